Background: an optimization exercise with open tools, aiming at small area and a short achievable clock period. Do not read the settings as production practice.
In this exercise RTL edits were held to simulation tests only and were not proved equivalent to the original.
The runs stand in the order in which they began. Some may have run side by side, so a run need not build on the results above it, and the first need not be the original design.
Not every run is shown, and edits may drop behaviour that the tests do not exercise.
Power is estimated from default activity; no workload was simulated.

<file path="run.sh">
#!/bin/bash
# synth_recipe.tcl (not shown) runs the flow's synth.tcl, then flattens the netlist and writes it again
# the make line also repeats each setting of config.mk as NAME=value (left out here)
make -C /OpenROAD-flow-scripts/flow DESIGN_CONFIG=/design/flow/config.mk WORK_HOME=/design/flow/orfs CLKGATE_MAP_FILE= SYNTH_SCRIPT=/design/flow/synth_recipe.tcl finish
</file>
<file path="design.v">
module immgen
(
    input logic [31:0]instruction,
    output logic [31:0]itype_imm,
    output logic [31:0]utype_imm,
    output logic [31:0]stype_imm,
    output logic [31:0]sbtype_imm,
    output logic [31:0]ujtype_imm
);
always_comb
begin
	utype_imm = {instruction[31:12] ,12'b0 };
		begin
			if(instruction[31]==1)
				itype_imm = {20'hFFFFF, instruction[31:20]};
			else 
				itype_imm = {20'd0, instruction[31:20]};
		end
		begin
			if(instruction[31]==1)
				stype_imm = {20'hFFFFF,instruction[31:25],instruction[11:7]};
			else 
				stype_imm = {20'd0,instruction[31:25],instruction[11:7]};
		end
		begin
			if(instruction[31]==1)
				sbtype_imm = {19'h7FFFF,instruction[31],instruction[7],instruction[30:25],instruction[11:8],1'b0};
			else 
				sbtype_imm = {19'd0,instruction[31],instruction[7],instruction[30:25],instruction[11:8],1'b0};
		end
		begin
			if(instruction[31]==1)
				ujtype_imm = {11'h7FF ,instruction[31],instruction[19:12],instruction[20],instruction[30:21],1'b0};
			else 
				ujtype_imm = {11'd0,instruction[31],instruction[19:12],instruction[20],instruction[30:21],1'b0};
		end
end
endmodule
module ALU_Control
(
    input logic [2:0]funct3,
    input logic [6:0] funct7,
    input logic [2:0] alu_op,
    output logic [5:0]ALU_Control
);
always_comb begin   
     ALU_Control = (alu_op == 3'b011)? 
               6'b111_111 :       
               (alu_op == 3'b010)? 
               {3'b010,funct3} :  
               ({alu_op, funct7} == {3'b000, 7'b0})? 
               {3'b000,funct3} : 
               ({alu_op, funct7} == {3'b000, 7'b0100000})? 
               {3'b001,funct3} :
               ({alu_op, funct3, funct7} == {3'b001, 3'b101, 7'b0})? 
               {3'b000,funct3} : 
               ({alu_op, funct3, funct7} == {3'b001, 3'b101, 7'b0100000})? 
               {3'b001,funct3} : 
               ({alu_op, funct3} == {3'b001, 3'b101})? 
               {3'b000,funct3} : 
               (alu_op == 3'b001)?                  
               {3'b000,funct3} : 
               6'b000_000;       
 end
endmodule:ALU_Control
module alu (
input logic [5:0] ALU_Control,
input logic [31:0] operand_A,operand_B,
output logic [31:0] ALU_result);
logic [4:0] shamt;
logic [31:0] sra_result;
assign shamt = operand_B[4:0];
assign sra_result = $signed(operand_A) >>> shamt;
always_comb begin 
   ALU_result= 
            (ALU_Control == 6'b000_000)? operand_A + operand_B:                 
            (ALU_Control == 6'b001_000)? operand_A - operand_B:                 
            (ALU_Control == 6'b000_100)? operand_A ^ operand_B:                 
            (ALU_Control == 6'b000_110)? operand_A | operand_B:                 
            (ALU_Control == 6'b000_111)? operand_A & operand_B:                 
            (ALU_Control == 6'b000_010)? {31'b0,$signed(operand_A) < $signed(operand_B)}:                 
            (ALU_Control == 6'b000_011)? {31'b0,operand_A < operand_B}:                 
            (ALU_Control == 6'b000_001)? operand_A << shamt:                    
            (ALU_Control == 6'b000_101)? operand_A >> shamt:                    
            (ALU_Control == 6'b001_101)? sra_result:                    
            (ALU_Control == 6'b111_111)? operand_A:                             
            (ALU_Control == 6'b010_000)? {31'b0,operand_A == operand_B}:              
            (ALU_Control == 6'b010_001)? {31'b0,operand_A != operand_B}:              
            (ALU_Control == 6'b010_100)? {31'b0,$signed(operand_A) < $signed(operand_B)}:               
            (ALU_Control == 6'b010_101)? {31'b0,$signed(operand_A) >= $signed(operand_B)}:              
            (ALU_Control == 6'b010_110)? {31'b0,operand_A < operand_B}:               
            (ALU_Control == 6'b010_111)? {31'b0,operand_A >= operand_B}: 32'b0;           
end
endmodule 
module controldecode 
(output bit regwrite , memwrite ,memread , memtoreg , operandbsel , branch_o ,
output bit [1:0] operandasel , nextpcsel , extendsel ,
output logic [2:0] aluop , 
input logic [6:0] opcodes );
always_comb begin 
case(opcodes) 
7'h33 : begin
memread=1'b0;
memwrite=1'b0;
memtoreg=1'b0;
regwrite=1'b1;
branch_o=1'b0;
operandasel=2'b0;
operandbsel=1'b0;
extendsel=2'b0;
nextpcsel=2'b0;
aluop=3'b0;
end
7'h3 : begin
memread=1'b1;
memwrite=1'b0;
memtoreg=1'b1;
regwrite=1'b1;
branch_o=1'b0;
operandasel=2'b0;
operandbsel=1'b1;
extendsel=2'b0;
nextpcsel=2'b0;
aluop=3'b100;
end
7'h23 : begin
memread=1'b0;
memwrite=1'b1;
memtoreg=1'b0;
regwrite=1'b0;
branch_o=1'b0;
operandasel=2'b0;
operandbsel=1'b1;
extendsel=2'b10;
nextpcsel=2'b0;
aluop=3'b101;
end
7'h63 : begin
memread=1'b0;
memwrite=1'b0;
memtoreg=1'b0;
regwrite=1'b0;
branch_o=1'b1;
operandasel=2'b0;
operandbsel=1'b0;
extendsel=2'b0;
nextpcsel=2'b01;
aluop=3'b010;
end
7'h13 : begin
memread=1'b0;
memwrite=1'b0;
memtoreg=1'b0;
regwrite=1'b1;
branch_o=1'b0;
operandasel=2'b0;
operandbsel=1'b1;
extendsel=2'b0;
nextpcsel=2'b0;
aluop=3'b001;
end
7'h67 : begin
memread=1'b0;
memwrite=1'b0;
memtoreg=1'b0;
regwrite=1'b1;
branch_o=1'b0;
operandasel=2'b01;
operandbsel=1'b0;
extendsel=2'b0;
nextpcsel=2'b11;
aluop=3'b011;
end
7'h6f : begin
memread=1'b0;
memwrite=1'b0;
memtoreg=1'b0;
regwrite=1'b1;
branch_o=1'b0;
operandasel=2'b01;
operandbsel=1'b0;
extendsel=2'b0;
nextpcsel=2'b10;
aluop=3'b011;
end
7'h37 : begin
memread=1'b0;
memwrite=1'b0;
memtoreg=1'b0;
regwrite=1'b1;
branch_o=1'b0;
operandasel=2'b10;
operandbsel=1'b1;
extendsel=2'b01;
nextpcsel=2'b00;
aluop=3'b110;
end
default : begin
memread=1'b0;
memwrite=1'b0;
memtoreg=1'b0;
regwrite=1'b0;
branch_o=1'b0;
operandasel=2'b0;
operandbsel=1'b0;
extendsel=2'b0;
nextpcsel=2'b0;
aluop=3'b0;
end
endcase
end
endmodule 
module splitter 
(
input logic [31:0] d_instr , pc_splitter , aluresult ,
output logic [6:0] opcode ,
output logic [4:0] rs1,rs2,rd,
output logic [2:0] funct3,
output logic [6:0] funct7,
output logic [19:0] instrmem_addr,
output logic [9:0] datamem_addr );
always_comb begin
opcode = d_instr[6:0];
rd = d_instr[11:7];
rs1 = d_instr[19:15];
rs2 = d_instr[24:20];
funct3 = d_instr[14:12];
funct7 = d_instr[31:25];
instrmem_addr = pc_splitter[21:2];
datamem_addr = aluresult[9:0];
end
endmodule
module operandSel 
(
input logic [1:0] operand_ASel ,extend_Sel ,
input logic [31:0] pc,
input logic operand_BSel ,
input logic [31:0] rs1,rs2,
input logic [31:0] stype_imm ,sbtype_imm , ujtype_imm, utype_imm ,itype_imm,
output logic [31:0] operand_A ,operand_B );
always_comb begin 
if (operand_BSel == 1'b1) begin
if (extend_Sel == 2'b0 ) 
operand_B=itype_imm;
else if (extend_Sel == 2'b01 )
operand_B=utype_imm;
else
operand_B=stype_imm;
end
else
operand_B=rs2;
if(operand_ASel == 2'b01)
operand_A=(pc+32'h4);
else if(operand_ASel == 2'b10)
operand_A=32'h0;
else
operand_A=rs1;
end
endmodule 
module ifu(
input logic clk,reset,
input [6:0] opcode,
output logic [31:0]  pc_ifu,
input [31:0] itype_imm_ifu,sbtype_imm_ifu,ujtype_imm_ifu,aluresult,rs1_ifu );
logic [31:0] pc; 
integer i;
always@(posedge clk) begin
if (reset)
pc <= 32'h0;
else if(aluresult == 32'b1 && opcode == 7'h63) 
pc <= sbtype_imm_ifu + pc;
else if (opcode == 7'h6f) 
pc <= pc + ujtype_imm_ifu;
else if (opcode == 7'h67) 
pc <= rs1_ifu + itype_imm_ifu;
else 
pc <= pc+32'h4;
end
assign pc_ifu=pc;
endmodule
module regfile( 
input logic  clk_regfile , reset_regfile , regwrite_regfile ,
input logic [4:0] rd , rs1_i  , rs2_i , 
input logic [31:0] writedata,
output logic [31:0] rs1_o , rs2_o);
logic [31:0] registers [0:31] ; 
integer i;
always @ (posedge clk_regfile ) begin
if (reset_regfile==1'b1) begin
for ( i=0 ; i<32 ; i=i+1)
registers[i] <= 32'b0; 
end
else begin
if(regwrite_regfile==1'b1) begin
if(rd==5'b0)
registers[rd] <= 32'b0;
else
registers[rd] <= writedata ; 
end
end
end
assign rs1_o = registers[rs1_i];
assign rs2_o = registers[rs2_i];
endmodule
module datamemory (
input logic memread ,
input logic [31:0] aluresult ,
input logic [31:0] dmem_rdata ,
output logic [31:0] writedata_to_reg );
always_comb begin
if (memread == 1'b1) 
writedata_to_reg = dmem_rdata ; 
else
writedata_to_reg = aluresult ;
end
endmodule 
module murtajiz_core (
input  logic        clk,
input  logic        reset,
output logic [19:0] imem_addr,
input  logic [31:0] imem_rdata,
output logic [9:0]  dmem_addr,
output logic [31:0] dmem_wdata,
output logic        dmem_we,
output logic        dmem_re,
input  logic [31:0] dmem_rdata );
logic regwrite , memwrite ,memread , memtoreg , operandbsel , branch_o ; 
logic [1:0] operandasel , nextpcsel , extendsel  ;
logic [2:0] alu_op , funct3 ;
logic [6:0] funct7 ;
logic [31:0] stype_imm , sbtype_imm , itype_imm , utype_imm , ujtype_imm ,rs1_o ,rs2_o ;
logic [31:0] operand_A,operand_B , ALU_result , pc_top , d_instr , writedata ;
logic [5:0] ALU_Control;
logic [4:0] rd ,rs1_in , rs2_in ;
logic [19:0] instrmem_addr;
logic [9:0] datamem_addr; 
logic [6:0] opcode ;
assign d_instr = (reset == 1'b0) ? imem_rdata : 32'h0;
assign imem_addr = instrmem_addr;
assign dmem_addr = datamem_addr;
assign dmem_wdata = rs2_o;
assign dmem_we = memwrite;
assign dmem_re = memread;
controldecode controldecodetop (
 .regwrite(regwrite)
,.memwrite(memwrite)
,.memread(memread)
,.memtoreg(memtoreg)
,.operandbsel(operandbsel)
,.branch_o(branch_o)
,.operandasel(operandasel)
,.nextpcsel(nextpcsel)
,.extendsel(extendsel)
,.aluop(alu_op)
,.opcodes(opcode)
);
immgen immgentop (
.stype_imm(stype_imm)
,.sbtype_imm(sbtype_imm)
,.utype_imm(utype_imm)
,.ujtype_imm(ujtype_imm)
,.itype_imm(itype_imm)
,.instruction(d_instr)
);
ALU_Control alucontroltop (
.funct3(funct3)
,.funct7(funct7)
,.alu_op(alu_op)
,.ALU_Control(ALU_Control)
);
alu alutop(
 .operand_A(operand_A)
,.operand_B(operand_B)
,.ALU_result(ALU_result)
,.ALU_Control(ALU_Control)
);
splitter splittertop (
 .opcode(opcode)
,.rs1(rs1_in)
,.rs2(rs2_in)
,.rd(rd)
,.funct3(funct3)
,.funct7(funct7)
,.instrmem_addr(instrmem_addr)
,.datamem_addr(datamem_addr)
,.pc_splitter(pc_top)
,.aluresult(ALU_result)
,.d_instr(d_instr)
);
operandSel operandseltop (
 .operand_ASel(operandasel)
,.operand_BSel(operandbsel)
,.pc(pc_top)
,.extend_Sel(extendsel)
,.rs1(rs1_o)
,.rs2(rs2_o)
,.stype_imm(stype_imm)
,.sbtype_imm(sbtype_imm)
,.utype_imm(utype_imm)
,.ujtype_imm(ujtype_imm)
,.itype_imm(itype_imm)
,.operand_A(operand_A)
,.operand_B(operand_B)
);
ifu ifutop (
 .clk(clk)
,.reset(reset)
,.opcode(opcode)
,.pc_ifu(pc_top)
,.rs1_ifu(rs1_o)
,.aluresult(ALU_result)
,.sbtype_imm_ifu(sbtype_imm)
,.itype_imm_ifu(itype_imm)
,.ujtype_imm_ifu(ujtype_imm)
);
regfile regfiletop(
 .clk_regfile(clk)
,.regwrite_regfile(regwrite)
,.reset_regfile(reset)
,.rs1_o(rs1_o)
,.rs2_o(rs2_o)
,.rd(rd)
,.rs1_i(rs1_in)
,.rs2_i(rs2_in)
,.writedata(writedata)
);
datamemory datamemorytop(
 .memread(memread)
,.aluresult(ALU_result)
,.dmem_rdata(dmem_rdata)
,.writedata_to_reg(writedata)
); 
endmodule 
</file>
<file path="constraint.sdc">
create_clock -name core_clock -period 11.0 [get_ports {clk}]
set_input_delay 2.2000 -clock core_clock [delete_from_list [all_inputs] [get_ports {clk}]]
set_output_delay 2.2000 -clock core_clock [all_outputs]
set_load 0.01 [all_outputs]
</file>
<file path="config.mk">
export PLATFORM = sky130hd
export DESIGN_NAME = murtajiz_core
export DESIGN_NICKNAME = murtajiz_core
export VERILOG_FILES = /design/flow/design.v
export SDC_FILE = /design/flow/constraint.sdc
export NUM_CORES = 4
export LEC_CHECK = 0
export CAP_MARGIN = 20
export CORE_MARGIN = 2
export CORE_UTILIZATION = 40
export SLEW_MARGIN = 20
</file>
==> summary.log, run 1 <==
INFO  logic_synthesis ys.warnings.count=9
INFO  worst_setup_path critPathMaxStageDelay=0.76ns
INFO  global_route   global_route.overflow_total=0
INFO  placed_design  port-buffer-count=129
INFO  pwr            power_frac_clock=0.318
INFO  pwr            swShare=0.356
INFO  worst_setup_path critical_path.n_buffers_inverters=6
INFO  worst_setup_path r2r-start=ifutop.pc[2]
INFO  job            maxCapViolations=0
INFO  logic_synthesis synthMostInstantiatedCell=sky130_fd_sc_hd__nor2_1
INFO  floorplanning  fp.dieArea=0.184mm2
INFO  floorplanning  std_cell_rows=155
INFO  cells_and_area drive_gt1_frac=0.159
INFO  hold_path      min_delay_worst_endpoint=ifutop.pc[0]
INFO  floorplanning  die_x=428um
INFO  logic_synthesis synth_seq_cells=1056
INFO  clock_network  cts_tree=done
INFO  logic_synthesis synth.top_cells.by_count=sky130_fd_sc_hd__nor2_1, sky130_fd_sc_hd__edfxtp_1, sky130_fd_sc_hd__nand2_1
INFO  sta            max_slew_margin=0.164
INFO  worst_setup_path timing.critical_path.to_type=output pin
INFO  pwr            total_leakage_power=30.1nW
INFO  sta            fin_hold_ws=0.476ns
INFO  floorplanning  floorplan.core_area=0.179mm2
INFO  worst_setup_path worstReg2RegEnd=regfiletop.registers[4][30]
INFO  routing        route.vias.total=67100
INFO  logic_synthesis yosysSeqAreaShare=0.436
INFO  global_route   first_global_vias=63800
INFO  routing        viasPerCell=6.86
INFO  clock_network  clockRootBuffer=sky130_fd_sc_hd__clkbuf_16
INFO  placed_design  place.gp.congestion=1.06
INFO  logic_synthesis synth_edf_count=1024
INFO  worst_setup_path criticalPathCategory=in -> out
INFO  logic_synthesis synth_area_per_cell=9.94um2
INFO  worst_setup_path cp_cell_sequence=clkdlybuf4s50_1 > nand4bb_1 > buf_4 > a2111oi_2 > buf_4 > nand2_1 > o21ai_0 > buf_4 > a21oi_1 > ha_1 > a21o_1 > a21oi_1 > o21bai_1 > o21bai_1 > a21oi_1 > a211o_1 > o311ai_0 > a31o_2 > nor2_1 > a21oi_1 > buf_4 > clkdlybuf4s50_1
INFO  sta            worst_slew_pin_slew=1.24ns
INFO  sta            max_freq=92.0MHz
INFO  global_route   grt_pass1_wl=502000um
INFO  sta            final_max_slew_viol_count=0
INFO  global_route   global_route.usage.total=0.384
INFO  logic_synthesis synth_top_area_frac=0.427
INFO  clock_network  cts_buffers=117
INFO  worst_setup_path number_of_cells_on_the_worst_reg_to_reg_path=23
INFO  worst_setup_path start_kind=primary input
INFO  status         run_status=finished clean
INFO  worst_setup_path cp_max_stage_cell=sky130_fd_sc_hd__a2111oi_2
INFO  pwr            power.share.combinational=0.303
INFO  sta            hold_viol_final=0
INFO  sta            rsz0062_at_grt=false
INFO  logic_synthesis async_flop_share=0
INFO  clock_network  clkLatencyLatePin=0.82ns
INFO  floorplanning  floorplan.die.height=428um
INFO  placed_design  dp.final_hpwl=255000um
INFO  pwr            power_density=149mW/mm2
INFO  worst_setup_path required_time_at_the_endpoint_of_the_critical_path=8.80ns
INFO  routing        routed_wirelength=364000um
INFO  clock_network  clk_pin_slew_worst_paths=0.06ns
INFO  routing        post_drt_wl_per_cell=37.2um
INFO  floorplanning  top_level_ports=130
INFO  worst_setup_path timing.critical_path.fanout_max=10
INFO  pwr            power_report.internal_total=7.87mW
INFO  cells_and_area area.growth.synth_to_final=13.5%
INFO  logic_synthesis synth_ff_type=sky130_fd_sc_hd__edfxtp_1
INFO  logic_synthesis syn-cell-area=0.0721mm2
INFO  sta            post-route-min-period=10.87ns
INFO  pwr            net-switching-power=4.35mW
INFO  worst_setup_path cp-startpoint=imem_rdata[2]
INFO  clock_network  clock_path_buffers=3
INFO  sta            finalCritPeriodShare=0.988
INFO  placed_design  placed_cells_incl_taps=9570
INFO  routing        final_antenna_net_count=0
INFO  pwr            worst_ir_drop_vdd=0.142mV
INFO  pwr            power.share.sequential=0.379
INFO  hold_path      worstHoldPathType=reg -> reg
INFO  logic_synthesis synthesis.instances=7250
INFO  routing        drc=0
INFO  clock_network  cts.htree.levels=3
INFO  worst_setup_path worst_path_dominant_cell_family=compound AO/OA/AOI/OAI gates
INFO  logic_synthesis synth.area.top_cells=sky130_fd_sc_hd__edfxtp_1, sky130_fd_sc_hd__nor2_1, sky130_fd_sc_hd__mux2i_1
INFO  hold_path      hold_path_startpoint=ifutop.pc[0]
INFO  worst_setup_path crit_arrival=8.67ns
INFO  clock_network  cts_hold_buf=0
INFO  sta            timing.final.setup_violations=0
INFO  worst_setup_path reg2reg_setup_slack=3.33ns
INFO  cells_and_area footprint_of_the_multi_input_gates=0.0374mm2
INFO  global_route   grt_max_degree=99
INFO  routing        initialDrtViolationCount=10300
INFO  logic_synthesis post_synth_num_cell_types=119
INFO  hold_path      whs_path_depth=2
INFO  sta            setup_tns=0ns
INFO  floorplanning  floorplan.initialDensity=0.403
INFO  cells_and_area filler_free_cell_count_of_the_finished_design=9790
INFO  cells_and_area seqCellArea=0.0314mm2
INFO  cells_and_area layout.nets=7581
INFO  clock_network  cts.sinks=1056
INFO  logic_synthesis post-synth-top-area-cell=sky130_fd_sc_hd__edfxtp_1
INFO  cells_and_area fillers=16900
INFO  sta            clock_skew=0.102ns
INFO  routing        drt_pre_antenna_iters=8
INFO  global_route   grt_antenna_before_repair=16
flip-flops by register name, indices dropped and copies added, names as in the netlist:
name,count
ifutop.pc,32
regfiletop.registers,1024
what timing repair did:
item | CTS | global route
pin swaps | 1 | 0
setup buffers | 1 | 0
setup endpoints to repair | 1 | 2
resized for setup | 1 | 2
worst min-delay path, stage by stage (launching register included):
cell and delay [ns]:
sky130_fd_sc_hd__dfxtp_1 0.31, sky130_fd_sc_hd__nand2_1 0.05, sky130_fd_sc_hd__a21oi_1 0.06
cell usage in the layout, fill, tap and decap left out, types with 29 or more instances in the layout:
| master | Yosys | final |
|---|---|---|
| sky130_fd_sc_hd__a31oi_1 | 44 | 42 |
| sky130_fd_sc_hd__nor2_2 | 71 | 80 |
| sky130_fd_sc_hd__mux2i_1 | 457 | 455 |
| sky130_fd_sc_hd__nor4_1 | 68 | 67 |
| sky130_fd_sc_hd__clkdlybuf4s50_1 | 0 | 122 |
| sky130_fd_sc_hd__o21ai_0 | 275 | 270 |
| sky130_fd_sc_hd__nand2b_1 | 59 | 55 |
| sky130_fd_sc_hd__mux4_2 | 192 | 192 |
| sky130_fd_sc_hd__nor2_1 | 1222 | 1212 |
| sky130_fd_sc_hd__ha_1 | 172 | 172 |
| sky130_fd_sc_hd__a21oi_1 | 427 | 421 |
| sky130_fd_sc_hd__o21bai_1 | 29 | 29 |
| sky130_fd_sc_hd__nand2_1 | 512 | 449 |
| sky130_fd_sc_hd__buf_12 | 0 | 49 |
| sky130_fd_sc_hd__a211oi_1 | 230 | 230 |
| sky130_fd_sc_hd__inv_1 | 149 | 148 |
| sky130_fd_sc_hd__buf_4 | 77 | 447 |
| sky130_fd_sc_hd__o21a_1 | 30 | 30 |
| sky130_fd_sc_hd__xnor2_1 | 60 | 60 |
| sky130_fd_sc_hd__nand4_1 | 47 | 47 |
| sky130_fd_sc_hd__conb_1 | 1 | 32 |
| sky130_fd_sc_hd__or3_1 | 31 | 31 |
| sky130_fd_sc_hd__o211ai_1 | 51 | 51 |
| sky130_fd_sc_hd__o22ai_1 | 142 | 141 |
| sky130_fd_sc_hd__xor2_1 | 42 | 42 |
| sky130_fd_sc_hd__and3b_1 | 102 | 102 |
| sky130_fd_sc_hd__nor3_1 | 167 | 166 |
| sky130_fd_sc_hd__a221o_1 | 89 | 89 |
| sky130_fd_sc_hd__dfxtp_1 | 32 | 32 |
| sky130_fd_sc_hd__clkbuf_16 | 0 | 119 |
| sky130_fd_sc_hd__nand2_2 | 3 | 61 |
| sky130_fd_sc_hd__a221oi_1 | 121 | 121 |
| sky130_fd_sc_hd__edfxtp_1 | 1024 | 1024 |
| sky130_fd_sc_hd__nor2b_1 | 67 | 66 |
| sky130_fd_sc_hd__nand3_1 | 85 | 84 |
| sky130_fd_sc_hd__a21o_1 | 51 | 51 |
| sky130_fd_sc_hd__clkinv_1 | 4 | 30 |
kinds of logic after synthesis:
family                   after synthesis  share of synthesized area
AND/OR/NAND/NOR                     2576                      0.166
AO/OA/AOI/OAI                       1811                      0.174
flip-flops                          1056                      0.436
buffers and inverters                856                     0.0544
multiplexers                         671                      0.127
adder cells (fa/ha/maj)              177                     0.0312
XOR/XNOR                             102                     0.0124
other                                  1                  0.0000520
worst max-delay path by stage:
stage | endpoint | slack (ns) | depth (start not counted)
5_1_grt | dmem_addr[0] | 0.07 | 21
6_report | dmem_addr[0] | 0.13 | 22
2_1_floorplan | dmem_addr[0] | 0.84 | 24
4_1_cts | dmem_addr[0] | 0.04 | 26
3_5_place_dp | dmem_addr[0] | -0.04 | 23
3_3_place_gp | dmem_addr[0] | -0.13 | 23
layout make-up:
class	count	area share
Inverter	167	0.00803
Sequential cell	1056	0.384
Timing Repair Buffer	627	0.0694
Clock inverter	76	0.00797
Tap cell	2355	0.0360
Antenna cell	4	0.000122
Multi-Input combinational cell	5369	0.458
Clock buffer	136	0.0372
layer usage:
metal,vias up,GRT usage,routed length (um)
met5,-,0,78
li1,27500,-,-
met1,33200,0.466,129000
met3,1315,0.0921,41600
met4,14,0.300,34600
met2,5082,0.588,159000
power by group through the flow:
| stage | Combinational [mW] | Sequential (mW) | Clock, mW |
|---|---|---|---|
| after floorplan | 2.00 | 4.68 | 0 |
| after global placement | 3.54 | 4.70 | 0 |
| after detailed placement | 3.53 | 4.71 | 0 |
| after CTS | 3.54 | 4.63 | 3.89 |
| after global routing | 3.80 | 4.64 | 4.04 |
| final | 3.70 | 4.63 | 3.89 |
metrics by stage:
step           power [mW]   util  setup WS (ns)  cell area, um2
2_1_floorplan        6.68      -          0.838           72200
3_3_place_gp         8.24  0.436         -0.125           78000
3_5_place_dp         8.24  0.436        -0.0404           78000
4_1_cts              12.1  0.457         0.0411           81700
5_1_grt              12.5  0.457         0.0699           81800
6_report             12.2  0.457          0.127           81800
==> inputs of run 2 (changes only) <==
==> design.v (replaced) <==
module murtajiz_core (
input  logic        clk,
input  logic        reset,
output logic [19:0] imem_addr,
input  logic [31:0] imem_rdata,
output logic [9:0]  dmem_addr,
output logic [31:0] dmem_wdata,
output logic        dmem_we,
output logic        dmem_re,
input  logic [31:0] dmem_rdata );
logic [31:0] pc;
logic [31:1][31:0] rf;             
wire [31:0] ins  = imem_rdata;
wire [6:0]  opc  = ins[6:0];
wire [4:0]  rd   = ins[11:7];
wire [4:0]  rs1a = ins[19:15];
wire [4:0]  rs2a = ins[24:20];
wire [2:0]  f3   = ins[14:12];
wire [6:0]  f7   = ins[31:25];
wire op_r    = (opc == 7'h33);
wire op_i    = (opc == 7'h13);
wire op_lui  = (opc == 7'h37);
wire op_ld   = (opc == 7'h03);
wire op_st   = (opc == 7'h23);
wire op_br   = (opc == 7'h63);
wire op_jal  = (opc == 7'h6f);
wire op_jalr = (opc == 7'h67);
wire f7_0  = (f7 == 7'h00);
wire f7_20 = (f7 == 7'h20);
wire r_add = op_r & ~f7_0 & ~f7_20;
wire arith = op_r | op_i;
wire [2:0] ef3 = r_add ? 3'b000 : f3;
wire alt   = f7_20 & ~r_add;                        
wire r_zero = op_r & f7_20 & (f3 != 3'b000) & (f3 != 3'b101);
wire do_sub = (op_r & f7_20 & (f3 == 3'b000)) | op_br |
              (arith & (ef3[2:1] == 2'b01));        
wire do_sra = alt & (f3 == 3'b101);
wire [31:0] iimm = {{20{ins[31]}}, ins[31:20]};
wire [31:0] bimm = {{19{ins[31]}}, ins[31], ins[7], ins[30:25], ins[11:8], 1'b0};
wire [31:0] jimm = {{11{ins[31]}}, ins[31], ins[19:12], ins[20], ins[30:21], 1'b0};
wire [31:0] uimm = {ins[31:12], 12'b0};
logic [31:0] rs1v, rs2v;
always_comb begin
  rs1v = 32'b0;
  rs2v = 32'b0;
  for (int i = 1; i < 32; i++) begin
    rs1v = rs1v | (rf[i] & {32{rs1a == 5'(i)}});
    rs2v = rs2v | (rf[i] & {32{rs2a == 5'(i)}});
  end
end
wire [9:0] ls_off = {ins[29:25], ins[5] ? ins[11:7] : ins[24:20]};
assign dmem_addr  = rs1v[9:0] + ls_off;
assign dmem_wdata = rs2v;
assign dmem_we    = ~reset & op_st;
assign dmem_re    = ~reset & op_ld;
wire use_rs2 = op_r | op_br;
wire [31:0] opb  = use_rs2 ? rs2v : iimm;
wire [31:0] opbx = opb ^ {32{do_sub}};
wire [32:0] sum  = {1'b0, rs1v} + {1'b0, opbx} + {32'b0, do_sub};
wire ltu = ~sum[32];
wire lt  = (rs1v[31] ^ opb[31]) ? rs1v[31] : sum[31];
wire eq  = (rs1v == opb);
wire [4:0]  shamt = opb[4:0];
wire shl = (ef3 == 3'b001);
logic [31:0] shin, shout, shres;
always_comb begin
  for (int k = 0; k < 32; k++) shin[k] = shl ? rs1v[31-k] : rs1v[k];
end
wire fill = do_sra & rs1v[31];
wire [63:0] shx = {{32{fill}}, shin} >> shamt;
assign shout = shx[31:0];
always_comb begin
  for (int k = 0; k < 32; k++) shres[k] = shl ? shout[31-k] : shout[k];
end
wire a_ok   = arith & ~r_zero & ~reset;
wire s_add  = a_ok & (ef3 == 3'b000);
wire s_sh   = a_ok & ((ef3 == 3'b001) | (ef3 == 3'b101));
wire s_slt  = a_ok & (ef3 == 3'b010);
wire s_sltu = a_ok & (ef3 == 3'b011);
wire s_xor  = a_ok & (ef3 == 3'b100);
wire s_or   = a_ok & (ef3 == 3'b110);
wire s_and  = a_ok & (ef3 == 3'b111);
wire s_lui  = op_lui & ~reset;
wire s_ld   = op_ld & ~reset;
wire s_link = (op_jal | op_jalr) & ~reset;
wire [31:0] pc4 = {pc[31:2] + 30'd1, pc[1:0]};
wire [31:0] wd =
    ({32{s_add}}  & sum[31:0]) |
    ({32{s_sh}}   & shres) |
    ({32{s_slt}}  & {31'b0, lt}) |
    ({32{s_sltu}} & {31'b0, ltu}) |
    ({32{s_xor}}  & (rs1v ^ opb)) |
    ({32{s_or}}   & (rs1v | opb)) |
    ({32{s_and}}  & (rs1v & opb)) |
    ({32{s_lui}}  & uimm) |
    ({32{s_ld}}   & dmem_rdata) |
    ({32{s_link}} & pc4);
wire regwrite = (arith | op_lui | op_ld | op_jal | op_jalr);
always_ff @(posedge clk) begin
  for (int i = 1; i < 32; i++)
    if (reset | (regwrite & (rd == 5'(i))))
      rf[i] <= wd;
end
wire taken = op_br & (f3[2] ? ((f3[1] ? ltu : lt) ^ f3[0])
                            : (~f3[1] & (eq ^ f3[0])));
wire [31:0] pc_tgt = pc + (op_jal ? jimm : bimm);
always_ff @(posedge clk) begin
  if (reset)                 pc <= 32'h0;
  else if (op_jalr)          pc <= sum[31:0];
  else if (op_jal | taken)   pc <= pc_tgt;
  else                       pc <= pc4;
end
assign imem_addr = pc[21:2];
endmodule
==> summary.log, run 2 <==
INFO  placed_design  place_area=0.0592mm2 [-24%]
INFO  logic_synthesis ys.warnings.count=1 [-8]
INFO  logic_synthesis yosysSeqAreaShare=0.556 [+0.120]
INFO  global_route   global_route.overflow_total=0 [unchanged]
INFO  worst_setup_path cp_cell_sequence=clkdlybuf4s50_1 > buf_4 > nor2b_4 > buf_4 > and2_1 > buf_4 > a22oi_1 > nand4_1 > or4_1 > ha_1 > a21oi_1 > o21bai_1 > a21oi_1 > o21bai_1 > a21oi_1 > xnor2_1 > clkdlybuf4s50_1
INFO  placed_design  dp.final_hpwl=170000um [-33%]
INFO  worst_setup_path reg2reg_setup_slack=3.91ns [+0.58 ns]
INFO  worst_setup_path crit_arrival=8.19ns [-0.48 ns]
INFO  cells_and_area drive_gt1_frac=0.116 [-0.0437]
INFO  clock_network  cts.htree.levels=3 [unchanged]
INFO  logic_synthesis synth_area_per_cell=11.2um2 [+13%]
INFO  logic_synthesis post_synth_num_cell_types=88 [-26%]
INFO  cells_and_area fillers=12300 [-27%]
INFO  logic_synthesis synth.area.top_cells=sky130_fd_sc_hd__edfxtp_1, sky130_fd_sc_hd__a22oi_1, sky130_fd_sc_hd__nand3_1
INFO  placed_design  place.gp.congestion=1.02 [-4.0%]
INFO  sta            rsz0062_at_grt=false
INFO  cells_and_area finish.utilization=0.464 [+0.00651]
INFO  floorplanning  top_level_ports=130 [unchanged]
INFO  sta            max_slew_margin=0.148 [-0.0167]
INFO  floorplanning  floorplan.core_area=0.136mm2 [-24%]
INFO  clock_network  clock_path_buffers=3 [unchanged]
INFO  logic_synthesis synth_ff_type=sky130_fd_sc_hd__edfxtp_1
INFO  cells_and_area seqCellArea=0.0304mm2 [-3.1%]
INFO  clock_network  clkLatencyLatePin=0.77ns [-0.05 ns]
INFO  pwr            worst_ir_drop_vdd=0.149mV [+4.8%]
INFO  clock_network  clk_pin_slew_worst_paths=0.06ns [about the same]
INFO  logic_synthesis synthMostInstantiatedCell=sky130_fd_sc_hd__edfxtp_1
INFO  logic_synthesis synthesis.instances=4884 [-33%]
INFO  cells_and_area layout.cells.most_common_list=sky130_fd_sc_hd__edfxtp_1, sky130_fd_sc_hd__nand3_1, sky130_fd_sc_hd__a22oi_1
INFO  sta            worst_slew_pin_slew=1.28ns [+0.0387 ns]
INFO  worst_setup_path critPathMaxStageDelay=0.69ns [-0.07 ns]
INFO  routing        post_drt_wl_per_cell=41.2um [+11%]
INFO  pwr            power_density=161mW/mm2 [+7.8%]
INFO  global_route   grt_max_degree=161 [+63%]
INFO  hold_path      whs_path_depth=2 [unchanged]
INFO  logic_synthesis synth_top_area_frac=0.544 [+0.117]
INFO  hold_path      worstHoldPathType=reg -> reg
INFO  cells_and_area max_ffs_per_register=992 [-3.1%]
INFO  routing        drc=0 [unchanged]
INFO  logic_synthesis synth.top_cells.by_count=sky130_fd_sc_hd__edfxtp_1, sky130_fd_sc_hd__nand3_1, sky130_fd_sc_hd__a22oi_1
INFO  clock_network  cts_buffers=107 [-8.5%]
INFO  cells_and_area register_with_the_highest_flop_count=rf
INFO  hold_path      min_delay_worst_endpoint=pc[0]
INFO  logic_synthesis syn-cell-area=0.0548mm2 [-24%]
INFO  cells_and_area area.growth.synth_to_final=14.9%
INFO  clock_network  postCtsSetupBuffers=0 [-1]
INFO  logic_synthesis synth_seq_cells=1024 [-3.0%]
INFO  cells_and_area final_common_cell=sky130_fd_sc_hd__edfxtp_1
INFO  routing        routed_wirelength=280000um [-23%]
INFO  floorplanning  floorplan.initialDensity=0.404 [+0.000752]
INFO  cells_and_area reg_top3=rf (992), pc (32)
INFO  global_route   grt_pass1_wl=380000um [-24%]
INFO  routing        final_antenna_net_count=0 [unchanged]
INFO  global_route   global_route.usage.total=0.387 [+0.00247]
INFO  placed_design  port-buffer-count=129 [unchanged]
INFO  job            maxCapViolations=0 [unchanged]
INFO  floorplanning  fp.dieArea=0.140mm2 [-24%]
INFO  clock_network  cts_tree=done
INFO  routing        initialDrtViolationCount=10900 [+6.1%]
INFO  floorplanning  std_cell_rows=135 [-13%]
INFO  sta            hold_viol_final=0 [unchanged]
INFO  clock_network  post_cts_resize_count=0 [-1]
INFO  worst_setup_path timing.critical_path.fanout_max=47 [+37]
INFO  sta            finalCritPeriodShare=0.945 [-0.0436]
INFO  routing        drt_pre_antenna_iters=13 [+5]
INFO  status         run_status=finished clean
INFO  worst_setup_path required_time_at_the_endpoint_of_the_critical_path=8.80ns [about the same]
INFO  clock_network  cts.sinks=1024 [-3.0%]
INFO  logic_synthesis post-synth-top-area-cell=sky130_fd_sc_hd__edfxtp_1
INFO  cells_and_area layout.nets=5138 [-32%]
INFO  sta            final_max_slew_viol_count=0 [unchanged]
INFO  logic_synthesis async_flop_share=0 [unchanged]
INFO  global_route   first_global_vias=46800 [-27%]
INFO  floorplanning  die_x=374um [-13%]
INFO  sta            timing.final.setup_violations=0 [unchanged]
INFO  worst_setup_path timing.critical_path.to_type=output pin
INFO  worst_setup_path number_of_cells_on_the_worst_reg_to_reg_path=24 [+4.3%]
INFO  worst_setup_path r2r-start=rf[160]
INFO  cells_and_area footprint_of_the_multi_input_gates=0.0229mm2 [-39%]
INFO  cells_and_area postLayoutCellArea=0.0629mm2 [-23%]
INFO  global_route   grt_antenna_before_repair=15 [-1]
INFO  clock_network  cts_hold_buf=0 [unchanged]
INFO  worst_setup_path worstReg2RegEnd=pc[11]
INFO  pwr            total_leakage_power=23.1nW [-23%]
INFO  clock_network  clockRootBuffer=sky130_fd_sc_hd__clkbuf_16
INFO  logic_synthesis synth_edf_count=992 [-3.1%]
INFO  routing        route.vias.total=50700 [-24%]
INFO  sta            max_freq=96.2MHz [+4.6%]
INFO  worst_setup_path criticalPathCategory=in -> out
INFO  routing        viasPerCell=7.44 [+8.5%]
INFO  sta            setup_tns=0ns [unchanged]
INFO  worst_setup_path cp_max_stage_cell=sky130_fd_sc_hd__clkdlybuf4s50_1
INFO  floorplanning  floorplan.die.height=374um [-13%]
INFO  sta            post-route-min-period=10.39ns [-0.480 ns]
INFO  worst_setup_path start_kind=primary input
INFO  sta            clock_skew=0.0411ns [-0.0613 ns]
INFO  hold_path      hold_path_startpoint=pc[0]
## run 2: layout make-up
cell class              count  share of cell area
inverters                 100             0.00604
multi-input cells        3335               0.364
repair buffers            366              0.0521
diodes                     10            0.000398
flip-flops and latches   1024               0.483
clock buffers             122              0.0434
well taps                1781              0.0354
clock inverters            78              0.0148
## run 2: critical path: cells and delay by family
kind | cells | cell delay (ns)
xor gates and xnor gates | 1 | 0.16
and+or+nand+nor | 4 | 1.44
AOI/OAI and AO/OA | 6 | 1.26
buffers and inverters | 5 | 2.71
adders and majority gates | 1 | 0.38
## run 2: where the power goes
| part | switching, mW | internal, mW | leakage [nW] | total, mW |
|---|---|---|---|---|
| registers | 0.123 | 4.43 | 10.5 | 4.56 |
| clock network | 1.67 | 2.18 | 1.78 | 3.85 |
| logic | 1.23 | 0.500 | 10.8 | 1.73 |
| total | 3.02 | 7.11 | 23.1 | 10.1 |
## run 2: worst max-delay path by stage
stage                         startpoint      endpoint  slack (ns)
after CTS                 imem_rdata[15]  dmem_addr[9]        0.91
after global routing      imem_rdata[17]  dmem_addr[9]        0.58
after floorplan           imem_rdata[20]         pc[3]        2.77
after detailed placement  imem_rdata[15]  dmem_addr[9]        0.93
final                     imem_rdata[15]  dmem_addr[9]        0.61
after global placement    imem_rdata[15]  dmem_addr[9]        0.95
## run 2: layer usage
metal | global-route usage | vias to the layer above | share of wire
li1 | - | 19500 | -
met1 | 0.484 | 24400 | 0.34
met2 | 0.551 | 5283 | 0.40
met3 | 0.145 | 1446 | 0.16
met4 | 0.266 | 28 | 0.089
met5 | 0.00617 | - | 0.00089
## run 2: cell families after synthesis
logic type	share of synthesized area
buffers and inverters	0.0387
muxes	0.0321
xor gates and xnor gates	0.0208
and+or+nand+nor	0.160
AOI/OAI and AO/OA	0.161
adders and majority gates	0.0319
DFF	0.556
## run 2: per-stage QoR
| step | instances | hold WS [ns] | power (mW) | setup WS [ns] |
|---|---|---|---|---|
| finish | 6816 | 0.480 | 10.1 | 0.607 |
| floorplan | 4884 | 0.436 | 5.43 | 2.77 |
| CTS | 6805 | 0.471 | 10.0 | 0.908 |
| detailed placement | 6605 | 0.462 | 6.27 | 0.926 |
| global route | 6807 | 0.487 | 10.3 | 0.580 |
| global placement | 6604 | 0.458 | 6.28 | 0.946 |
==> inputs of run 3 (changes only) <==
--- a/design.v
+++ b/design.v
@@ -40,23 +40,32 @@
 wire [31:0] jimm = {{11{ins[31]}}, ins[31], ins[19:12], ins[20], ins[30:21], 1'b0};
 wire [31:0] uimm = {ins[31:12], 12'b0};
 logic [31:0] rs1v, rs2v;
+logic [31:1] sel1, sel2;
 always_comb begin
-  rs1v = 32'b0;
-  rs2v = 32'b0;
   for (int i = 1; i < 32; i++) begin
-    rs1v = rs1v | (rf[i] & {32{rs1a == 5'(i)}});
-    rs2v = rs2v | (rf[i] & {32{rs2a == 5'(i)}});
+    sel1[i] = (rs1a == 5'(i));
+    sel2[i] = (rs2a == 5'(i));
   end
 end
+for (genvar b = 0; b < 32; b++) begin : g_rd
+  logic [31:1] col;
+  for (genvar i = 1; i < 32; i++) begin : g_col
+    assign col[i] = rf[i][b];
+  end
+  rdbit u_rd1 (.d(col), .sel(sel1), .v(rs1v[b]));
+  rdbit u_rd2 (.d(col), .sel(sel2), .v(rs2v[b]));
+end
 wire [9:0] ls_off = {ins[29:25], ins[5] ? ins[11:7] : ins[24:20]};
-assign dmem_addr  = rs1v[9:0] + ls_off;
+logic co_unused;
+padd #(.N(10), .L(4)) u_aadd (.a(rs1v[9:0]), .b(ls_off), .cin(1'b0), .s(dmem_addr), .cout(co_unused));
 assign dmem_wdata = rs2v;
 assign dmem_we    = ~reset & op_st;
 assign dmem_re    = ~reset & op_ld;
 wire use_rs2 = op_r | op_br;
 wire [31:0] opb  = use_rs2 ? rs2v : iimm;
 wire [31:0] opbx = opb ^ {32{do_sub}};
-wire [32:0] sum  = {1'b0, rs1v} + {1'b0, opbx} + {32'b0, do_sub};
+logic [32:0] sum;
+padd #(.N(32), .L(5)) u_add (.a(rs1v), .b(opbx), .cin(do_sub), .s(sum[31:0]), .cout(sum[32]));
 wire ltu = ~sum[32];
 wire lt  = (rs1v[31] ^ opb[31]) ? rs1v[31] : sum[31];
 wire eq  = (rs1v == opb);
@@ -112,3 +121,35 @@
 end
 assign imem_addr = pc[21:2];
 endmodule
+module padd #(parameter int N = 32, parameter int L = 5) (
+input  logic [N-1:0] a, b,
+input  logic         cin,
+output logic [N-1:0] s,
+output logic         cout );
+wire [N-1:0] p0 = a ^ b;
+for (genvar l = 0; l <= L; l++) begin : lv
+  wire [N-1:0] g, p;
+  if (l == 0) begin : g_in
+    assign g = {a[N-1:1] & b[N-1:1], (a[0] & b[0]) | (p0[0] & cin)};
+    assign p = p0;
+  end else begin : g_pre
+    for (genvar i = 0; i < N; i++) begin : g_bit
+      if (i >= (1 << (l-1))) begin : g_op
+        assign g[i] = lv[l-1].g[i] | (lv[l-1].p[i] & lv[l-1].g[i - (1 << (l-1))]);
+        assign p[i] = lv[l-1].p[i] & lv[l-1].p[i - (1 << (l-1))];
+      end else begin : g_pass
+        assign g[i] = lv[l-1].g[i];
+        assign p[i] = lv[l-1].p[i];
+      end
+    end
+  end
+end
+assign s    = p0 ^ {lv[L].g[N-2:0], cin};
+assign cout = lv[L].g[N-1];
+endmodule
+module rdbit (
+input  logic [31:1] d,
+input  logic [31:1] sel,
+output logic        v );
+assign v = |(d & sel);
+endmodule
--- a/config.mk
+++ b/config.mk
@@ -8,4 +8,6 @@
 export CAP_MARGIN = 20
 export CORE_MARGIN = 2
 export CORE_UTILIZATION = 40
+export SETUP_SLACK_MARGIN = 3.5
 export SLEW_MARGIN = 20
+export SYNTH_HIERARCHICAL = 1
==> summary.log, run 3 <==
INFO  clock_network  cts.htree.levels=3 [unchanged]
INFO  worst_setup_path critPathMaxStageDelay=1.48ns [+0.79 ns]
INFO  floorplanning  floorplan.die.height=366um [-2.2%]
INFO  sta            clock_skew=0.0709ns [+0.0299 ns]
INFO  cells_and_area layout.cells.most_common_list=sky130_fd_sc_hd__edfxtp_1, sky130_fd_sc_hd__a22oi_1, sky130_fd_sc_hd__buf_4
INFO  worst_setup_path cp_cell_sequence=buf_16 > buf_4 > or3b_4 > buf_4 > nor2_2 > a22o_1 > a221oi_2 > nand3_1 > or4_1 > a21oi_1 > mux4_2 > o21ai_1 > nor2_1 > o21ai_1 > a221o_1 > buf_4
INFO  worst_setup_path timing.critical_path.to_type=flop
INFO  routing        route.vias.total=47300 [-6.7%]
INFO  clock_network  cts_tree=done
INFO  sta            max_slew_margin=-0.355 [-0.503]
INFO  routing        drt_pre_antenna_iters=9 [-4]
INFO  sta            worst_slew_pin_slew=2.03ns [+0.747 ns]
INFO  worst_setup_path start_kind=primary input
INFO  routing        viasPerCell=7.15 [-3.9%]
INFO  sta            final_max_slew_viol_count=39 [+39]
INFO  clock_network  cts_hold_buf=0 [unchanged]
INFO  worst_setup_path criticalPathCategory=in -> reg
INFO  status         run_status=complete, but fails checks
INFO  sta            finalCritPeriodShare=0.741 [-0.204]
INFO  cells_and_area fillers=11000 [-10%]
INFO  sta            hold_viol_final=0 [unchanged]
INFO  cells_and_area finish.utilization=0.514 [+0.0502]
INFO  clock_network  clk_pin_slew_worst_paths=0.06ns [about the same]
INFO  routing        routed_wirelength=254000um [-9.5%]
INFO  routing        initialDrtViolationCount=8152 [-25%]
INFO  clock_network  cts_buffers=108 [+0.93%]
INFO  worst_setup_path crit_arrival=8.64ns [+0.45 ns]
INFO  floorplanning  floorplan.initialDensity=0.404 [about the same]
INFO  sta            timing.final.setup_violations=0 [unchanged]
INFO  pwr            total_leakage_power=23.9nW [+3.2%]
INFO  clock_network  cts.sinks=1024 [unchanged]
INFO  floorplanning  die_x=366um [-2.2%]
INFO  worst_setup_path crit_path_frequent_cell=sky130_fd_sc_hd__buf_4
INFO  sta            setup_tns=0ns [unchanged]
INFO  cells_and_area filler_free_cell_count_of_the_finished_design=6615 [-2.9%]
INFO  pwr            power_density=147mW/mm2 [-8.6%]
INFO  pwr            p_total=9.82mW [-3.2%]
INFO  cells_and_area drive_gt1_frac=0.249 [+0.133]
INFO  floorplanning  floorplan.core_area=0.130mm2 [-4.4%]
INFO  logic_synthesis synthesis.instances=4175 [-15%]
INFO  cells_and_area reg_top3=rf (992), pc (32)
INFO  placed_design  dp.final_hpwl=159000um [-6.4%]
INFO  global_route   grt_max_degree=48 [-70%]
INFO  routing        post_drt_wl_per_cell=38.4um [-6.8%]
INFO  floorplanning  std_cell_rows=132 [-2.2%]
INFO  sta            max_freq=123MHz [+27%]
INFO  global_route   global_route.usage.total=0.359 [-0.0281]
INFO  floorplanning  fp.dieArea=0.134mm2 [-4.4%]
INFO  hold_path      worstHoldPathType=reg -> reg
INFO  logic_synthesis syn-cell-area=0.0523mm2 [-4.5%]
INFO  worst_setup_path cp_max_stage_cell=sky130_fd_sc_hd__o21ai_1
INFO  pwr            worst_ir_drop_vdd=0.140mV [-6.0%]
INFO  floorplanning  top_level_ports=130 [unchanged]
INFO  cells_and_area register_with_the_highest_flop_count=rf
INFO  cells_and_area final_common_cell=sky130_fd_sc_hd__edfxtp_1
INFO  status           check-failures=max-capacitance violations, max-slew violations
INFO  worst_setup_path timing.critical_path.fanout_max=31 [-34%]
INFO  routing        drc=0 [unchanged]
INFO  logic_synthesis ys.warnings.count=7 [+6]
INFO  worst_setup_path critical_path.n_buffers_inverters=4 [-1]
INFO  global_route   grt_antenna_before_repair=26 [+11]
INFO  cells_and_area max_ffs_per_register=992 [unchanged]
INFO  worst_setup_path worst_path_dominant_cell_family=compound AO/OA/AOI/OAI gates
INFO  global_route   first_global_vias=43000 [-8.0%]
INFO  clock_network  clkLatencyLatePin=0.77ns [about the same]
INFO  clock_network  clockRootBuffer=sky130_fd_sc_hd__clkbuf_16
INFO  global_route   global_route.overflow_total=0 [unchanged]
INFO  logic_synthesis synth_area_per_cell=12.5um2 [+12%]
INFO  placed_design  place.gp.congestion=1.03 [+1.1%]
INFO  sta            rsz0062_at_grt=true
INFO  job            maxCapViolations=5 [+5]
INFO  sta            post-route-min-period=8.15ns [-2.24 ns]
INFO  global_route   grt_pass1_wl=337000um [-11%]
INFO  cells_and_area layout.nets=4978 [-3.1%]
INFO  placed_design  port-buffer-count=129 [unchanged]
INFO  cells_and_area area.growth.synth_to_final=27.4%
INFO  clock_network  clock_path_buffers=3 [unchanged]
INFO  routing        final_antenna_net_count=0 [unchanged]
INFO  worst_setup_path required_time_at_the_endpoint_of_the_critical_path=11.49ns [+2.69 ns]
INFO  placed_design  placed_cells_incl_taps=6084 [-7.9%]
-- run 3: cell count changes in the layout (fill, tap and decap cells not counted), moves of 68 or more --
cell                       before  now
sky130_fd_sc_hd__a22oi_1      462  767
sky130_fd_sc_hd__a32oi_1      110    0
sky130_fd_sc_hd__nand3_1      636  169
sky130_fd_sc_hd__and3_1        91   22
sky130_fd_sc_hd__nand2_1      264  178
sky130_fd_sc_hd__buf_4        219  342
sky130_fd_sc_hd__mux2i_1      133   41
sky130_fd_sc_hd__a221oi_2       0   68
-- run 3: path summary, 6_finish.rpt --
path                       start      end  slack (ns)  depth (start not counted)
setup reg to reg         rf[128]  rf[674]        4.91                         17
setup / recovery  imem_rdata[16]   rf[11]        2.85                         16
hold reg to reg            pc[0]    pc[0]        0.47                          2
hold / removal             pc[0]    pc[0]        0.47                          2
-- run 3: stage by stage --
| stage | hold WS, ns | worst slack [ns] | area (um2) |
|---|---|---|---|
| floorplan | 0.436 | 3.04 | 53200 |
| global placement | 0.445 | 1.09 | 57800 |
| detailed placement | 0.455 | 1.08 | 57800 |
| CTS | 0.463 | 3.14 | 64400 |
| global route | 0.499 | 3.06 | 66700 |
| finish | 0.466 | 2.85 | 66700 |
-- run 3: layout make-up --
type | count | area (um2) | share of cell area
Sequential cell | 1024 | 30400 | 0.456
Tap cell | 1742 | 2180 | 0.0327
Timing Repair Buffer | 598 | 5990 | 0.0898
Multi-Input combinational cell | 2942 | 24300 | 0.364
Clock inverter | 70 | 583 | 0.00875
Inverter | 98 | 383 | 0.00574
Antenna cell | 14 | 35.0 | 0.000525
Clock buffer | 127 | 2770 | 0.0416
-- run 3: metal layers --
metal  part of all wire  GRT usage
met2               0.41      0.513
met3               0.15      0.128
met4              0.095      0.264
met5            0.00084          0
met1               0.34      0.446
-- run 3: power by group --
part / internal [mW] / switching (mW) / leakage [nW] / total [mW]
logic: 0.618 / 1.15 / 11.7 / 1.77
registers: 4.42 / 0.0863 / 10.5 / 4.51
clock network: 1.93 / 1.61 / 1.64 / 3.54
-- run 3: what timing repair did --
item | 4_1_cts | 5_1_grt
resized for setup | 372 | 224
endpoints found under the setup margin | 1065 | 657
pin swaps | 127 | 156
setup buffers | 180 | 93
cloned | 25 | 18
-- run 3: tightest hold or removal path, stage by stage, from the launching register on --
cell and delay, ns:
sky130_fd_sc_hd__dfxtp_1 0.31, sky130_fd_sc_hd__nand2_1 0.05, sky130_fd_sc_hd__a21oi_1 0.06
==> inputs of run 4 (changes only) <==
--- a/design.v
+++ b/design.v
@@ -32,28 +32,28 @@
 wire [2:0] ef3 = r_add ? 3'b000 : f3;
 wire alt   = f7_20 & ~r_add;                        
 wire r_zero = op_r & f7_20 & (f3 != 3'b000) & (f3 != 3'b101);
-wire do_sub = (op_r & f7_20 & (f3 == 3'b000)) | op_br |
-              (arith & (ef3[2:1] == 2'b01));        
+wire do_sub = op_r & f7_20 & (f3 == 3'b000);       
 wire do_sra = alt & (f3 == 3'b101);
 wire [31:0] iimm = {{20{ins[31]}}, ins[31:20]};
 wire [31:0] bimm = {{19{ins[31]}}, ins[31], ins[7], ins[30:25], ins[11:8], 1'b0};
 wire [31:0] jimm = {{11{ins[31]}}, ins[31], ins[19:12], ins[20], ins[30:21], 1'b0};
 wire [31:0] uimm = {ins[31:12], 12'b0};
 logic [31:0] rs1v, rs2v;
-logic [31:1] sel1, sel2;
-always_comb begin
-  for (int i = 1; i < 32; i++) begin
-    sel1[i] = (rs1a == 5'(i));
-    sel2[i] = (rs2a == 5'(i));
-  end
-end
-for (genvar b = 0; b < 32; b++) begin : g_rd
+logic [31:1] sel1lo, sel1hi, sel2;
+regdec u_dec1lo (.a(rs1a), .sel(sel1lo));
+regdec u_dec1hi (.a(rs1a), .sel(sel1hi));
+regdec u_dec2   (.a(rs2a), .sel(sel2));
+for (genvar k = 0; k < 32; k++) begin : g_rd
   logic [31:1] col;
   for (genvar i = 1; i < 32; i++) begin : g_col
-    assign col[i] = rf[i][b];
+    assign col[i] = rf[i][k];
   end
-  rdbit u_rd1 (.d(col), .sel(sel1), .v(rs1v[b]));
-  rdbit u_rd2 (.d(col), .sel(sel2), .v(rs2v[b]));
+  if (k < 10) begin : g_lo
+    rdbit u_rd1 (.d(col), .sel(sel1lo), .v(rs1v[k]));
+  end else begin : g_hi
+    rdbit u_rd1 (.d(col), .sel(sel1hi), .v(rs1v[k]));
+  end
+  rdbit u_rd2 (.d(col), .sel(sel2), .v(rs2v[k]));
 end
 wire [9:0] ls_off = {ins[29:25], ins[5] ? ins[11:7] : ins[24:20]};
 logic co_unused;
@@ -62,13 +62,13 @@
 assign dmem_we    = ~reset & op_st;
 assign dmem_re    = ~reset & op_ld;
 wire use_rs2 = op_r | op_br;
-wire [31:0] opb  = use_rs2 ? rs2v : iimm;
-wire [31:0] opbx = opb ^ {32{do_sub}};
+logic [31:0] opb, opbx;
+bsel u_bsa (.rs2(rs2v), .imm(iimm), .use_rs2(use_rs2), .inv(do_sub), .b(opbx));
+bsel u_bsl (.rs2(rs2v), .imm(iimm), .use_rs2(use_rs2), .inv(1'b0),   .b(opb));
 logic [32:0] sum;
 padd #(.N(32), .L(5)) u_add (.a(rs1v), .b(opbx), .cin(do_sub), .s(sum[31:0]), .cout(sum[32]));
-wire ltu = ~sum[32];
-wire lt  = (rs1v[31] ^ opb[31]) ? rs1v[31] : sum[31];
-wire eq  = (rs1v == opb);
+logic ltu, lt, eq;
+cmp32 u_cmp (.a(rs1v), .b(opb), .ltu(ltu), .lt(lt), .eq(eq));
 wire [4:0]  shamt = opb[4:0];
 wire shl = (ef3 == 3'b001);
 logic [31:0] shin, shout, shres;
@@ -93,9 +93,7 @@
 wire s_ld   = op_ld & ~reset;
 wire s_link = (op_jal | op_jalr) & ~reset;
 wire [31:0] pc4 = {pc[31:2] + 30'd1, pc[1:0]};
-wire [31:0] wd =
-    ({32{s_add}}  & sum[31:0]) |
-    ({32{s_sh}}   & shres) |
+wire [31:0] wd_early =
     ({32{s_slt}}  & {31'b0, lt}) |
     ({32{s_sltu}} & {31'b0, ltu}) |
     ({32{s_xor}}  & (rs1v ^ opb)) |
@@ -104,6 +102,8 @@
     ({32{s_lui}}  & uimm) |
     ({32{s_ld}}   & dmem_rdata) |
     ({32{s_link}} & pc4);
+logic [31:0] wd;
+wbsel u_wb (.e(wd_early), .sum(sum[31:0]), .sh(shres), .s_add(s_add), .s_sh(s_sh), .wd(wd));
 wire regwrite = (arith | op_lui | op_ld | op_jal | op_jalr);
 always_ff @(posedge clk) begin
   for (int i = 1; i < 32; i++)
@@ -113,11 +113,11 @@
 wire taken = op_br & (f3[2] ? ((f3[1] ? ltu : lt) ^ f3[0])
                             : (~f3[1] & (eq ^ f3[0])));
 wire [31:0] pc_tgt = pc + (op_jal ? jimm : bimm);
+wire [31:0] pc_nt = op_jalr ? sum[31:0] : (op_jal ? pc_tgt : pc4);
 always_ff @(posedge clk) begin
-  if (reset)                 pc <= 32'h0;
-  else if (op_jalr)          pc <= sum[31:0];
-  else if (op_jal | taken)   pc <= pc_tgt;
-  else                       pc <= pc4;
+  if (reset)      pc <= 32'h0;
+  else if (taken) pc <= pc_tgt;
+  else            pc <= pc_nt;
 end
 assign imem_addr = pc[21:2];
 endmodule
@@ -126,11 +126,25 @@
 input  logic         cin,
 output logic [N-1:0] s,
 output logic         cout );
-wire [N-1:0] p0 = a ^ b;
+logic [N-1:0] g0, p0;
+pgen #(.N(N)) u_pg (.a(a), .b(b), .g(g0), .p(p0));
+pfx #(.N(N), .L(L)) u_pfx (.g0(g0), .p0(p0), .cin(cin), .s(s), .cout(cout));
+endmodule
+module pgen #(parameter int N = 32) (
+input  logic [N-1:0] a, b,
+output logic [N-1:0] g, p );
+assign g = a & b;
+assign p = a ^ b;
+endmodule
+module pfx #(parameter int N = 32, parameter int L = 5) (
+input  logic [N-1:0] g0, p0,
+input  logic         cin,
+output logic [N-1:0] s,
+output logic         cout );
 for (genvar l = 0; l <= L; l++) begin : lv
   wire [N-1:0] g, p;
   if (l == 0) begin : g_in
-    assign g = {a[N-1:1] & b[N-1:1], (a[0] & b[0]) | (p0[0] & cin)};
+    assign g = {g0[N-1:1], g0[0] | (p0[0] & cin)};
     assign p = p0;
   end else begin : g_pre
     for (genvar i = 0; i < N; i++) begin : g_bit
@@ -151,5 +165,77 @@
 input  logic [31:1] d,
 input  logic [31:1] sel,
 output logic        v );
+logic [3:0] q;
+logic [1:0] qn;
+rdq8 u_q0 (.d({d[7:1], 1'b0}),  .sel({sel[7:1], 1'b0}),  .v(q[0]));
+rdq8 u_q1 (.d(d[15:8]),  .sel(sel[15:8]),  .v(q[1]));
+rdq8 u_q2 (.d(d[23:16]), .sel(sel[23:16]), .v(q[2]));
+rdq8 u_q3 (.d(d[31:24]), .sel(sel[31:24]), .v(q[3]));
+nor2m  u_n0 (.a(q[0]), .b(q[1]), .y(qn[0]));
+nor2m  u_n1 (.a(q[2]), .b(q[3]), .y(qn[1]));
+nand2m u_n2 (.a(qn[0]), .b(qn[1]), .y(v));
+endmodule
+module rdq8 (
+input  logic [7:0] d,
+input  logic [7:0] sel,
+output logic       v );
 assign v = |(d & sel);
 endmodule
+module nor2m (input logic a, b, output logic y);
+assign y = ~(a | b);
+endmodule
+module nand2m (input logic a, b, output logic y);
+assign y = ~(a & b);
+endmodule
+module regdec (
+input  logic [4:0]  a,
+output logic [31:1] sel );
+always_comb
+  for (int i = 1; i < 32; i++) sel[i] = (a == 5'(i));
+endmodule
+module cmp32 (
+input  logic [31:0] a, b,
+output logic        ltu, lt, eq );
+wire [30:0] l0 = ~a[30:0] & b[30:0];
+wire [30:0] e0 = ~(a[30:0] ^ b[30:0]);
+wire [15:0] l1, e1;
+wire [7:0]  l2, e2;
+wire [3:0]  l3, e3;
+wire [1:0]  l4, e4;
+assign l1[15] = l0[30];
+assign e1[15] = e0[30];
+for (genvar i = 0; i < 15; i++) begin : g1
+  assign l1[i] = l0[2*i+1] | (e0[2*i+1] & l0[2*i]);
+  assign e1[i] = e0[2*i+1] & e0[2*i];
+end
+for (genvar i = 0; i < 8; i++) begin : g2
+  assign l2[i] = l1[2*i+1] | (e1[2*i+1] & l1[2*i]);
+  assign e2[i] = e1[2*i+1] & e1[2*i];
+end
+for (genvar i = 0; i < 4; i++) begin : g3
+  assign l3[i] = l2[2*i+1] | (e2[2*i+1] & l2[2*i]);
+  assign e3[i] = e2[2*i+1] & e2[2*i];
+end
+for (genvar i = 0; i < 2; i++) begin : g4
+  assign l4[i] = l3[2*i+1] | (e3[2*i+1] & l3[2*i]);
+  assign e4[i] = e3[2*i+1] & e3[2*i];
+end
+wire lt30 = l4[1] | (e4[1] & l4[0]);
+wire eq30 = e4[1] & e4[0];
+wire e31  = ~(a[31] ^ b[31]);
+assign ltu = (~a[31] & b[31]) | (e31 & lt30);
+assign lt  = (a[31] & ~b[31]) | (e31 & lt30);
+assign eq  = e31 & eq30;
+endmodule
+module wbsel (
+input  logic [31:0] e, sum, sh,
+input  logic        s_add, s_sh,
+output logic [31:0] wd );
+assign wd = e | ({32{s_add}} & sum) | ({32{s_sh}} & sh);
+endmodule
+module bsel (
+input  logic [31:0] rs2, imm,
+input  logic        use_rs2, inv,
+output logic [31:0] b );
+assign b = (use_rs2 ? rs2 : imm) ^ {32{inv}};
+endmodule
--- a/config.mk
+++ b/config.mk
@@ -8,6 +8,6 @@
 export CAP_MARGIN = 20
 export CORE_MARGIN = 2
 export CORE_UTILIZATION = 40
-export SETUP_SLACK_MARGIN = 3.5
+export SETUP_SLACK_MARGIN = 4.2
 export SLEW_MARGIN = 20
 export SYNTH_HIERARCHICAL = 1
==> summary.log, run 4 <==
INFO  sta            setup_tns=0ns [unchanged]
INFO  clock_network  clock_path_buffers=3 [unchanged]
INFO  cells_and_area reg_top3=rf (992), pc (32)
INFO  cells_and_area layout.cells.most_common_list=sky130_fd_sc_hd__a22oi_1, sky130_fd_sc_hd__edfxtp_1, sky130_fd_sc_hd__buf_4
INFO  worst_setup_path cp-startpoint=imem_rdata[15]
INFO  cells_and_area layout.nets=5389 [+8.3%]
INFO  routing        post_drt_wl_per_cell=35.7um [-6.9%]
INFO  sta            worst_slew_pin_slew=1.42ns [-0.604 ns]
INFO  cells_and_area seqCellArea=0.0304mm2 [unchanged]
INFO  cells_and_area postLayoutCellArea=0.0696mm2 [+4.3%]
INFO  placed_design  port-buffer-count=129 [unchanged]
INFO  worst_setup_path worstReg2RegEnd=rf[156]
INFO  job            maxCapViolations=0 [-5]
INFO  worst_setup_path criticalPathCategory=in -> out
INFO  sta            clock_skew=0.0648ns [-0.00612 ns]
INFO  pwr            power_density=149mW/mm2 [+1.3%]
INFO  sta            max_slew_margin=0.0483 [+0.403]
INFO  placed_design  place_area=0.0598mm2 [+3.5%]
INFO  sta            worst_slack=3.85ns [+1.00 ns]
INFO  floorplanning  floorplan.die.height=373um [+1.9%]
INFO  sta            fin_hold_ws=0.481ns [+0.0147 ns]
INFO  routing        route.vias.total=48800 [+3.1%]
INFO  logic_synthesis synthesis.instances=4417 [+5.8%]
INFO  routing        viasPerCell=6.95 [-2.9%]
INFO  routing        initialDrtViolationCount=8528 [+4.6%]
INFO  worst_setup_path timing.critical_path.to_type=output pin
INFO  cells_and_area drive_gt1_frac=0.248 [-0.00137]
INFO  clock_network  cts_hold_buf=0 [unchanged]
INFO  worst_setup_path crit_arrival=4.95ns [-3.69 ns]
INFO  worst_setup_path critPathMaxStageDelay=0.47ns [-1.01 ns]
INFO  cells_and_area footprint_of_the_multi_input_gates=0.0262mm2 [+7.9%]
INFO  floorplanning  std_cell_rows=135 [+2.3%]
INFO  floorplanning  fp.dieArea=0.139mm2 [+3.9%]
INFO  cells_and_area area.growth.synth_to_final=27.9%
INFO  clock_network  cts.sinks=1024 [unchanged]
INFO  clock_network  cts_tree=done
INFO  routing        routed_wirelength=251000um [-1.2%]
INFO  clock_network  clkLatencyLatePin=0.75ns [-0.02 ns]
INFO  global_route   grt_pass1_wl=341000um [+1.2%]
INFO  sta            finalCritPeriodShare=0.650 [-0.0909]
INFO  worst_setup_path start_kind=primary input
INFO  sta            timing.final.setup_violations=0 [unchanged]
INFO  sta            final_max_slew_viol_count=0 [-100%]
INFO  worst_setup_path total_stage_count_of_the_critical_path=16 [unchanged]
INFO  floorplanning  die_x=373um [+1.9%]
INFO  logic_synthesis syn-cell-area=0.0544mm2 [+4.0%]
INFO  floorplanning  floorplan.initialDensity=0.402 [-0.00157]
INFO  routing        drc=0 [unchanged]
INFO  worst_setup_path r2r-start=rf[64]
INFO  global_route   grt_max_degree=58 [+21%]
INFO  routing        drt_pre_antenna_iters=12 [+3]
INFO  floorplanning  top_level_ports=130 [unchanged]
INFO  sta            rsz0062_at_grt=true
INFO  global_route   grt_antenna_before_repair=12 [-54%]
INFO  cells_and_area max_ffs_per_register=992 [unchanged]
INFO  status         run_status=finished clean
INFO  logic_synthesis synth_area_per_cell=12.3um2 [-1.7%]
INFO  global_route   first_global_vias=44700 [+3.9%]
INFO  clock_network  cts.htree.levels=3 [unchanged]
INFO  pwr            worst_ir_drop_vdd=0.143mV [+2.2%]
INFO  worst_setup_path crit_path_end=dmem_addr[6]
INFO  sta            max_freq=140MHz [+14%]
INFO  placed_design  place.gp.congestion=1.02 [-1.2%]
INFO  clock_network  clockRootBuffer=sky130_fd_sc_hd__clkbuf_16
INFO  worst_setup_path number_of_cells_on_the_worst_reg_to_reg_path=20 [+3]
INFO  routing        final_antenna_net_count=0 [unchanged]
INFO  placed_design  dp.final_hpwl=153000um [-3.9%]
INFO  worst_setup_path reg2reg_setup_slack=6.07ns [+1.16 ns]
INFO  placed_design  dpl_ws=1.14ns [+0.0633 ns]
INFO  cells_and_area final_common_cell=sky130_fd_sc_hd__a22oi_1
INFO  worst_setup_path timing.critical_path.fanout_max=8 [-74%]
INFO  cells_and_area fillers=11400 [+3.4%]
INFO  sta            post-route-min-period=7.15ns [-1.00 ns]
INFO  worst_setup_path cp_max_stage_cell=sky130_fd_sc_hd__or3b_4
INFO  worst_setup_path required_time_at_the_endpoint_of_the_critical_path=8.80ns [-2.69 ns]
INFO  worst_setup_path cp_cell_sequence=buf_16 > or3b_4 > buf_12 > nor2_4 > a22oi_2 > nand4_1 > nor2_4 > nand2_4 > ha_4 > ha_4 > o21ai_4 > a21oi_2 > a31oi_2 > buf_4 > xnor2_2 > buf_2
INFO  sta            hold_viol_final=0 [unchanged]
INFO  hold_path      worstHoldPathType=reg -> reg
INFO  floorplanning  floorplan.core_area=0.135mm2 [+4.4%]
INFO  clock_network  clk_pin_slew_worst_paths=0.06ns [about the same]
INFO  worst_setup_path worst_path_dominant_cell_family=simple AND/OR/NAND/NOR gates
INFO  cells_and_area register_with_the_highest_flop_count=rf
INFO  global_route   global_route.overflow_total=0 [unchanged]
INFO  pwr            total_leakage_power=24.9nW [+4.5%]
INFO  clock_network  cts_buffers=109 [+0.93%]
INFO  logic_synthesis ys.warnings.count=8 [+1]
INFO  worst_setup_path critical_path.n_buffers_inverters=4 [unchanged]
INFO  global_route   global_route.usage.total=0.342 [-0.0161]
## run 4: how the worst min path moves through the flow
stage | from | endpoint | slack [ns] | cells after the start
2_1_floorplan | pc[0] | pc[0] | 0.45 | 2
3_3_place_gp | pc[0] | pc[0] | 0.46 | 2
3_5_place_dp | pc[0] | pc[0] | 0.47 | 2
4_1_cts | pc[0] | pc[0] | 0.47 | 2
5_1_grt | pc[0] | pc[0] | 0.49 | 2
6_report | pc[0] | pc[0] | 0.48 | 2
## run 4: power breakdown
group / leakage [nW] / switching (mW) / internal, mW
clock network: 1.71 / 1.58 / 2.12
registers: 10.5 / 0.0842 / 4.42
logic: 12.7 / 1.42 / 0.749
total: 24.9 / 3.09 / 7.29
## run 4: stage by stage
stage | std cells | power, mW | utilization
after floorplan | 4482 | 5.48 | -
after global placement | 6450 | 6.24 | 0.442
after detailed placement | 6451 | 6.24 | 0.442
after CTS | 6930 | 10.1 | 0.501
after global routing | 7010 | 10.6 | 0.514
final | 7021 | 10.4 | 0.514
## run 4: layout make-up
cell class,count,area share
inverter,115,0.00646
tap,1781,0.0320
sequential,1024,0.437
antenna,11,0.000396
clock buffer,132,0.0408
clock inverter,63,0.0103
timing repair buffer,672,0.0956
multi-input combinational,3223,0.377
## run 4: timing repair
| item | CTS | global route |
|---|---|---|
| pin swaps | 196 | 120 |
| resized for setup | 553 | 210 |
| gates cloned | 27 | 6 |
| buffers inserted | 257 | 74 |
| endpoints found under the setup margin | 1065 | 991 |
## run 4: layer usage
layer / wire length, um / global-route usage / vias to the layer above
met5: 29 / 0 / -
met4: 17900 / 0.185 / 4
met3: 36500 / 0.110 / 914
li1: - / - / 19700
met1: 91500 / 0.451 / 24000
met2: 105000 / 0.500 / 4230
## run 4: worst min-delay path: cells and delay by family, from the launching register on
| family | cells | cell delay [ns] |
|---|---|---|
| AOI/OAI and AO/OA | 2 | 0.12 |
| DFF | 1 | 0.31 |
==> inputs of run 5 (changes only) <==
--- a/config.mk
+++ b/config.mk
@@ -8,6 +8,9 @@
 export CAP_MARGIN = 20
 export CORE_MARGIN = 2
 export CORE_UTILIZATION = 40
-export SETUP_SLACK_MARGIN = 4.2
+export CTS_CLUSTER_DIAMETER = 120
+export CTS_CLUSTER_SIZE = 20
+export SETUP_SLACK_MARGIN = 3.5
 export SLEW_MARGIN = 20
 export SYNTH_HIERARCHICAL = 1
+export TNS_END_PERCENT = 5
==> summary.log, run 5 <==
INFO  status         run_status=finished clean
INFO  floorplanning  floorplan.initialDensity=0.402 [unchanged]
INFO  placed_design  dp.final_hpwl=148000um [-3.2%]
INFO  pwr            total_leakage_power=22.1nW [-11%]
INFO  sta            worst_slew_pin_slew=1.21ns [-0.209 ns]
INFO  floorplanning  fp.dieArea=0.139mm2 [unchanged]
INFO  cells_and_area layout.nets=5094 [-5.5%]
INFO  floorplanning  floorplan.core_area=0.135mm2 [unchanged]
INFO  pwr            power.share.combinational=0.209 [about the same]
INFO  routing        drc=0 [unchanged]
INFO  hold_path      min_delay_worst_endpoint=pc[0]
INFO  clock_network  cts_tree=done
INFO  pwr            power_density=134mW/mm2 [-10%]
INFO  sta            rsz0062_at_grt=true
INFO  pwr            net-switching-power=2.56mW [-17%]
INFO  sta            timing.final.setup_violations=0 [unchanged]
INFO  sta            hold_viol_final=0 [unchanged]
INFO  pwr            power_frac_clock=0.263 [-0.093]
INFO  clock_network  clk_pin_slew_worst_paths=0.08ns [+0.02 ns]
INFO  placed_design  port-buffer-count=129 [unchanged]
INFO  logic_synthesis syn-cell-area=0.0544mm2 [unchanged]
INFO  worst_setup_path timing.critical_path.fanout_max=31 [+23]
INFO  worst_setup_path criticalPathCategory=in -> reg
INFO  cells_and_area fillers=12000 [+5.0%]
INFO  floorplanning  floorplan.die.height=373um [unchanged]
INFO  cells_and_area footprint_of_the_multi_input_gates=0.0247mm2 [-5.8%]
INFO  global_route   global_route.overflow_total=0 [unchanged]
INFO  clock_network  cts.sinks=1024 [unchanged]
INFO  pwr            worst_ir_drop_vdd=0.127mV [-11%]
INFO  placed_design  place_area=0.0597mm2 [-0.23%]
INFO  floorplanning  std_cell_rows=135 [unchanged]
INFO  cells_and_area layout.cells.most_common_list=sky130_fd_sc_hd__a22oi_1, sky130_fd_sc_hd__edfxtp_1, sky130_fd_sc_hd__buf_4
INFO  global_route   grt_antenna_before_repair=14 [+2]
INFO  sta            clock_skew=0.0514ns [-0.0135 ns]
INFO  sta            setup_tns=0ns [unchanged]
INFO  routing        viasPerCell=6.85 [-1.4%]
INFO  hold_path      hold_path_startpoint=pc[0]
INFO  routing        route.vias.total=45500 [-6.7%]
INFO  clock_network  clkLatencyLatePin=0.74ns [about the same]
INFO  cells_and_area final_common_cell=sky130_fd_sc_hd__a22oi_1
INFO  clock_network  cts_buffers=58 [-47%]
INFO  cells_and_area filler_free_cell_count_of_the_finished_design=6643 [-5.4%]
INFO  sta            max_slew_margin=0.191 [+0.142]
INFO  routing        post_drt_wl_per_cell=33.9um [-5.2%]
INFO  sta            max_freq=130MHz [-7.0%]
INFO  sta            post-route-min-period=7.69ns [+0.536 ns]
INFO  cells_and_area postLayoutCellArea=0.0634mm2 [-8.9%]
INFO  routing        initialDrtViolationCount=6771 [-21%]
INFO  pwr            p_total=8.51mW [-18%]
INFO  worst_setup_path timing.critical_path.to_type=flop
INFO  global_route   grt_max_degree=57 [-1.7%]
INFO  routing        drt_pre_antenna_iters=6 [-6]
INFO  logic_synthesis synthesis.instances=4417 [unchanged]
INFO  sta            final_max_slew_viol_count=0 [unchanged]
INFO  worst_setup_path reg2reg_setup_slack=5.74ns [-0.33 ns]
INFO  floorplanning  die_x=373um [unchanged]
INFO  worst_setup_path required_time_at_the_endpoint_of_the_critical_path=11.39ns [+2.59 ns]
INFO  cells_and_area drive_gt1_frac=0.157 [-0.0908]
INFO  logic_synthesis ys.warnings.count=8 [unchanged]
INFO  hold_path      whs_path_depth=2 [unchanged]
INFO  clock_network  cts.htree.levels=2 [-1]
INFO  clock_network  clock_path_buffers=3 [unchanged]
INFO  floorplanning  top_level_ports=130 [unchanged]
INFO  worst_setup_path number_of_cells_on_the_worst_reg_to_reg_path=15 [-25%]
INFO  cells_and_area reg_top3=rf (992), pc (32)
INFO  clock_network  clockRootBuffer=sky130_fd_sc_hd__clkbuf_16
INFO  sta            finalCritPeriodShare=0.699 [+0.0488]
INFO  worst_setup_path r2r-start=rf[322]
INFO  worst_setup_path crit_arrival=8.08ns [+3.13 ns]
INFO  routing        final_antenna_net_count=0 [unchanged]
INFO  global_route   global_route.usage.total=0.310 [-0.0327]
INFO  placed_design  place.gp.congestion=1.00 [-1.6%]
INFO  cells_and_area seqCellArea=0.0304mm2 [unchanged]
INFO  routing        routed_wirelength=225000um [-10%]
INFO  placed_design  placed_cells_incl_taps=6437 [-0.22%]
INFO  hold_path      worstHoldPathType=reg -> reg
INFO  pwr            power.share.sequential=0.528 [+0.094]
INFO  global_route   grt_pass1_wl=313000um [-8.2%]
INFO  job            maxCapViolations=0 [unchanged]
INFO  cells_and_area max_ffs_per_register=992 [unchanged]
INFO  global_route   first_global_vias=42700 [-4.5%]
INFO  cells_and_area register_with_the_highest_flop_count=rf
INFO  worst_setup_path worstReg2RegEnd=rf[467]
INFO  pwr            power_report.internal_total=5.95mW [-18%]
INFO  pwr            swShare=0.301 [+0.00284]
INFO  worst_setup_path start_kind=primary input
INFO  logic_synthesis synth_area_per_cell=12.3um2 [unchanged]
INFO  cells_and_area area.growth.synth_to_final=16.5%
==> run 5: cell count changes in the layout (fill, tap and decap cells not counted), moves of 19 or more <==
cell	change
sky130_fd_sc_hd__clkbuf_16	-55
sky130_fd_sc_hd__a22oi_2	-20
sky130_fd_sc_hd__nor2_1	+52
sky130_fd_sc_hd__nor2_2	-21
sky130_fd_sc_hd__mux2i_1	+21
sky130_fd_sc_hd__buf_4	-121
sky130_fd_sc_hd__nand2_1	+22
sky130_fd_sc_hd__clkinv_1	-19
sky130_fd_sc_hd__buf_12	-34
sky130_fd_sc_hd__nor2_4	-27
sky130_fd_sc_hd__buf_6	-54
sky130_fd_sc_hd__clkbuf_1	-22
sky130_fd_sc_hd__clkdlybuf4s50_1	+33
sky130_fd_sc_hd__a22oi_1	+20
==> run 5: timing repair <==
item                       in CTS  in global routing
cloned                          8                  4
pin swaps                      42                 23
setup endpoints to repair    1065               1028
hold buffers                    0                  0
gates resized for setup       173                 96
buffers inserted               77                 45
==> run 5: layer usage <==
layer  routed length [um]  track usage
met1                84400        0.408
met2                98700        0.469
met4                12400        0.154
met3                29400       0.0851
met5                   79            0
==> run 5: stage by stage <==
step | utilization | hold slack, ns | setup slack (ns)
2_1_floorplan | - | 0.453 | 3.56
3_3_place_gp | 0.441 | 0.469 | 1.42
3_5_place_dp | 0.441 | 0.477 | 1.39
4_1_cts | 0.462 | 0.489 | 3.26
5_1_grt | 0.468 | 0.515 | 3.23
6_report | 0.469 | 0.490 | 3.31
==> run 5: final cells by class <==
type                    instances  area share
clock inverters                 9     0.00172
flip-flops and latches       1024       0.480
repair buffers                441      0.0636
well taps                    1781      0.0352
clock buffers                  58      0.0229
inverters                     115     0.00687
diodes                          5    0.000197
multi-input cells            3210       0.390
==> run 5: power by group through the flow <==
stage | combinational (mW) | sequential, mW | clock, mW
final | 1.77 | 4.49 | 2.24
after global routing | 1.84 | 4.51 | 2.37
after CTS | 1.67 | 4.49 | 2.25
after global placement | 1.63 | 4.57 | 0
after floorplan | 0.899 | 4.57 | 0
after detailed placement | 1.62 | 4.58 | 0
==> run 5: worst max-delay path, cell delays in order <==
cell and delay [ns]:
sky130_fd_sc_hd__clkdlybuf4s50_1 0.45, sky130_fd_sc_hd__buf_12 0.17, sky130_fd_sc_hd__nand2b_4 0.25, sky130_fd_sc_hd__buf_4 0.19, sky130_fd_sc_hd__nor2_4 0.05, sky130_fd_sc_hd__buf_4 0.16, sky130_fd_sc_hd__buf_12 0.14, sky130_fd_sc_hd__a22oi_1 0.15
sky130_fd_sc_hd__nand4_1 0.21, sky130_fd_sc_hd__nor2_1 0.42, sky130_fd_sc_hd__nand2_1 0.17, sky130_fd_sc_hd__mux2i_1 0.25, sky130_fd_sc_hd__xnor2_2 0.15, sky130_fd_sc_hd__inv_1 0.26, sky130_fd_sc_hd__buf_4 0.33, sky130_fd_sc_hd__mux4_2 0.55
sky130_fd_sc_hd__mux4_2 0.51, sky130_fd_sc_hd__mux2i_1 0.24, sky130_fd_sc_hd__o311a_1 0.18, sky130_fd_sc_hd__o21ai_0 0.28, sky130_fd_sc_hd__a221o_1 0.40, sky130_fd_sc_hd__buf_4 0.31
==> run 5: worst max-delay path by stage <==
stage / start / endpoint / slack (ns)
floorplan: imem_rdata[20] / rf[126] / 3.56
global placement: imem_rdata[24] / rf[219] / 1.42
detailed placement: imem_rdata[24] / rf[379] / 1.39
CTS: imem_rdata[23] / dmem_wdata[23] / 3.26
global route: imem_rdata[23] / rf[467] / 3.23
finish: imem_rdata[23] / rf[467] / 3.31
==> inputs of run 6 (changes only) <==
--- a/design.v
+++ b/design.v
@@ -190,8 +190,28 @@
 module regdec (
 input  logic [4:0]  a,
 output logic [31:1] sel );
-always_comb
-  for (int i = 1; i < 32; i++) sel[i] = (a == 5'(i));
+logic [4:0] an;
+logic [3:0] p2n;
+logic [7:0] p3n;
+for (genvar j = 0; j < 5; j++) begin : g_inv
+  invm u_inv (.a(a[j]), .y(an[j]));
+end
+for (genvar j = 0; j < 4; j++) begin : g_p2
+  nand2m u_p2 (.a(j[0] ? a[0] : an[0]), .b(j[1] ? a[1] : an[1]), .y(p2n[j]));
+end
+for (genvar k = 0; k < 8; k++) begin : g_p3
+  nand3m u_p3 (.a(k[0] ? a[2] : an[2]), .b(k[1] ? a[3] : an[3]), .c(k[2] ? a[4] : an[4]),
+               .y(p3n[k]));
+end
+for (genvar i = 1; i < 32; i++) begin : g_sel
+  nor2m u_sel (.a(p3n[i >> 2]), .b(p2n[i & 3]), .y(sel[i]));
+end
+endmodule
+module invm (input logic a, output logic y);
+assign y = ~a;
+endmodule
+module nand3m (input logic a, b, c, output logic y);
+assign y = ~(a & b & c);
 endmodule
 module cmp32 (
 input  logic [31:0] a, b,
--- a/config.mk
+++ b/config.mk
@@ -10,7 +10,6 @@
 export CORE_UTILIZATION = 40
 export CTS_CLUSTER_DIAMETER = 120
 export CTS_CLUSTER_SIZE = 20
-export SETUP_SLACK_MARGIN = 3.5
+export SETUP_SLACK_MARGIN = 4.2
 export SLEW_MARGIN = 20
 export SYNTH_HIERARCHICAL = 1
-export TNS_END_PERCENT = 5
==> summary.log, run 6 <==
INFO  routing        drt_pre_antenna_iters=9 [+3]
INFO  floorplanning  die_x=371um [-0.42%]
INFO  sta            max_freq=138MHz [+6.1%]
INFO  job            maxCapViolations=0 [unchanged]
INFO  sta            final_max_slew_viol_count=0 [unchanged]
INFO  global_route   grt_pass1_wl=331000um [+5.8%]
INFO  cells_and_area drive_gt1_frac=0.241 [+0.0839]
INFO  cells_and_area area.growth.synth_to_final=23.8%
INFO  pwr            power_report.internal_total=6.10mW [+2.5%]
INFO  worst_setup_path timing.critical_path.fanout_max=10 [-68%]
INFO  cells_and_area layout.cells.most_common_list=sky130_fd_sc_hd__edfxtp_1, sky130_fd_sc_hd__a22oi_1, sky130_fd_sc_hd__buf_4
INFO  pwr            net-switching-power=2.78mW [+8.9%]
INFO  sta            max_slew_margin=0.110 [-0.0811]
INFO  logic_synthesis synth_area_per_cell=12.3um2 [+0.27%]
INFO  worst_setup_path criticalPathCategory=in -> out
INFO  global_route   grt_antenna_before_repair=17 [+3]
INFO  sta            hold_viol_final=0 [unchanged]
INFO  floorplanning  floorplan.initialDensity=0.404 [+0.00161]
INFO  global_route   global_route.usage.total=0.338 [+0.0281]
INFO  floorplanning  floorplan.die.height=371um [-0.42%]
INFO  sta            clock_skew=0.0780ns [+0.0267 ns]
INFO  logic_synthesis synthesis.instances=4368 [-1.1%]
INFO  cells_and_area register_with_the_highest_flop_count=rf
INFO  clock_network  clockRootBuffer=sky130_fd_sc_hd__clkbuf_16
INFO  worst_setup_path timing.critical_path.to_type=output pin
INFO  clock_network  cts_tree=done
INFO  floorplanning  floorplan.core_area=0.134mm2 [-1.2%]
INFO  placed_design  port-buffer-count=129 [unchanged]
INFO  routing        final_antenna_net_count=0 [unchanged]
INFO  clock_network  cts.htree.levels=2 [unchanged]
INFO  clock_network  cts_buffers=58 [unchanged]
INFO  worst_setup_path crit_arrival=5.05ns [-3.03 ns]
INFO  routing        drc=0 [unchanged]
INFO  global_route   met3_usage=0.117 [+0.0322]
INFO  floorplanning  fp.dieArea=0.138mm2 [-0.83%]
INFO  sta            rsz0062_at_grt=true
INFO  cells_and_area fillers=11400 [-4.5%]
INFO  cells_and_area postLayoutCellArea=0.0668mm2 [+5.4%]
INFO  pwr            power_density=133mW/mm2 [-0.88%]
INFO  clock_network  clk_pin_slew_worst_paths=0.10ns [+0.02 ns]
INFO  global_route   globalRouteMet2Util=0.477 [+0.00792]
INFO  global_route   grt_use_met1=0.446 [+0.0381]
INFO  sta            post-route-min-period=7.25ns [-0.442 ns]
INFO  routing        routed_wirelength=245000um [+8.9%]
INFO  pwr            power.share.combinational=0.236 [+0.027]
INFO  sta            timing.final.setup_violations=0 [unchanged]
INFO  routing        initialDrtViolationCount=8650 [+28%]
INFO  clock_network  clock_path_buffers=3 [unchanged]
INFO  pwr            p_total=8.88mW [+4.4%]
INFO  global_route   gr-max-usage-layer=met2
INFO  cells_and_area final_common_cell=sky130_fd_sc_hd__edfxtp_1
INFO  worst_setup_path required_time_at_the_endpoint_of_the_critical_path=8.80ns [-2.59 ns]
INFO  routing        viasPerCell=7.03 [+2.6%]
INFO  clock_network  cts.sinks=1024 [unchanged]
INFO  pwr            power_frac_clock=0.257 [-0.006]
INFO  worst_setup_path start_kind=primary input
INFO  floorplanning  std_cell_rows=134 [-0.74%]
INFO  global_route   grt_max_degree=58 [+1.8%]
INFO  sta            setup_tns=0ns [unchanged]
INFO  cells_and_area reg_top3=rf (992), pc (32)
INFO  status         run_status=finished clean
INFO  pwr            total_leakage_power=23.4nW [+5.9%]
INFO  cells_and_area layout.nets=5256 [+3.2%]
INFO  placed_design  place.gp.congestion=1.01 [+0.67%]
INFO  hold_path      worstHoldPathType=reg -> reg
INFO  pwr            power.share.sequential=0.507 [-0.021]
INFO  logic_synthesis syn-cell-area=0.0539mm2 [-0.84%]
INFO  pwr            swShare=0.313 [+0.0128]
INFO  global_route   global_route.overflow_total=0 [unchanged]
INFO  floorplanning  top_level_ports=130 [unchanged]
INFO  placed_design  place_area=0.0592mm2 [-0.74%]
INFO  routing        post_drt_wl_per_cell=36.0um [+6.4%]
INFO  pwr            worst_ir_drop_vdd=0.142mV [+12%]
INFO  sta            worst_slew_pin_slew=1.33ns [+0.114 ns]
INFO  cells_and_area max_ffs_per_register=992 [unchanged]
INFO  routing        route.vias.total=47800 [+5.1%]
INFO  sta            finalCritPeriodShare=0.659 [-0.0402]
INFO  placed_design  dp.final_hpwl=154000um [+4.1%]
INFO  logic_synthesis ys.warnings.count=7 [-1]
INFO  clock_network  clkLatencyLatePin=0.77ns [+0.03 ns]
INFO  global_route   first_global_vias=43700 [+2.5%]
run 6: power groups by stage:
stage	clock (mW)	sequential, mW	combinational (mW)
after global placement	0	4.58	1.61
after CTS	2.30	4.50	1.86
after detailed placement	0	4.58	1.60
after global routing	2.43	4.52	2.13
final	2.28	4.50	2.10
after floorplan	0	4.56	0.885
run 6: layout make-up:
type	instances	area, um2	area share
diodes	11	27.5	0.000412
clock inverters	7	148	0.00221
well taps	1768	2210	0.0331
multi-input cells	3184	26100	0.391
flip-flops and latches	1024	30400	0.456
clock buffers	66	1480	0.0222
repair buffers	611	5840	0.0874
inverters	133	536	0.00802
run 6: path summary, 6_finish.rpt:
check,startpoint,to,slack [ns],cells after the start
setup / recovery,imem_rdata[17],dmem_addr[8],3.75,18
hold / removal,pc[0],pc[0],0.47,2
setup reg to reg,rf[32],rf[88],5.90,19
hold reg to reg,pc[0],pc[0],0.47,2
run 6: worst max-delay path: stages:
cell and delay [ns]:
sky130_fd_sc_hd__buf_16 0.15, sky130_fd_sc_hd__clkinvlp_4 0.19, sky130_fd_sc_hd__buf_12 0.17, sky130_fd_sc_hd__nand3_4 0.17
sky130_fd_sc_hd__nor2_4 0.10, sky130_fd_sc_hd__a22oi_1 0.18, sky130_fd_sc_hd__nand4_1 0.23, sky130_fd_sc_hd__nor2_4 0.22
sky130_fd_sc_hd__nand2_4 0.10, sky130_fd_sc_hd__ha_4 0.17, sky130_fd_sc_hd__or2_4 0.23, sky130_fd_sc_hd__ha_4 0.16
sky130_fd_sc_hd__o21ai_2 0.12, sky130_fd_sc_hd__a21oi_2 0.09, sky130_fd_sc_hd__a31oi_4 0.19, sky130_fd_sc_hd__o21ai_2 0.08
sky130_fd_sc_hd__xor2_1 0.14, sky130_fd_sc_hd__buf_2 0.14
run 6: routing by layer:
| metal | up-vias | share of wire |
|---|---|---|
| li1 | 19200 | - |
| met1 | 23500 | 0.36 |
| met2 | 4240 | 0.41 |
| met3 | 848 | 0.15 |
| met4 | 18 | 0.076 |
| met5 | - | 0.00056 |
run 6: timing repair:
item                                    in CTS  in global routing
setup buffers                              152                117
pin swaps                                  193                183
endpoints found under the hold margin        0                  0
cloned                                      19                 10
endpoints found under the setup margin    1066                998
gates resized for setup                    620                228
hold buffers                                 0                  0
run 6: metrics by stage:
stage          hold WS (ns)  cells  setup WS, ns  utilization
2_1_floorplan         0.436   4433          4.23            -
3_3_place_gp          0.445   6417          1.58        0.443
3_5_place_dp          0.455   6417          1.56        0.443
4_1_cts               0.469   6661          3.84        0.483
5_1_grt               0.504   6793          3.66        0.500
6_report              0.470   6804          3.75        0.500

what the ideal ports hide:
The flow's constraints put no driver on any port. The routed layouts listed below were extracted and timed again, unchanged, in two steps. Step 1, drivers: a clkbuf_16 drives clk and a buf_2 each remaining input, both assumed. Step 2 moves the port delays by t, midway between the first and last clock arrival at a register: inputs arrive t later, outputs are due t later. That takes back most of the time a late clock gives input paths. Three values: no drivers, after step 1, after step 2; two values: the first two.
| run | shift t [ns] | setup WS [ns] | worst setup path after step 2 | slew at the worst register clock pin (ns) | pins driven straight from the clock port |
|---|---|---|---|---|---|
| run 1 | 0.858 | 0.127 / 0.103 / 0.103 | input to output | 0.08 / 0.08 | 1 |
| run 2 | 0.834 | 0.607 / 0.576 / 0.489 | input to register | 0.07 / 0.07 | 1 |
| run 3 | 0.806 | 2.848 / 2.780 / 1.974 | input to register | 0.07 / 0.07 | 1 |
| run 4 | 0.799 | 3.847 / 3.561 / 3.234 | input to register | 0.07 / 0.07 | 1 |
| run 5 | 0.797 | 3.311 / 3.289 / 2.565 | input to register | 0.09 / 0.09 | 1 |
| run 6 | 0.808 | 3.753 / 3.661 / 3.275 | input to register | 0.10 / 0.10 | 1 |
For run 3, which loses most, drivers alone change the setup slack by -0.068 ns; drivers and shift together by -0.874 ns.
